From an optimization exercise on the open Yosys and OpenROAD flow, aimed at small area and a short achievable clock period; shortcuts taken in it are not production practice. Only simulation tests tie the RTL to the original design; equivalence was not proved. The runs stand in the order in which they began. Some may have run side by side, so a run need not build on the results above it, and the first need not be the original design. Some runs may be left out. An edit can pass the tests and still lose a function that they never use. No activity file was given, so power comes from the tool's default toggle rates.

[design/flow/design.v]
module safe_mult #(
        parameter A_WIDTH = 16,  
        parameter A_FRAC  = 14,  
        parameter B_WIDTH = 16,  
        parameter B_FRAC  = 14,  
        parameter Q_WIDTH = 16,  
        parameter Q_FRAC  = 14   
    ) (
        input signed [A_WIDTH-1:0] A,
        input signed [B_WIDTH-1:0] B,
        output [Q_WIDTH-1:0] Q,
        output overflow
    );
    localparam A_INT = A_WIDTH - A_FRAC;
    localparam B_INT = B_WIDTH - B_FRAC;
    localparam Q_FULLSCALE_FRAC = A_FRAC + B_FRAC;
    localparam Q_FULLSCALE_INT  = A_INT + B_INT;
    localparam Q_FULLSCALE_WIDTH = Q_FULLSCALE_INT + Q_FULLSCALE_FRAC;
    localparam Q_FRAC_OVERHEAD = (Q_FULLSCALE_FRAC >= Q_FRAC) ? (Q_FULLSCALE_FRAC-Q_FRAC) : (Q_FRAC-Q_FULLSCALE_FRAC);
    localparam Q_int = Q_WIDTH - Q_FRAC;
    localparam GUARD_WIDTH = (Q_FULLSCALE_INT > Q_int) ? Q_FULLSCALE_INT - Q_int : 1;  
    wire [GUARD_WIDTH-1:0] guard_bits;
    wire signed [Q_FULLSCALE_WIDTH - 1:0]  Q_fullscale;
    wire        [Q_FULLSCALE_INT-1:0]  Q_fullscale_int_bits;
    wire        [Q_FULLSCALE_FRAC-1:0] Q_fullscale_frac_bits;
    wire        [Q_int-1:0]            Q_int_bits;
    wire        [Q_FRAC-1:0]           Q_frac_bits;
    assign Q_fullscale = A*B;
    assign Q_fullscale_int_bits  = Q_fullscale[Q_FULLSCALE_WIDTH-1:Q_FULLSCALE_FRAC];
    assign Q_fullscale_frac_bits = Q_fullscale[Q_FULLSCALE_FRAC-1:0];
    generate
        if (Q_FULLSCALE_INT >= Q_int) begin : g_int_trunc
            assign Q_int_bits = Q_fullscale_int_bits[Q_int-1:0];
        end else begin : g_int_ext
            assign Q_int_bits = { {Q_int - Q_FULLSCALE_INT{Q_fullscale_int_bits[Q_FULLSCALE_INT-1]}} , Q_fullscale_int_bits};
        end
        if (Q_FULLSCALE_FRAC >= Q_FRAC) begin : g_frac_trunc
            assign Q_frac_bits = Q_fullscale_frac_bits[Q_FULLSCALE_FRAC-1:Q_FRAC_OVERHEAD];
        end else begin : g_frac_ext
            assign Q_frac_bits = {Q_fullscale_frac_bits, {Q_FRAC_OVERHEAD{1'b0}}};
        end
    endgenerate
    assign Q = {Q_int_bits, Q_frac_bits};
    generate
        if (Q_FULLSCALE_INT > Q_int) begin : g_guard
            assign guard_bits = Q_fullscale[Q_FULLSCALE_WIDTH-1:Q_FULLSCALE_WIDTH-GUARD_WIDTH];
        end else begin : g_no_guard
            assign guard_bits = 0;
        end
    endgenerate
    assign overflow = (Q_FULLSCALE_INT > Q_int) ? ( (Q[Q_WIDTH-1] == 1'b0) ? |guard_bits != 1'b0 : &guard_bits != 1'b1) : 1'b0;
endmodule
module safe_adder #(
        parameter A_WIDTH = 16,  
        parameter A_FRAC  = 14,  
        parameter B_WIDTH = 16,  
        parameter B_FRAC  = 14,  
        parameter Q_WIDTH = 16,  
        parameter Q_FRAC  = 14,   
        parameter OP = "ADD"     
    ) (
        input signed [A_WIDTH-1:0] A,
        input signed [B_WIDTH-1:0] B,
        output [Q_WIDTH-1:0] Q,
        output overflow
    );
    initial
      begin
          if (OP != "ADD" && OP != "SUB")
              $error("Illegal value for OP parameter");
      end
    localparam A_INT = A_WIDTH - A_FRAC;
    localparam B_INT = B_WIDTH - B_FRAC;
    localparam Q_FULLSCALE_FRAC = (A_FRAC > B_FRAC) ? A_FRAC : B_FRAC;
    localparam Q_FULLSCALE_INT  = (A_INT > B_INT) ? A_INT + 1 : B_INT + 1;  
    localparam Q_FULLSCALE_WIDTH = Q_FULLSCALE_INT + Q_FULLSCALE_FRAC;
    localparam Q_FRAC_OVERHEAD = (Q_FULLSCALE_FRAC >= Q_FRAC) ? (Q_FULLSCALE_FRAC-Q_FRAC) : (Q_FRAC-Q_FULLSCALE_FRAC);
    localparam Q_INT = Q_WIDTH - Q_FRAC;
    localparam GUARD_WIDTH = (Q_FULLSCALE_INT > Q_INT) ? Q_FULLSCALE_INT - Q_INT : 1;  
    wire [GUARD_WIDTH-1:0] guard_bits;
    wire signed [Q_FULLSCALE_WIDTH - 1:0]  Q_fullscale;
    wire        [Q_FULLSCALE_INT-1:0]  Q_fullscale_int_bits;
    wire        [Q_FULLSCALE_FRAC-1:0] Q_fullscale_frac_bits;
    wire        [Q_INT-1:0]            Q_int_bits;
    wire        [Q_FRAC-1:0]           Q_frac_bits;
    wire signed [B_WIDTH-1:0] B_buff;
    assign B_buff = (OP == "SUB") ? ~(B) + 1 : B;
    wire [Q_FULLSCALE_WIDTH-2:0] B_scaled;  
    wire [Q_FULLSCALE_WIDTH-2:0] A_scaled;  
    generate
        if (A_WIDTH == B_WIDTH && A_FRAC == B_FRAC)  
          begin 
              assign Q_fullscale = A + B_buff;
          end
        else if (A_INT == B_INT && A_FRAC > B_FRAC)  
          begin
              assign A_scaled = A;
              assign B_scaled = {B_buff, {A_FRAC-B_FRAC{1'b0}}};
              assign Q_fullscale = A + $signed({B_buff, {A_FRAC-B_FRAC{1'b0}}});
          end
        else if (A_INT == B_INT && A_FRAC < B_FRAC)  
          begin
              assign A_scaled = {A, {B_FRAC-A_FRAC{1'b0}}};
              assign B_scaled = B_buff;
              assign Q_fullscale = $signed({A, {B_FRAC-A_FRAC{1'b0}}}) + B_buff;
          end
        else if (A_INT > B_INT && A_FRAC == B_FRAC)  
          begin
              assign A_scaled = A;
              assign B_scaled = {{A_INT-B_INT{B_buff[B_WIDTH-1]}}, B_buff};
              assign Q_fullscale = A + $signed({{A_INT-B_INT{B_buff[B_WIDTH-1]}}, B_buff});  
          end
        else if (A_INT < B_INT && A_FRAC == B_FRAC)  
          begin
              assign A_scaled = {{B_INT-A_INT{A[A_WIDTH-1]}}, A};
              assign B_scaled = B_buff;
              assign Q_fullscale = $signed({{B_INT-A_INT{A[A_WIDTH-1]}}, A}) + B_buff;   
          end
        else if (A_INT > B_INT && A_FRAC > B_FRAC)
          begin
              assign A_scaled = A;
              assign B_scaled = {{A_INT-B_INT{B_buff[B_WIDTH-1]}}, B_buff, {A_FRAC-B_FRAC{1'b0}}};
              assign Q_fullscale = A + $signed({{A_INT-B_INT{B_buff[B_WIDTH-1]}}, B_buff, {A_FRAC-B_FRAC{1'b0}}});  
          end
        else if (A_INT > B_INT && A_FRAC < B_FRAC)
          begin
              assign A_scaled = {A, {B_FRAC-A_FRAC{1'b0}}};
              assign B_scaled = {{A_INT-B_INT{B_buff[B_WIDTH-1]}}, B_buff};
              assign Q_fullscale = $signed({A, {B_FRAC-A_FRAC{1'b0}}}) + $signed({{A_INT-B_INT{B_buff[B_WIDTH-1]}}, B_buff});  
          end
        else if (A_INT < B_INT && A_FRAC < B_FRAC)
          begin
              assign A_scaled = {{B_INT-A_INT{A[A_WIDTH-1]}}, A, {B_FRAC-A_FRAC{1'b0}}};
              assign B_scaled = B_buff;
              assign Q_fullscale = $signed({{B_INT-A_INT{A[A_WIDTH-1]}}, A, {B_FRAC-A_FRAC{1'b0}}}) + B_buff;
          end
        else if (A_INT < B_INT && A_FRAC > B_FRAC)
          begin
              assign B_scaled    = {B_buff, {A_FRAC-B_FRAC{1'b0}}};
              assign A_scaled    = {{B_INT-A_INT{A[A_WIDTH-1]}}, A};
              assign Q_fullscale = $signed({{B_INT-A_INT{A[A_WIDTH-1]}}, A}) +$signed( {B_buff, {A_FRAC-B_FRAC{1'b0}}});
          end
        else
          begin
              assign Q_fullscale = A + B_buff;
          end 
    endgenerate
    integer test_width1;
    integer test_width2;
    initial begin
    end
    assign Q_fullscale_int_bits  = Q_fullscale[Q_FULLSCALE_WIDTH-1:Q_FULLSCALE_FRAC];
    assign Q_fullscale_frac_bits = Q_fullscale[Q_FULLSCALE_FRAC-1:0];
    generate
        if (Q_FULLSCALE_INT >= Q_INT) begin : g_int_trunc
            assign Q_int_bits = Q_fullscale_int_bits[Q_INT-1:0];
        end else begin : g_int_ext
            assign Q_int_bits = { {Q_INT - Q_FULLSCALE_INT{Q_fullscale_int_bits[Q_FULLSCALE_INT-1]}} , Q_fullscale_int_bits};
        end
        if (Q_FULLSCALE_FRAC >= Q_FRAC) begin : g_frac_trunc
            assign Q_frac_bits = Q_fullscale_frac_bits[Q_FULLSCALE_FRAC-1:Q_FRAC_OVERHEAD];
        end else begin : g_frac_ext
            assign Q_frac_bits = {Q_fullscale_frac_bits, {Q_FRAC_OVERHEAD{1'b0}}};
        end
    endgenerate
    assign Q = {Q_int_bits, Q_frac_bits};
    generate
        if (Q_FULLSCALE_INT > Q_INT) begin : g_guard
            assign guard_bits = Q_fullscale[Q_FULLSCALE_WIDTH-1:Q_FULLSCALE_WIDTH-(Q_FULLSCALE_INT-Q_INT)];
        end else begin : g_no_guard
            assign guard_bits = 0;
        end
    endgenerate
    assign overflow = (Q_FULLSCALE_INT > Q_INT) ? ( (Q[Q_WIDTH-1] == 1'b0) ? |guard_bits != 1'b0 : &guard_bits != 1'b1) : 1'b0;
endmodule
module fir_generic #(
        parameter INPUT_W       = 16,
        parameter INPUT_FRAC_W  = 14,
        parameter COEFF_W       = 16,
        parameter COEFF_FRAC_W  = 14,
        parameter OUTPUT_W      = 16,
        parameter OUTPUT_FRAC_W = 14,
        parameter FILTER_TAPS   = 4
    ) (
        input rst,
        input clk,
        input         [FILTER_TAPS*COEFF_W - 1 : 0] coeff_vector,
        input  signed [INPUT_W-1:0]                 data_in,
        input                                       sample_en,
        output signed [OUTPUT_W-1:0]                data_out,
        output reg                                  sample_valid,
        output                                      overflow
    );
    localparam MULT_W = INPUT_W + COEFF_W;
    localparam MULT_FRAC_W = OUTPUT_FRAC_W + COEFF_FRAC_W;
    localparam ACC_W = (MULT_W + FILTER_TAPS);
    localparam ACC_FRAC_W = MULT_FRAC_W;
    wire signed [MULT_W - 1: 0] filter_product [FILTER_TAPS - 1: 0];
    wire signed [ACC_W - 1: 0] filter_sum [FILTER_TAPS - 2: 0];
    reg  signed [ACC_W - 1: 0] filter_pipeline [FILTER_TAPS - 1: 0];
    wire signed [OUTPUT_W - 1: 0] result;
    wire signed [INPUT_W - 1: 0] coeff[FILTER_TAPS-1: 0];
    wire [FILTER_TAPS-1:0] mult_overflow;
    wire [FILTER_TAPS-2:0] add_overflow;
    wire                   rescale_overflow;
    genvar i;
    generate
        for (i = 1; i <= FILTER_TAPS; i = i + 1)
          begin
              assign coeff[i-1] = coeff_vector[i*INPUT_W - 1 : (i-1)*INPUT_W];
          end
    endgenerate
    generate
      for (i = 0; i < FILTER_TAPS; i = i + 1)
        begin
            safe_mult #(
                .A_WIDTH (INPUT_W),  
                .A_FRAC  (INPUT_FRAC_W),  
                .B_WIDTH (COEFF_W),  
                .B_FRAC  (COEFF_FRAC_W),  
                .Q_WIDTH (MULT_W),  
                .Q_FRAC  (MULT_FRAC_W)   
            ) filter_mult (
                .A        (data_in),
                .B        (coeff[i]),
                .Q        (filter_product[i]),
                .overflow (mult_overflow[i])
            );
        end
    endgenerate
    always @(posedge clk)
      begin: PIPELINE
          integer k;
          if (rst)
            begin
                for (k = 0; k <= FILTER_TAPS-1; k = k + 1)
                  begin
                      filter_pipeline[k] <= 0;
                  end
                sample_valid <= 1'b0;
            end
          else if (sample_en)
             begin
                 filter_pipeline[FILTER_TAPS-1] <= filter_product[FILTER_TAPS-1];
                 for (k = 0; k < FILTER_TAPS-1; k = k + 1)
                   begin
                       filter_pipeline[k] <= filter_sum[k];
                   end
                 sample_valid <= 1'b1;
             end
          else
            begin
                sample_valid <= 1'b0;
            end
      end
    genvar j;
    generate
        for (j = 0; j < FILTER_TAPS - 1; j = j + 1)
          begin
              safe_adder #(
                  .A_WIDTH (ACC_W),  
                  .A_FRAC  (ACC_FRAC_W),  
                  .B_WIDTH (MULT_W),  
                  .B_FRAC  (MULT_FRAC_W),  
                  .Q_WIDTH (ACC_W),  
                  .Q_FRAC  (ACC_FRAC_W),   
                  .OP ("ADD")     
              ) filter_add (
                  .A (filter_pipeline[j+1]),
                  .B (filter_product[j]),
                  .Q (filter_sum[j]),
                  .overflow (add_overflow[j])
              );
          end
    endgenerate
    safe_adder #(
          .A_WIDTH (ACC_W),  
          .A_FRAC  (ACC_FRAC_W),  
          .B_WIDTH (2),  
          .B_FRAC  (1),  
          .Q_WIDTH (OUTPUT_W),  
          .Q_FRAC  (OUTPUT_FRAC_W),   
          .OP ("ADD")     
      ) output_rescale (
          .A (filter_pipeline[0]),
          .B (2'd0),
          .Q (result),
          .overflow (rescale_overflow)
      );
    assign data_out = result;
    assign overflow = |add_overflow | |mult_overflow | rescale_overflow;
endmodule
module fir_top (
        input          rst,
        input          clk,
        input  [255:0] coeff_vector,
        input  [15:0]  data_in,
        input          sample_en,
        output [15:0]  data_out,
        output         sample_valid,
        output         overflow
    );
    fir_generic #(
        .INPUT_W       (16),
        .INPUT_FRAC_W  (14),
        .COEFF_W       (16),
        .COEFF_FRAC_W  (14),
        .OUTPUT_W      (16),
        .OUTPUT_FRAC_W (14),
        .FILTER_TAPS   (16)
    ) u_fir (
        .rst          (rst),
        .clk          (clk),
        .coeff_vector (coeff_vector),
        .data_in      (data_in),
        .sample_en    (sample_en),
        .data_out     (data_out),
        .sample_valid (sample_valid),
        .overflow     (overflow)
    );
endmodule
[design/flow/run.sh]
#!/bin/bash
# synth_recipe.tcl (not shown) runs the flow's synth.tcl, then flattens the netlist and writes it again
# the make line also repeats each setting of config.mk as NAME=value (left out here)
make -C /OpenROAD-flow-scripts/flow DESIGN_CONFIG=/design/flow/config.mk WORK_HOME=/design/flow/orfs CLKGATE_MAP_FILE= SYNTH_SCRIPT=/design/flow/synth_recipe.tcl finish
[design/flow/config.mk]
export PLATFORM = sky130hd
export DESIGN_NAME = fir_top
export DESIGN_NICKNAME = fir_top
export VERILOG_FILES = /design/flow/design.v
export SDC_FILE = /design/flow/constraint.sdc
export NUM_CORES = 4
export LEC_CHECK = 0
export CAP_MARGIN = 20
export CORE_MARGIN = 2
export CORE_UTILIZATION = 40
export SETUP_SLACK_MARGIN = 0.5
export SLEW_MARGIN = 20
[design/flow/constraint.sdc]
create_clock -name core_clock -period 16.0 [get_ports {clk}]
set_input_delay 3.2000 -clock core_clock [delete_from_list [all_inputs] [get_ports {clk}]]
set_output_delay 3.2000 -clock core_clock [all_outputs]
set_load 0.01 [all_outputs]
==> impl_metrics.toml, run 1 <==
[die]
io_pins = 293
dieWidth_microns = 768.9
floorplan.die_area_sq_mm = 0.5911
start_util_pct = 40.19
row_count = 280
fp.coreArea_sq_mm = 0.5823
die_h_microns = 768.9

[yosys]
syn_nets = 33264
synth-edff-count = 0
synth.cell_area_sq_mm = 0.2340
muxShareOfSynthArea_pct = 1.802
synth.largest_area_cell = "fa_1"
synth_simple_gate_area_share_pct = 12.27
yosysWarnings = 5
synth_xor_area_share_pct = 2.624
ys_seq_area_share_pct = 6.194
ys_types = 95
synth_area_leaders = "fa_1 (48%), ha_1 (11%), inv_1 (11%)"
synthArstFlopShare_pct = 0
synthAdderAreaFrac_pct = 59.02
ys.flop_type = "dfxtp_1"
avgSynthCellArea_sq_um = 9.238
synth_top_family_by_area = "adder cells"
synth_cells = 25330
synth_top_area_share_pct = 48.18
ys_seq_elements = 724
synth-compound-area-share_pct = 5.805

[placed_design]
portBuffers = 292
gp_congestion = 0.9140
place_ws_ps = -381.3
placed_cells = 32943
dp_hpwl_microns = 551700

[setup_path]
crit_family = "adder cells"
reg2reg_depth = 24
crit_fanout = 16
required_ps = 12800
critPathLaunchType = "input pin"
cp_num_cells = 28
cp.arrival_ps = 12100
slowest_stage = "clkdlybuf4s15_1"
end_kind = "primary output"
worst-setup-path-type = "in -> out"
cpMostUsedCell = "fa_1"
cp.buffers_inverters = 7
regToRegSetupSlack_ps = 8820
cpPeakStageDelay_ps = 650

[detailed_routing]
wl_per_cell_microns = 19.95
routed_wl_microns = 663300
drc = 0
ant_nets = 0
viasPerCell = 4.963
vias = 165019
first_pass_iters = 6
drt-initial-drc-count = 9187

[timing]
hold_viol = 0
fin_crit_sh_pct = 95.65
slew_headroom_pct = 27.36
fin_ws_ps = 695.8
skew_ps = 44.65
hold_slack_ps = 463.9
setup_viol = 0
tightest_slew_ps = 1090
min_period_ps = 15300
slew_violations = 0
fmax_mhz = 65.34
rsz0062_at_grt = "no"

[cells_and_area]
layout_common_cells = "inv_1 (6677), fa_1 (5590), nand2_1 (2479)"
area_growth_pct = 8.017
drive_above_1_share_pct = 3.793
fin_cells = 33249
fill_cells = 56787
final_common_cell = "inv_1"
nNetsFinal = 33292

[global_routing]
grt_pass1_wl_microns = 1048000
antenna_found_initial = 116
first_global_vias = 178228
grt_remaining_overflow = 0
grtUsageTotal_pct = 22.81
grt_max_degree = 141

[min_path]
min_path_type = "reg -> reg"
min_path_cells = 1

[clock_tree]
tritoncts = "done"
clock_latency_ps = 900
cts_num_sinks = 724
cts_made_buffers = 105
h-tree-depth = 3
clk_pin_slew_ps = 60
root_buffer = "clkbuf_16"
cts_hold_buf = 0
clockBufferDepth = 4

[status]
status = "finished clean"

[flow_run]
maxCapViolCount = 0
## routing by layer
metal / vias to the layer above / global-route usage [%] / wire length, microns / part of all wire (%)
met4: 54 / 5.944 / 20490 / 3.1
met1: 85257 / 31.43 / 287700 / 43
li1: 74620 / - / - / -
met3: 858 / 3.255 / 41510 / 6.3
met2: 4230 / 37.82 / 313200 / 47
met5: - / 0 / 345 / 0.052
## sequential cells by signal, summed over array words and instances (netlist names)
name	cells
u_fir.sample_valid	1
u_fir.filter_pipeline	723
## cell type report
| cell class | instances | area [sq um] | area share (%) |
|---|---|---|---|
| repair buffers | 867 | 8379 | 3.315 |
| well taps | 7755 | 9703 | 3.839 |
| clock buffers | 130 | 2893 | 1.144 |
| diodes | 55 | 137.6 | 0.05445 |
| flip-flops and latches | 724 | 14490 | 5.734 |
| multi-input cells | 16967 | 191300 | 75.69 |
| clock inverters | 58 | 653.1 | 0.2584 |
| inverters | 6693 | 25180 | 9.962 |
## per-stage QoR
step                setup TNS, ps  utilization (%)  area (sq um)
finish                          0            43.41        252800
detailed placement         -381.3            42.55        247800
global placement           -335.9            42.55        247800
CTS                             0            43.22        251700
global route                    0            43.40        252700
floorplan                       0                -        234000
## kinds of logic (layout without fill, tap and decap cells)
group                    after synthesis  after routing
flip-flops                           724            724
other                                  0             55
adder cells (fa/ha/maj)             7659           7659
multiplexers                         421            421
AO/OA/AOI/OAI                       2112           2112
XOR/XNOR                             699            699
AND/OR/NAND/NOR                     6076           6076
buffers and inverters               7639           7748
## synth_stat cells (all sizes together) (12+ instances only)
library cell	n
and3	52
xor2	208
or3	32
nand4	76
a21boi	14
o2111ai	12
a31o	13
xnor2	491
buf	58
a221o	14
a2111oi	18
fa	5632
nor4	15
a211oi	116
a41oi	13
or2	13
mux2i	418
nand3	107
nor3	79
o31a	13
o31ai	32
clkbuf	888
a31oi	49
o21ai	369
inv	6692
a21o	378
o21bai	118
dfxtp	724
nor2	1172
nor2b	96
a21oi	696
o211ai	39
nand2	2486
ha	2027
o21a	93
nand2b	146
and2	1756
a211o	20
nor3b	12
## path summary, 6_finish.rpt
check,start,end
worst max register to register,u_fir.filter_pipeline[4][15],u_fir.filter_pipeline[3][46]
worst min-delay path,u_fir.filter_pipeline[13][39],u_fir.filter_pipeline[13][39]
worst min register to register,u_fir.filter_pipeline[13][39],u_fir.filter_pipeline[13][39]
worst max-delay path,coeff_vector[68],overflow
## timing repair
action,in CTS,in global routing
endpoints found under the setup margin,1,1
buffers inserted,22,38
gates resized for setup,103,166
gates cloned,0,3
pin swaps,8,19
endpoints found under the hold margin,0,0
Power of run 1 is not shown: default switching activity piles up to over one toggle a cycle in this logic, so the estimate is an artifact.
==> run 2: too many edits to list; what changed since run 1 <==
design/flow/design.v: 321 -> 7897 lines; modules unchanged: 0
  fir_top: edited, 29 -> 7897 lines, shown in part
  removed: safe_mult, safe_adder, fir_generic
==> module fir_top, changes in run 2, first 53 of 7925 lines <==
@@ -1,29 +1,7897 @@
 module fir_top (
-        input          rst,
-        input          clk,
-        input  [255:0] coeff_vector,
-        input  [15:0]  data_in,
-        input          sample_en,
-        output [15:0]  data_out,
-        output         sample_valid,
-        output         overflow
-    );
-    fir_generic #(
-        .INPUT_W       (16),
-        .INPUT_FRAC_W  (14),
-        .COEFF_W       (16),
-        .COEFF_FRAC_W  (14),
-        .OUTPUT_W      (16),
-        .OUTPUT_FRAC_W (14),
-        .FILTER_TAPS   (16)
-    ) u_fir (
-        .rst          (rst),
-        .clk          (clk),
-        .coeff_vector (coeff_vector),
-        .data_in      (data_in),
-        .sample_en    (sample_en),
-        .data_out     (data_out),
-        .sample_valid (sample_valid),
-        .overflow     (overflow)
-    );
+    input          rst,
+    input          clk,
+    input  [255:0] coeff_vector,
+    input  [15:0]  data_in,
+    input          sample_en,
+    output [15:0]  data_out,
+    output         sample_valid,
+    output         overflow
+);
+    reg sample_valid_r;
+    always @(posedge clk) sample_valid_r <= ~rst & sample_en;
+    assign sample_valid = sample_valid_r;
+    wire [15:0] c0 = coeff_vector[15:0];
+    wire [7:0] one0, two0, neg0;
+    assign one0[0] = c0[0] ^ 1'b0;
+    assign two0[0] = (c0[1] & ~c0[0] & ~1'b0) | (~c0[1] & c0[0] & 1'b0);
+    assign neg0[0] = c0[1];
+    assign one0[1] = c0[2] ^ c0[1];
+    assign two0[1] = (c0[3] & ~c0[2] & ~c0[1]) | (~c0[3] & c0[2] & c0[1]);
+    assign neg0[1] = c0[3];
+    assign one0[2] = c0[4] ^ c0[3];
+    assign two0[2] = (c0[5] & ~c0[4] & ~c0[3]) | (~c0[5] & c0[4] & c0[3]);
+    assign neg0[2] = c0[5];
+    assign one0[3] = c0[6] ^ c0[5];
--- a/design/flow/config.mk
+++ b/design/flow/config.mk
@@ -6,7 +6,10 @@
 export NUM_CORES = 4
 export LEC_CHECK = 0
 export CAP_MARGIN = 20
+export CELL_PAD_IN_SITES_DETAIL_PLACEMENT = 1
+export CELL_PAD_IN_SITES_GLOBAL_PLACEMENT = 1
 export CORE_MARGIN = 2
 export CORE_UTILIZATION = 40
+export PLACE_DENSITY = 0.55
 export SETUP_SLACK_MARGIN = 0.5
 export SLEW_MARGIN = 20
==> run 2 against run 1 <==
Die area down 38%. Critical path depth down 16. Still clean. Cell count down 36%. Sequential share of layout area up 7.4 points.
==> impl_metrics.toml, run 2 <==
[timing]
setup_viol = 0
tightest_slew_ps = 1149
hold_viol = 0
fmax_mhz = 127.0
slew_headroom_pct = 23.41
min_period_ps = 7871
skew_ps = 47.12
fin_crit_sh_pct = 49.19
slew_violations = 0
hold_slack_ps = 479.3
tns_ps = 0
rsz0062_at_grt = "no"

[setup_path]
end_kind = "register"
crit_fanout = 86
required_ps = 16770
cpMostUsedCell = "fa_1"
cpPeakStageDelay_ps = 680
worst-setup-path-type = "in -> reg"
regToRegSetupSlack_ps = 12150
cp.arrival_ps = 8640
timing.critical_path.cells = "buf_8 -> buf_4 -> buf_4 -> xnor2_1 -> nor2_1 -> a211oi_1 -> fa_1 -> fa_1 -> fa_1 -> fa_1 -> fa_1 -> a211oi_1"
slowest_stage = "buf_4"
critPathLaunchType = "input pin"

[pwr]
powerDensity_mw_per_mm2 = 173.3
leakagePower_nw = 60.46
total_power_mw = 27.01
vdd_drop_max_uv = 139.4

[cells_and_area]
final_common_cell = "nor2_1"
layout_common_cells = "nor2_1 (3610), fa_1 (2227), xnor2_1 (1884)"
nNetsFinal = 19259
drive_above_1_share_pct = 5.025
finish.utilization_pct = 43.43
multiInputGateArea_sq_mm = 0.1106
seqCellArea_sq_mm = 0.02040
area_growth_pct = 8.164
fill_cells = 42023

[die]
floorplan.die_area_sq_mm = 0.3652
io_pins = 293
fp.coreArea_sq_mm = 0.3589
start_util_pct = 40.16
dieWidth_microns = 604.3
die_h_microns = 604.3
row_count = 220

[yosys]
ys_types = 56
yosysWarnings = 1
synth_top_area_share_pct = 30.93
synth.largest_area_cell = "fa_1"
syn_nets = 20080
synth_area_leaders = "fa_1 (31%), dfxtp_1 (14%), xnor2_1 (12%)"
synthArstFlopShare_pct = 0
avgSynthCellArea_sq_um = 8.301
synth_cells = 17365
synth.most_common_cell = "nor2_1"
synth.cell_area_sq_mm = 0.1441
ys.flop_type = "dfxtp_1"
ys_seq_elements = 1019
synth-edff-count = 0
ys_seq_area_share_pct = 14.15
synth_commonest_cells = "nor2_1 (3613), fa_1 (2227), xnor2_1 (1903), inv_1 (1783), a211oi_1 (1622)"

[clock_tree]
cts_num_sinks = 1019
cts_made_buffers = 146
tritoncts = "done"
clk_pin_slew_ps = 50
post_cts_resized = 0
postCtsSetupBuffers = 0
root_buffer = "clkbuf_16"
clock_latency_ps = 890
h-tree-depth = 4
clockBufferDepth = 4
cts_hold_buf = 0

[min_path]
min_path_type = "reg -> reg"

[flow_run]
maxCapViolCount = 0

[detailed_routing]
drt-initial-drc-count = 10044
vias = 123387
first_pass_iters = 6
routed_wl_microns = 620700
ant_nets = 0
wl_per_cell_microns = 28.94
viasPerCell = 5.754
drc = 0

[global_routing]
grtUsageTotal_pct = 33.85
first_global_vias = 130483
grt_remaining_overflow = 0
grt_pass1_wl_microns = 915100
grt_max_degree = 177
antenna_found_initial = 77

[placed_design]
dp_hpwl_microns = 461000
gp_congestion = 0.8963
portBuffers = 292

[status]
status = "finished clean"
[run 2: changes by cell type in the layout (fill, tap and decap cells not counted), moves of 295 or more]
cell      previous run  this run
o22ai_1              6       424
nand2_1           2479       696
a211oi_1           112      1621
xnor2_1            484      1884
dfxtp_1            724      1019
ha_1              2024       213
a21o_1             377         6
and2_1            1756        28
fa_1              5590      2227
inv_1             6677      1782
nor2_1            1171      3610
[run 2: path summary, 6_finish.rpt]
check | start | end | cells past startpoint
min | vs1[30] | vs1[30] | 2
max reg2reg | vc8[14] | vc7[16] | 10
max | data_in[9] | vc4[19] | 12
min reg2reg | vs1[30] | vs1[30] | 2
[run 2: final cells by class]
cell class                      instances  area share [%]
Antenna cell                           16         0.02568
Sequential cell                      1019           13.08
Clock buffer                          192           2.676
Inverter                             1785           4.306
Clock inverter                         68          0.5931
Multi-Input combinational cell      12795           70.92
Tap cell                             4773           3.831
Timing Repair Buffer                  797           4.562
[run 2: where the power goes]
part	leakage (nW)	total, mW	switching [mW]	internal (mW)
Sequential	8.44	3.94	0.558	3.39
Clock	2.48	3.60	1.44	2.16
Combinational	49.5	19.5	11.3	8.19
Total	60.5	27.0	13.3	13.7
[run 2: cell families (layout without fill, tap and decap cells)]
family,Yosys count,after routing,synth area share (%)
buffers and inverters,3551,2842,9.247
xor gates and xnor gates,1982,1982,12.04
adders and majority gates,2440,2440,32.78
AOI/OAI and AO/OA,3197,3197,15.04
muxes,644,644,4.474
DFF,1019,1019,14.15
other,0,16,0
and+or+nand+nor,4532,4532,12.26
[run 2: per-layer routing]
metal / up-vias / GRT usage [%] / part of all wire (%) / wire length, microns
li1: 54136 / - / - / -
met1: 64451 / 48.10 / 45 / 280500
met2: 3944 / 51.86 / 44 / 273200
met3: 812 / 6.023 / 7.1 / 44330
met4: 44 / 11.02 / 3.6 / 22390
met5: - / 0 / 0.046 / 285
[run 2: through the flow]
| step | worst slack (ps) | cells | cell area, sq um |
|---|---|---|---|
| after floorplan | 8711 | 17365 | 144100 |
| after global placement | 7368 | 21169 | 150800 |
| after detailed placement | 7324 | 21169 | 150800 |
| after CTS | 8217 | 21429 | 155900 |
| after global routing | 8009 | 21439 | 155900 |
| final | 8129 | 21445 | 155900 |
[run 2: critical path: cells and delay by family]
kind	cells	cell delay, ps
simple gates	1	70
xor+xnor	1	200
fa+ha+maj	5	2340
compound gates	2	580
buf+inv	3	1980
==> inputs of run 3 (changes only) <==
==> design/flow/flow/run.sh (new file) <==
#!/bin/bash
set -euo pipefail
bash standard.sh SETUP_SLACK_MARGIN=9 finish > standard_flow.log 2>&1
==> design/flow/standard.sh (new file) <==
#!/bin/bash
# synth_recipe.tcl (not shown) runs the flow's synth.tcl, then flattens the netlist and writes it again
# the make line also repeats each setting of config.mk as NAME=value (left out here)
make -C /OpenROAD-flow-scripts/flow DESIGN_CONFIG=/design/flow/config.mk WORK_HOME=/design/flow/orfs CLKGATE_MAP_FILE= SYNTH_SCRIPT=/design/flow/synth_recipe.tcl "${@:-finish}"
--- a/design/flow/config.mk
+++ b/design/flow/config.mk
@@ -11,5 +11,4 @@
 export CORE_MARGIN = 2
 export CORE_UTILIZATION = 40
 export PLACE_DENSITY = 0.55
-export SETUP_SLACK_MARGIN = 0.5
 export SLEW_MARGIN = 20
removed: design/flow/run.sh
==> run 3 against run 2 <==
Combinational power grew 3%. Cell count is essentially flat. Total power grew 2.0%.
==> impl_metrics.toml, run 3 <==
[clock_tree]
tritoncts = "done"
cts_hold_buf = 0
clockBufferDepth = 4
clk_pin_slew_ps = 50
cts_num_sinks = 1019
cts_made_buffers = 145
h-tree-depth = 4
clock_latency_ps = 900
root_buffer = "clkbuf_16"

[cells_and_area]
finish.utilization_pct = 43.91
fill_cells = 41725
layout_common_cells = "nor2_1 (3600), fa_1 (2226), xnor2_1 (1874)"
final_common_cell = "nor2_1"
drive_above_1_share_pct = 5.870
nNetsFinal = 19271
area_growth_pct = 9.354

[flow_run]
maxCapViolCount = 0

[detailed_routing]
top_layer = "met5"
wl_met3_microns = 48200
ant_nets = 0
wl_per_cell_microns = 29.93
routed_wl_microns = 642400
drc = 0
drt-met1-wl_microns = 288100
met2_length_microns = 279300
drt-initial-drc-count = 10533
vias = 124305
viasPerCell = 5.791
first_pass_iters = 5

[yosys]
synth_commonest_cells = "nor2_1 (3613), fa_1 (2227), xnor2_1 (1903), inv_1 (1783), a211oi_1 (1622)"
ys_seq_elements = 1019
synth_area_leaders = "fa_1 (31%), dfxtp_1 (14%), xnor2_1 (12%)"
ys_seq_area_share_pct = 14.15
synth-edff-count = 0
synth.largest_area_cell = "fa_1"
synth_cells = 17365
avgSynthCellArea_sq_um = 8.301
ys.flop_type = "dfxtp_1"
syn_nets = 20080
synth.cell_area_sq_mm = 0.1441
ys_types = 56
yosysWarnings = 1
synthArstFlopShare_pct = 0
synth.most_common_cell = "nor2_1"
synth_top_area_share_pct = 30.93

[global_routing]
first_global_vias = 131420
grt_max_degree = 186
grt_pass1_wl_microns = 932500
antenna_found_initial = 94
grt_remaining_overflow = 0
grtUsageTotal_pct = 34.64

[setup_path]
cp.arrival_ps = 7730
critPathLaunchType = "input pin"
crit_fanout = 101
worst-setup-path-type = "in -> reg"
required_ps = 16720
end_kind = "register"

[timing]
slew_headroom_pct = 5.967
rsz0062_at_grt = "yes"
tns_ps = 0
fin_crit_sh_pct = 43.83
slew_violations = 0
setup_viol = 0
min_period_ps = 7012
hold_viol = 0
tightest_slew_ps = 1396
skew_ps = 34.50
fmax_mhz = 142.6

[min_path]
min_path_type = "reg -> reg"

[die]
floorplan.die_area_sq_mm = 0.3652
row_count = 220
io_pins = 293
fp.coreArea_sq_mm = 0.3589
die_h_microns = 604.3
start_util_pct = 40.16
dieWidth_microns = 604.3

[placed_design]
portBuffers = 292
dp_hpwl_microns = 466500
gp_congestion = 0.8875

[status]
status = "finished clean"

[pwr]
leakagePower_nw = 61.15
vdd_drop_max_uv = 142.9
powerDensity_mw_per_mm2 = 174.8
==> run 3: stage by stage <==
stage	power, mW	instance area, sq um	hold WS (ps)	instances	worst slack, ps
2_1_floorplan	16.44	144300	444.2	17365	8963
3_3_place_gp	23.65	150700	464.1	21159	7414
3_5_place_dp	24.05	150700	464.6	21159	7395
4_1_cts	27.84	156400	479.7	21418	8890
5_1_grt	30.36	157600	502.7	21451	8880
6_report	27.55	157600	479.2	21465	8988
==> run 3: cell families (layout without fill, tap and decap cells) <==
group,after synthesis,after routing,share of synthesized area (%)
other,0,31,0
adder cells (fa/ha/maj),2440,2440,32.78
AO/OA/AOI/OAI,3197,3197,15.04
multiplexers,644,644,4.474
XOR/XNOR,1982,1982,12.04
AND/OR/NAND/NOR,4532,4532,12.26
buffers and inverters,3551,2847,9.247
flip-flops,1019,1019,14.15
==> run 3: routing by layer <==
metal | vias up | track usage, %
met1 | 64838 | 49.10
met3 | 953 | 6.277
met4 | 50 | 12.79
li1 | 54183 | -
met5 | - | 0
met2 | 4281 | 52.46
==> run 3: layout make-up <==
class	instances	area (sq um)	share of cell area (%)
diodes	31	77.57	0.04922
clock inverters	57	833.3	0.5287
flip-flops and latches	1019	20400	12.94
clock buffers	195	4139	2.626
repair buffers	810	8215	5.212
well taps	4773	5972	3.789
inverters	1785	6720	4.264
multi-input cells	12795	111300	70.59
==> run 3: final timing paths <==
path | start | to | slack (ps) | cells past startpoint
setup / recovery | data_in[4] | vc15[14] | 8990 | 14
hold / removal | vc12[14] | vc12[14] | 480 | 2
setup reg to reg | vs8[14] | vc7[16] | 12150 | 10
hold reg to reg | vc12[14] | vc12[14] | 480 | 2
==> run 3: timing repair <==
action | in CTS | in global routing
gates cloned | 5 | 8
pin swaps | 13 | 8
endpoints found under the hold margin | 0 | 0
resized for setup | 131 | 241
endpoints found under the setup margin | 293 | 206
setup buffers | 2 | 8
==> run 3: where the power goes <==
part	switching, mW	internal (mW)	leakage [nW]
Clock	1.44	2.10	2.43
Sequential	0.558	3.39	8.44
Combinational	11.7	8.32	50.3
==> run 3: worst max-delay path: stages <==
cell and delay [ps]:
buf_8 350, buf_16 440, buf_6 410, xnor2_1 140
o22ai_1 150, a21oi_1 90, fa_1 520, fa_1 460
fa_1 550, inv_1 50, fa_1 460, ha_1 290
mux2i_1 140, nor2_1 50
==> inputs of run 4 (changes only) <==
--- a/design/flow/config.mk
+++ b/design/flow/config.mk
@@ -5,6 +5,7 @@
 export SDC_FILE = /design/flow/constraint.sdc
 export NUM_CORES = 4
 export LEC_CHECK = 0
+export ABC_AREA = 1
 export CAP_MARGIN = 20
 export CELL_PAD_IN_SITES_DETAIL_PLACEMENT = 1
 export CELL_PAD_IN_SITES_GLOBAL_PLACEMENT = 1
==> run 4 against run 3 <==
Still clean. Setup slack gained 6.1 ps. Flip-flop and latch count is the same. Area after synthesis shrank 9.6%. Clock power shrank 3%. Global-route usage grew 5.2 points. Critical endpoint is now vc13[20].
==> impl_metrics.toml, run 4 <==
[status]
status = "finished clean"

[die]
io_pins = 293
fp.coreArea_sq_mm = 0.3240
row_count = 209
start_util_pct = 40.20
floorplan.die_area_sq_mm = 0.3302
dieWidth_microns = 574.7
die_h_microns = 574.7

[placed_design]
place_ws_ps = 7220
portBuffers = 292
dp_hpwl_microns = 473000
gp_congestion = 0.9442

[global_routing]
grt_pass1_wl_microns = 964600
grtUsageTotal_pct = 39.87
first_global_vias = 133080
grt_max_degree = 176
grt_remaining_overflow = 0
antenna_found_initial = 67

[clock_tree]
cts_num_sinks = 1019
cts_made_buffers = 147
clock_latency_ps = 900
h-tree-depth = 4
clk_pin_slew_ps = 70
clockBufferDepth = 4
tritoncts = "done"
root_buffer = "clkbuf_16"

[setup_path]
end_kind = "register"
cp.arrival_ps = 7700
cpPeakStageDelay_ps = 520
cp.buffers_inverters = 4
timing.critical_path.cells = "buf_8 -> inv_16 -> buf_16 -> o22ai_1 -> a221oi_1 -> fa_1 -> fa_1 -> fa_1 -> fa_1 -> inv_1 -> ha_1 -> o21ai_1 -> a21oi_1"
r2r-start = "vs13[14]"
required_ps = 16700
critPathLaunchType = "input pin"
crit_fanout = 85
cpMostUsedCell = "fa_1"
crit_family = "adder cells"
cp-startpoint = "data_in[13]"
slowest_stage = "fa_1"
worst-setup-path-type = "in -> reg"

[cells_and_area]
final_common_cell = "fa_1"
drive_above_1_share_pct = 8.747
area_growth_pct = 10.92
finish.utilization_pct = 44.59
fill_cells = 37544
nNetsFinal = 17769
layout_common_cells = "fa_1 (2226), inv_1 (2209), o22ai_1 (1934)"

[yosys]
synth.most_common_cell = "inv_1"
synth_top_area_share_pct = 34.23
synth_area_leaders = "fa_1 (34%), dfxtp_1 (16%), o22ai_1 (9.3%)"
avgSynthCellArea_sq_um = 8.314
ys_seq_area_share_pct = 15.66
syn_nets = 18382
ys_seq_elements = 1019
synthArstFlopShare_pct = 0
synth-edff-count = 0
ys_types = 44
yosysWarnings = 1
synth_commonest_cells = "inv_1 (2329), fa_1 (2227), o22ai_1 (1935), a221oi_1 (1368), o21ai_0 (1310)"
synth.largest_area_cell = "fa_1"
ys.flop_type = "dfxtp_1"
synth_cells = 15667
synth.cell_area_sq_mm = 0.1303

[detailed_routing]
drt-initial-drc-count = 15012
vias = 131102
ant_nets = 0
wl_per_cell_microns = 34.81
routed_wl_microns = 679100
drc = 0
viasPerCell = 6.720
first_pass_iters = 7

[pwr]
vdd_drop_max_uv = 140.9
powerDensity_mw_per_mm2 = 183.3
leakagePower_nw = 55.71
total_power_mw = 26.49

[flow_run]
maxCapViolCount = 0

[timing]
slew_violations = 0
rsz0062_at_grt = "yes"
hold_viol = 0
tightest_slew_ps = 1304
fin_ws_ps = 8994
min_period_ps = 7006
fin_crit_sh_pct = 43.79
slew_headroom_pct = 12.13
tns_ps = 0
setup_viol = 0
fmax_mhz = 142.7
skew_ps = 57.45

[min_path]
min-delay-start = "vc1[23]"
min_path_type = "reg -> reg"
run 4: metrics by stage:
step | instance area [sq um] | hold slack (ps) | std cells
after global routing | 144400 | 502.0 | 19498
after detailed placement | 135100 | 457.8 | 18963
after floorplan | 130300 | 435.4 | 15667
final | 144500 | 466.6 | 19510
after global placement | 135100 | 448.2 | 18962
after CTS | 141000 | 465.6 | 19249
run 4: final cells by class:
cell class	instances	area, sq um	area share [%]
clock buffers	205	4292	2.970
flip-flops and latches	1019	20400	14.12
multi-input cells	10576	95010	65.76
clock inverters	49	573.1	0.3966
well taps	4325	5411	3.745
inverters	2360	9478	6.560
repair buffers	937	9160	6.340
diodes	26	65.06	0.04503
repair inverters	13	85.08	0.05889
run 4: layer usage:
metal  share of wire (%)  up-vias  global-route usage, %  wire length [microns]
li1                    -    53658                      -                      -
met1                  40    67685                  53.43                 273900
met2                  42     7976                  58.20                 283300
met3                  12     1737                  11.98                  80680
met4                 6.0       46                  19.99                  40920
met5               0.051        -                      0                    346
run 4: power breakdown:
group | total, mW | switching, mW | internal, mW
combinational | 19.2 | 11.6 | 7.62
clock | 3.42 | 1.40 | 2.02
sequential | 3.83 | 0.447 | 3.38
total | 26.5 | 13.5 | 13.0
run 4: logic make-up after synthesis:
group | synth area share (%)
AO/OA/AOI/OAI | 29.45
buffers and inverters | 12.11
adder cells (fa/ha/maj) | 36.27
AND/OR/NAND/NOR | 6.388
flip-flops | 15.66
XOR/XNOR | 0.1210
run 4: repair_timing:
action,in CTS,in global routing
endpoints found under the setup margin,324,258
endpoints found under the hold margin,0,0
cloned,5,15
hold buffers,0,0
resized for setup,251,462
setup buffers,27,219
pin swaps,0,3
run 4: final timing paths:
check	cells past startpoint	slack [ps]	end
max	13	8990	vc13[20]
min	2	470	vc1[23]
max reg2reg	10	12020	vc12[16]
min reg2reg	2	470	vc1[23]
run 4: tightest hold or removal path: stages, from the launching register on:
cell and delay, ps:
dfxtp_1 300, inv_1 60, a21oi_1 60
--- run 5: outline of the changes from run 4 ---
design/flow/design.v: 7897 -> 7266 lines; modules unchanged: 0
  fir_top: edited, 7897 -> 7266 lines, shown in part
==> module fir_top as of run 5, first 44 of 7266 lines <==
module fir_top (
    input          rst,
    input          clk,
    input  [255:0] coeff_vector,
    input  [15:0]  data_in,
    input          sample_en,
    output [15:0]  data_out,
    output         sample_valid,
    output         overflow
);
    reg sample_valid_r;
    always @(posedge clk) sample_valid_r <= ~rst & sample_en;
    assign sample_valid = sample_valid_r;
    reg [15:0] xr;
    always @(posedge clk)
        if (rst) xr <= 16'h0;
        else if (sample_en) xr <= data_in;
    reg [15:0] cr2;
    always @(posedge clk) if (rst) cr2 <= 16'h0; else if (sample_en) cr2 <= coeff_vector[47:32];
    reg [15:0] cr3;
    always @(posedge clk) if (sample_en) cr3 <= coeff_vector[63:48];
    reg [15:0] cr4;
    always @(posedge clk) if (sample_en) cr4 <= coeff_vector[79:64];
    reg [15:0] cr5;
    always @(posedge clk) if (sample_en) cr5 <= coeff_vector[95:80];
    reg [15:0] cr6;
    always @(posedge clk) if (sample_en) cr6 <= coeff_vector[111:96];
    reg [15:0] cr7;
    always @(posedge clk) if (sample_en) cr7 <= coeff_vector[127:112];
    reg [15:0] cr8;
    always @(posedge clk) if (sample_en) cr8 <= coeff_vector[143:128];
    reg [15:0] cr9;
    always @(posedge clk) if (sample_en) cr9 <= coeff_vector[159:144];
    reg [15:0] cr10;
    always @(posedge clk) if (sample_en) cr10 <= coeff_vector[175:160];
    reg [15:0] cr11;
    always @(posedge clk) if (sample_en) cr11 <= coeff_vector[191:176];
    reg [15:0] cr12;
    always @(posedge clk) if (sample_en) cr12 <= coeff_vector[207:192];
    reg [15:0] cr13;
    always @(posedge clk) if (sample_en) cr13 <= coeff_vector[223:208];
    reg [15:0] cr14;
    always @(posedge clk) if (sample_en) cr14 <= coeff_vector[239:224];
    reg [15:0] cr15;
==> design/flow/flow/run.sh (replaced) <==
#!/bin/bash
set -euo pipefail
bash standard.sh SETUP_SLACK_MARGIN=10 finish > standard_flow.log 2>&1
==> run 5 against run 4 <==
Die area is essentially flat. Clock skew is 37 ps higher. Non-clock buffer count decreased by 53. Flip-flop and latch count increased by 202. Cell count decreased by 6.8%. Via count down 17%. Total power is 38% higher. Area after synthesis about the same. Wire length decreased by 15%. Clock power is about 20% higher. Critical path type unchanged. Critical endpoint is now a0s[23]. Largest cell class unchanged. Highest routed layer unchanged.
==> impl_metrics.toml, run 5 <==
[clock_tree]
clock_latency_ps = 950
cts_hold_buf = 0
root_buffer = "clkbuf_16"
tritoncts = "done"
clk_pin_slew_ps = 60
h-tree-depth = 4
cts_made_buffers = 175
clockBufferDepth = 4
cts_num_sinks = 1221

[timing]
slew_headroom_pct = 18.26
setup_viol = 0
min_period_ps = 6719
hold_viol = 0
skew_ps = 94.75
slew_violations = 0
rsz0062_at_grt = "yes"
fmax_mhz = 148.8
tightest_slew_ps = 1225
fin_crit_sh_pct = 41.99
tns_ps = 0

[placed_design]
dp_hpwl_microns = 379100
portBuffers = 292
placed_cell_area_sq_mm = 0.1368
gp_congestion = 0.8765

[global_routing]
grt_pass1_wl_microns = 847900
grt_remaining_overflow = 0
first_global_vias = 121799
grtUsageTotal_pct = 34.81
antenna_found_initial = 19
grt_max_degree = 193

[detailed_routing]
drt-initial-drc-count = 7648
first_pass_iters = 5
viasPerCell = 6.008
vias = 109297
routed_wl_microns = 580400
wl_per_cell_microns = 31.91
ant_nets = 0
drc = 0

[setup_path]
worst-setup-path-type = "in -> reg"
cp.arrival_ps = 7490
required_ps = 16770
cp-startpoint = "coeff_vector[9]"
r2r-start = "xr[3]"
critPathLaunchType = "input pin"
crit_fanout = 5
end_kind = "register"

[die]
start_util_pct = 40.18
floorplan.die_area_sq_mm = 0.3303
die_h_microns = 574.7
fp.coreArea_sq_mm = 0.3243
io_pins = 293
dieWidth_microns = 574.7
row_count = 209

[yosys]
ys.flop_type = "dfxtp_1"
synth_top_area_share_pct = 33.25
ys_types = 40
synthAdderAreaFrac_pct = 35.48
ys_seq_elements = 1221
synth_simple_gate_area_share_pct = 3.337
muxShareOfSynthArea_pct = 0
yosysWarnings = 1
synth_top_family_by_area = "adder cells"
synth-edff-count = 208
synthArstFlopShare_pct = 0
synth.most_common_cell = "fa_1"
avgSynthCellArea_sq_um = 9.358
synth_xor_area_share_pct = 14.07
ys_seq_area_share_pct = 20.36
syn_nets = 16592
synth_commonest_cells = "fa_1 (2164), xor2_1 (2025), o22ai_1 (1900), inv_1 (1842), o21ai_0 (1059)"
synth-compound-area-share_pct = 17.16
synth_cells = 13921
synth_area_leaders = "fa_1 (33%), dfxtp_1 (16%), xor2_1 (14%)"
synth.cell_area_sq_mm = 0.1303
synth.largest_area_cell = "fa_1"

[cells_and_area]
area_growth_pct = 13.98
layout_common_cells = "fa_1 (2054), xor2_1 (1979), o22ai_1 (1831)"
fin_area_sq_mm = 0.1485
nNetsFinal = 16385
drive_above_1_share_pct = 10.47
final_common_cell = "fa_1"

[flow_run]
maxCapViolCount = 0

[min_path]
min_path_type = "reg -> reg"
min-delay-start = "bs5[33]"

[pwr]
pwr-share-comb_pct = 76.4
p_seq_share_pct = 12.4
p_int_mw = 18.69
total_power_mw = 36.46
leakagePower_nw = 58.59
switchingPower_mw = 17.77
swShare_pct = 48.75
vdd_drop_max_uv = 355.6
powerDensity_mw_per_mm2 = 245.5
clkPwrFrac_pct = 11.2

[status]
status = "finished clean"
[run 5: power by group through the flow]
stage,combinational [mW],sequential (mW),clock [mW]
global placement,26.0,4.56,0
floorplan,18.3,4.41,0
global route,31.6,4.62,4.30
CTS,27.6,4.52,4.19
finish,27.8,4.52,4.10
detailed placement,26.4,4.59,0
[run 5: final timing paths]
check | end | slack (ps) | cells past startpoint
hold reg to reg | bs5[33] | 470 | 2
setup / recovery | a0s[23] | 9280 | 23
setup reg to reg | bc8[19] | 9980 | 14
hold / removal | bs5[33] | 470 | 2
[run 5: logic make-up (layout without fill, tap and decap cells)]
group	count (synthesis)	in the layout
AOI/OAI and AO/OA	3958	3958
xor gates and xnor gates	2093	2093
adders and majority gates	2396	2396
buffers and inverters	3156	3094
DFF	1221	1221
other	0	7
and+or+nand+nor	1097	1097
[run 5: worst max-delay path, cell delays in order]
cell and delay [ps]:
buf_6 80, buf_12 150, nor2_4 60, o21ai_4 150, buf_6 140, buf_6 110, o22ai_4 60, xor2_2 180
fa_2 410, fa_2 550, fa_2 440, fa_2 360, fa_1 420, inv_2 80, ha_4 220, a21oi_4 170
nand2_4 80, a21oi_2 140, nor2_1 60, nor2_1 140, xnor2_1 80, o21ai_1 120, inv_1 50
[run 5: stage by stage]
step | util, % | instances | hold slack, ps | setup WS (ps)
detailed placement | 42.20 | 17563 | 462.0 | 6982
global placement | 42.20 | 17563 | 446.4 | 6834
CTS | 45.35 | 18127 | 474.3 | 9226
global route | 45.79 | 18188 | 494.9 | 9125
finish | 45.79 | 18191 | 467.8 | 9281
floorplan | - | 13921 | 435.4 | 8702
[run 5: final cells by class]
| class | count | area, sq um |
|---|---|---|
| clock inverter | 76 | 838.3 |
| fill | 35820 | 175800 |
| multi-input combinational | 9544 | 93910 |
| timing repair buffer | 884 | 9094 |
| sequential | 1221 | 26580 |
| clock buffer | 246 | 4911 |
| tap | 4325 | 5411 |
| timing repair inverter | 6 | 55.05 |
| antenna | 7 | 17.52 |
| inverter | 1882 | 7665 |
[run 5: what timing repair did]
item | 4_1_cts | 5_1_grt
endpoints found under the hold margin | 0 | 0
setup buffers | 220 | 52
gates resized for setup | 666 | 251
endpoints found under the setup margin | 601 | 235
gates cloned | 22 | 4
pin swaps | 145 | 140
[run 5: routing by layer]
metal | vias up | global-route usage (%) | share of wire [%]
met3 | 1503 | 5.917 | 6.7
met2 | 4414 | 58.48 | 48
li1 | 45155 | - | -
met1 | 58217 | 43.75 | 40
met4 | 8 | 15.96 | 5.1
met5 | - | 0 | 0.0091
==> inputs of run 6 (changes only) <==
--- a/design/flow/design.v
+++ b/design/flow/design.v
@@ -7234,33 +7234,68 @@
     wire [35:0] s0 = {t0_c320, t0_c318, t0_c316, t0_c314, t0_c310, t0_c306, t0_c300, t0_c294, t0_c286, t0_c278, t0_c268, t0_c258, t0_c246, t0_c234, t0_c220, t0_c206, t0_c192, t0_c176, t0_c160, t0_c144, t0_c128, t0_c112, t0_c98, t0_c84, t0_c72, t0_c60, t0_c50, t0_c40, t0_c32, t0_c24, t0_c18, t0_c12, t0_c8, t0_c4, p0_0_1, p0_0_0};
     wire [35:0] c0s = {t0_s321, t0_s319, t0_s317, t0_s315, t0_s313, t0_s309, t0_s305, t0_s299, t0_s293, t0_s285, t0_s277, t0_s267, t0_s257, t0_s245, t0_s233, t0_s219, t0_s205, t0_s191, t0_s175, t0_s159, t0_s143, t0_s127, t0_s111, t0_s97, t0_s83, t0_s71, t0_s59, t0_s49, t0_s39, t0_s31, t0_s23, t0_s17, t0_s11, t0_s7, t0_s3, t0_s1};
     wire [35:0] a0s_d;
-    wire [5:0] a0g_d, a0p_d;
+    wire [8:0] a0g_d, a0p_d;
     wire [35:0] pr0 = s0 ^ c0s;
-    assign {a0g_d[0], a0s_d[5:0]} = s0[5:0] + c0s[5:0];
-    assign a0p_d[0] = &pr0[5:0];
-    assign {a0g_d[1], a0s_d[11:6]} = s0[11:6] + c0s[11:6];
-    assign a0p_d[1] = &pr0[11:6];
-    assign {a0g_d[2], a0s_d[17:12]} = s0[17:12] + c0s[17:12];
-    assign a0p_d[2] = &pr0[17:12];
-    assign {a0g_d[3], a0s_d[23:18]} = s0[23:18] + c0s[23:18];
-    assign a0p_d[3] = &pr0[23:18];
-    assign {a0g_d[4], a0s_d[29:24]} = s0[29:24] + c0s[29:24];
-    assign a0p_d[4] = &pr0[29:24];
-    assign {a0g_d[5], a0s_d[35:30]} = s0[35:30] + c0s[35:30];
-    assign a0p_d[5] = &pr0[35:30];
+    assign {a0g_d[0], a0s_d[3:0]} = s0[3:0] + c0s[3:0];
+    assign a0p_d[0] = &pr0[3:0];
+    assign {a0g_d[1], a0s_d[7:4]} = s0[7:4] + c0s[7:4];
+    assign a0p_d[1] = &pr0[7:4];
+    assign {a0g_d[2], a0s_d[11:8]} = s0[11:8] + c0s[11:8];
+    assign a0p_d[2] = &pr0[11:8];
+    assign {a0g_d[3], a0s_d[15:12]} = s0[15:12] + c0s[15:12];
+    assign a0p_d[3] = &pr0[15:12];
+    assign {a0g_d[4], a0s_d[19:16]} = s0[19:16] + c0s[19:16];
+    assign a0p_d[4] = &pr0[19:16];
+    assign {a0g_d[5], a0s_d[23:20]} = s0[23:20] + c0s[23:20];
+    assign a0p_d[5] = &pr0[23:20];
+    assign {a0g_d[6], a0s_d[27:24]} = s0[27:24] + c0s[27:24];
+    assign a0p_d[6] = &pr0[27:24];
+    assign {a0g_d[7], a0s_d[31:28]} = s0[31:28] + c0s[31:28];
+    assign a0p_d[7] = &pr0[31:28];
+    assign {a0g_d[8], a0s_d[35:32]} = s0[35:32] + c0s[35:32];
+    assign a0p_d[8] = &pr0[35:32];
     reg [35:0] a0s;
-    reg [5:0] a0g, a0p;
+    reg [8:0] a0g, a0p;
     always @(posedge clk)
-        if (rst) begin a0s <= 36'h0; a0g <= 6'h0; a0p <= 6'h0; end
+        if (rst) begin a0s <= 36'h0; a0g <= 9'h0; a0p <= 9'h0; end
         else if (sample_en) begin a0s <= a0s_d; a0g <= a0g_d; a0p <= a0p_d; end
-    wire [5:0] bcin;
+    wire [8:0] bcin;
     assign bcin[0] = 1'b0;
-    assign bcin[1] = a0g[0] | (a0p[0] & bcin[0]);
-    assign bcin[2] = a0g[1] | (a0p[1] & bcin[1]);
-    assign bcin[3] = a0g[2] | (a0p[2] & bcin[2]);
-    assign bcin[4] = a0g[3] | (a0p[3] & bcin[3]);
-    assign bcin[5] = a0g[4] | (a0p[4] & bcin[4]);
-    wire [35:0] a0 = {a0s[35] ^ (bcin[5] & (&a0s[34:30])), a0s[34] ^ (bcin[5] & (&a0s[33:30])), a0s[33] ^ (bcin[5] & (&a0s[32:30])), a0s[32] ^ (bcin[5] & (&a0s[31:30])), a0s[31] ^ (bcin[5] & (&a0s[30:30])), a0s[30] ^ bcin[5], a0s[29] ^ (bcin[4] & (&a0s[28:24])), a0s[28] ^ (bcin[4] & (&a0s[27:24])), a0s[27] ^ (bcin[4] & (&a0s[26:24])), a0s[26] ^ (bcin[4] & (&a0s[25:24])), a0s[25] ^ (bcin[4] & (&a0s[24:24])), a0s[24] ^ bcin[4], a0s[23] ^ (bcin[3] & (&a0s[22:18])), a0s[22] ^ (bcin[3] & (&a0s[21:18])), a0s[21] ^ (bcin[3] & (&a0s[20:18])), a0s[20] ^ (bcin[3] & (&a0s[19:18])), a0s[19] ^ (bcin[3] & (&a0s[18:18])), a0s[18] ^ bcin[3], a0s[17] ^ (bcin[2] & (&a0s[16:12])), a0s[16] ^ (bcin[2] & (&a0s[15:12])), a0s[15] ^ (bcin[2] & (&a0s[14:12])), a0s[14] ^ (bcin[2] & (&a0s[13:12])), a0s[13] ^ (bcin[2] & (&a0s[12:12])), a0s[12] ^ bcin[2], a0s[11] ^ (bcin[1] & (&a0s[10:6])), a0s[10] ^ (bcin[1] & (&a0s[9:6])), a0s[9] ^ (bcin[1] & (&a0s[8:6])), a0s[8] ^ (bcin[1] & (&a0s[7:6])), a0s[7] ^ (bcin[1] & (&a0s[6:6])), a0s[6] ^ bcin[1], a0s[5] ^ (bcin[0] & (&a0s[4:0])), a0s[4] ^ (bcin[0] & (&a0s[3:0])), a0s[3] ^ (bcin[0] & (&a0s[2:0])), a0s[2] ^ (bcin[0] & (&a0s[1:0])), a0s[1] ^ (bcin[0] & (&a0s[0:0])), a0s[0] ^ bcin[0]};
+    wire bG0_1 = a0g[1] | (a0p[1] & a0g[0]);
+    wire bP0_1 = a0p[1] & a0p[0];
+    wire bG0_3 = a0g[3] | (a0p[3] & a0g[2]);
+    wire bP0_3 = a0p[3] & a0p[2];
+    wire bG0_5 = a0g[5] | (a0p[5] & a0g[4]);
+    wire bP0_5 = a0p[5] & a0p[4];
+    wire bG0_7 = a0g[7] | (a0p[7] & a0g[6]);
+    wire bP0_7 = a0p[7] & a0p[6];
+    wire bG1_2 = a0g[2] | (a0p[2] & bG0_1);
+    wire bP1_2 = a0p[2] & bP0_1;
+    wire bG1_3 = bG0_3 | (bP0_3 & bG0_1);
+    wire bP1_3 = bP0_3 & bP0_1;
+    wire bG1_6 = a0g[6] | (a0p[6] & bG0_5);
+    wire bP1_6 = a0p[6] & bP0_5;
+    wire bG1_7 = bG0_7 | (bP0_7 & bG0_5);
+    wire bP1_7 = bP0_7 & bP0_5;
+    wire bG2_4 = a0g[4] | (a0p[4] & bG1_3);
+    wire bP2_4 = a0p[4] & bP1_3;
+    wire bG2_5 = bG0_5 | (bP0_5 & bG1_3);
+    wire bP2_5 = bP0_5 & bP1_3;
+    wire bG2_6 = bG1_6 | (bP1_6 & bG1_3);
+    wire bP2_6 = bP1_6 & bP1_3;
+    wire bG2_7 = bG1_7 | (bP1_7 & bG1_3);
+    wire bP2_7 = bP1_7 & bP1_3;
+    wire bG3_8 = a0g[8] | (a0p[8] & bG2_7);
+    wire bP3_8 = a0p[8] & bP2_7;
+    assign bcin[1] = a0g[0];
+    assign bcin[2] = bG0_1;
+    assign bcin[3] = bG1_2;
+    assign bcin[4] = bG1_3;
+    assign bcin[5] = bG2_4;
+    assign bcin[6] = bG2_5;
+    assign bcin[7] = bG2_6;
+    assign bcin[8] = bG2_7;
+    wire [35:0] a0 = {a0s[35] ^ (bcin[8] & (&a0s[34:32])), a0s[34] ^ (bcin[8] & (&a0s[33:32])), a0s[33] ^ (bcin[8] & (&a0s[32:32])), a0s[32] ^ bcin[8], a0s[31] ^ (bcin[7] & (&a0s[30:28])), a0s[30] ^ (bcin[7] & (&a0s[29:28])), a0s[29] ^ (bcin[7] & (&a0s[28:28])), a0s[28] ^ bcin[7], a0s[27] ^ (bcin[6] & (&a0s[26:24])), a0s[26] ^ (bcin[6] & (&a0s[25:24])), a0s[25] ^ (bcin[6] & (&a0s[24:24])), a0s[24] ^ bcin[6], a0s[23] ^ (bcin[5] & (&a0s[22:20])), a0s[22] ^ (bcin[5] & (&a0s[21:20])), a0s[21] ^ (bcin[5] & (&a0s[20:20])), a0s[20] ^ bcin[5], a0s[19] ^ (bcin[4] & (&a0s[18:16])), a0s[18] ^ (bcin[4] & (&a0s[17:16])), a0s[17] ^ (bcin[4] & (&a0s[16:16])), a0s[16] ^ bcin[4], a0s[15] ^ (bcin[3] & (&a0s[14:12])), a0s[14] ^ (bcin[3] & (&a0s[13:12])), a0s[13] ^ (bcin[3] & (&a0s[12:12])), a0s[12] ^ bcin[3], a0s[11] ^ (bcin[2] & (&a0s[10:8])), a0s[10] ^ (bcin[2] & (&a0s[9:8])), a0s[9] ^ (bcin[2] & (&a0s[8:8])), a0s[8] ^ bcin[2], a0s[7] ^ (bcin[1] & (&a0s[6:4])), a0s[6] ^ (bcin[1] & (&a0s[5:4])), a0s[5] ^ (bcin[1] & (&a0s[4:4])), a0s[4] ^ bcin[1], a0s[3] ^ (bcin[0] & (&a0s[2:0])), a0s[2] ^ (bcin[0] & (&a0s[1:0])), a0s[1] ^ (bcin[0] & (&a0s[0:0])), a0s[0] ^ bcin[0]};
     assign data_out = a0[29:14];
     assign overflow = ~(&a0[35:29] | ~|a0[35:29]);
 endmodule
==> run 6 against run 5 <==
Register-to-register slack improved by 40 ps. Global-route usage rose by 1.0 points. Critical endpoint is now a0s[19]. Total power barely moved. Clock skew fell by 2.1 ps. First-iteration DRC count rose by 21%. Area after synthesis rose by 0.41%. Setup slack improved by 210 ps. Flip-flop and latch count rose by 6. Still clean on timing, DRC and antenna. Non-clock buffer count fell by 2. Critical path type unchanged. Wire length rose by 2.9%.
==> impl_metrics.toml, run 6 <==
[status]
status = "finished clean"

[die]
dieWidth_microns = 575.9
floorplan.die_area_sq_mm = 0.3316
io_pins = 293
fp.coreArea_sq_mm = 0.3248
die_h_microns = 575.9
start_util_pct = 40.28
row_count = 209

[placed_design]
dp_hpwl_microns = 408300
portBuffers = 292
gp_congestion = 0.8898
placed_cell_area_sq_mm = 0.1372

[yosys]
synth_commonest_cells = "fa_1 (2166), xor2_1 (2020), o22ai_1 (1880), inv_1 (1871), o21ai_0 (1055)"
ys_seq_elements = 1227
synth-edff-count = 208
synth_top_area_share_pct = 33.15
synth.most_common_cell = "fa_1"
synth.cell_area_sq_mm = 0.1308
ys.flop_type = "dfxtp_1"
synth_cells = 13977
synthArstFlopShare_pct = 0
yosysWarnings = 1
ys_types = 40
avgSynthCellArea_sq_um = 9.360
synth_area_leaders = "fa_1 (33%), dfxtp_1 (16%), xor2_1 (14%)"
synth.largest_area_cell = "fa_1"
ys_seq_area_share_pct = 20.37
syn_nets = 16652

[detailed_routing]
drt-initial-drc-count = 9216
viasPerCell = 6.034
wl_per_cell_microns = 32.75
drc = 0
vias = 110084
first_pass_iters = 6
ant_nets = 0
routed_wl_microns = 597500

[timing]
slew_violations = 0
slew_headroom_pct = 13.87
hold_viol = 0
fmax_mhz = 153.8
hold_slack_ps = 468.2
setup_viol = 0
rsz0062_at_grt = "yes"
min_period_ps = 6504
tns_ps = 0
fin_crit_sh_pct = 40.65
skew_ps = 92.62
tightest_slew_ps = 1292

[global_routing]
grt_pass1_wl_microns = 872600
grt_max_degree = 157
grtUsageTotal_pct = 35.82
antenna_found_initial = 17
grt_remaining_overflow = 0
first_global_vias = 121504

[min_path]
min-delay-start = "bs4[33]"
min_path_type = "reg -> reg"

[cells_and_area]
layout_common_cells = "fa_1 (2059), xor2_1 (1973), o22ai_1 (1803)"
final_common_cell = "fa_1"
nNetsFinal = 16442
fin_area_sq_mm = 0.1488
area_growth_pct = 13.76
finish.utilization_pct = 45.82
drive_above_1_share_pct = 10.78

[setup_path]
critPathLaunchType = "input pin"
required_ps = 16800
end_kind = "register"
cp.arrival_ps = 7300
r2r-start = "xr[1]"
worst-setup-path-type = "in -> reg"
crit_fanout = 4
cp-startpoint = "coeff_vector[14]"

[clock_tree]
clock_latency_ps = 950
cts_made_buffers = 176
cts_hold_buf = 0
clockBufferDepth = 4
clk_pin_slew_ps = 60
h-tree-depth = 4
cts_num_sinks = 1227
tritoncts = "done"
root_buffer = "clkbuf_16"

[pwr]
vdd_drop_max_uv = 255.0
leakagePower_nw = 58.86
powerDensity_mw_per_mm2 = 245.2

[flow_run]
maxCapViolCount = 0
run 6: cells by family after synthesis:
group           Yosys count  share of synthesized area, %
compound gates         3953                         17.15
xor+xnor               2089                         13.99
fa+ha+maj              2400                         35.38
buf+inv                3184                         9.739
flops                  1227                         20.37
simple gates           1124                         3.371
run 6: cell type report:
| type | instances | area (sq um) |
|---|---|---|
| flip-flops and latches | 1227 | 26710 |
| clock buffers | 230 | 4818 |
| inverters | 1910 | 7620 |
| repair buffers | 882 | 8951 |
| multi-input cells | 9570 | 94180 |
| fillers | 36007 | 176000 |
| clock inverters | 97 | 1114 |
| well taps | 4325 | 5411 |
| diodes | 3 | 7.507 |
run 6: path summary, 6_finish.rpt:
kind	endpoint	slack, ps	cells after the start
max	a0s[19]	9500	21
min	bs4[33]	470	2
max reg2reg	bc7[11]	10020	12
min reg2reg	bs4[33]	470	2
run 6: per-layer routing:
layer	GRT usage, %	vias up	routed length (microns)
met1	47.92	58437	248500
met2	57.13	4940	273200
met3	6.804	1419	48080
met5	0	-	57
met4	14.31	8	27640
li1	-	45280	-
run 6: power by group:
| group | internal, mW | switching [mW] |
|---|---|---|
| sequential | 4.05 | 0.526 |
| clock | 2.42 | 1.76 |
| combinational | 12.1 | 15.6 |
| total | 18.6 | 17.9 |
run 6: critical path: stages:
cell           delay, ps
dlygate4sd2_1        260
nand2_2               80
nand2_1               50
o21ai_1               90
buf_6                150
o22ai_4               70
xor2_2               190
fa_2                 410
fa_2                 550
fa_2                 440
fa_2                 540
inv_2                 40
ha_4                 270
ha_4                 220
nand2_1               80
nor2_2                50
a211oi_2             240
nand2_1              100
nand2_2               70
o221ai_2             110
inv_1                 80
run 6: per-stage QoR:
stage | worst slack, ps | cells | power (mW)
3_3_place_gp | 7011 | 17621 | 30.68
3_5_place_dp | 7106 | 17624 | 31.09
5_1_grt | 9330 | 18243 | 40.54
2_1_floorplan | 8929 | 13977 | 22.52
6_report | 9496 | 18244 | 36.49
4_1_cts | 9470 | 18157 | 36.14
run 6: what timing repair did:
item                                    4_1_cts  5_1_grt
hold endpoints to repair                      0        0
pin swaps                                   140      146
cloned                                       18        2
endpoints found under the setup margin      641      352
setup buffers                               188       77
resized for setup                           645      269
--- run 7: outline of the changes from run 6 ---
design/flow/design.v: 7301 -> 7460 lines; modules unchanged: 0
  fir_top: edited, 7301 -> 7460 lines, shown in part
==> module fir_top, changes in run 7, first 38 of 1541 lines <==
@@ -6182,571 +6182,762 @@
     wire t1_s91, t1_c92;
     assign {t1_c92, t1_s91} = q1_5_9 + q1_6_7 + q1_7_5;
     wire t1_s93, t1_c94;
-    assign {t1_c94, t1_s93} = bs2[20] + bc2[20] + q1_2_16;
+    assign {t1_c94, t1_s93} = 1'b1 + bs2[20] + bc2[20];
     wire t1_s95, t1_c96;
-    assign {t1_c96, t1_s95} = q1_3_14 + q1_4_12 + q1_5_10;
+    assign {t1_c96, t1_s95} = q1_2_16 + q1_3_14 + q1_4_12;
     wire t1_s97, t1_c98;
-    assign {t1_c98, t1_s97} = q1_6_8 + q1_7_6;
+    assign {t1_c98, t1_s97} = q1_5_10 + q1_6_8 + q1_7_6;
     wire t1_s99, t1_c100;
-    assign {t1_c100, t1_s99} = bs2[21] + bc2[21] + q1_3_15;
+    assign {t1_c100, t1_s99} = 1'b1 + bs2[21] + bc2[21];
     wire t1_s101, t1_c102;
-    assign {t1_c102, t1_s101} = q1_4_13 + q1_5_11 + q1_6_9;
+    assign {t1_c102, t1_s101} = q1_3_15 + q1_4_13 + q1_5_11;
     wire t1_s103, t1_c104;
-    assign {t1_c104, t1_s103} = bs2[22] + bc2[22] + q1_3_16;
+    assign {t1_c104, t1_s103} = q1_6_9 + q1_7_7;
     wire t1_s105, t1_c106;
-    assign {t1_c106, t1_s105} = q1_4_14 + q1_5_12;
+    assign {t1_c106, t1_s105} = bs2[22] + bc2[22] + q1_3_16;
     wire t1_s107, t1_c108;
-    assign {t1_c108, t1_s107} = bs2[23] + bc2[23] + q1_4_15;
+    assign {t1_c108, t1_s107} = q1_4_14 + q1_5_12 + q1_6_10;
     wire t1_s109, t1_c110;
-    assign {t1_c110, t1_s109} = bs2[24] + bc2[24];
+    assign {t1_c110, t1_s109} = 1'b1 + bs2[23] + bc2[23];
     wire t1_s111, t1_c112;
-    assign {t1_c112, t1_s111} = bs2[2] + bc2[2];
+    assign {t1_c112, t1_s111} = q1_4_15 + q1_5_13;
     wire t1_s113, t1_c114;
-    assign {t1_c114, t1_s113} = bs2[3] + bc2[3];
+    assign {t1_c114, t1_s113} = bs2[24] + bc2[24] + q1_4_16;
     wire t1_s115, t1_c116;
-    assign {t1_c116, t1_s115} = bs2[4] + bc2[4] + q1_0_4;
--- a/design/flow/config.mk
+++ b/design/flow/config.mk
@@ -10,6 +10,6 @@
 export CELL_PAD_IN_SITES_DETAIL_PLACEMENT = 1
 export CELL_PAD_IN_SITES_GLOBAL_PLACEMENT = 1
 export CORE_MARGIN = 2
-export CORE_UTILIZATION = 40
+export CORE_UTILIZATION = 30
 export PLACE_DENSITY = 0.55
 export SLEW_MARGIN = 20
==> run 7 against run 6 <==
Final area increased by 1.5%. Sequential share of layout area decreased by 0.27 points. Worst hold slack got worse by 1.5 ps. Flip-flop and latch count unchanged. Global-route usage decreased by 10 points. Via count decreased by 1.2%. Still clean on timing, DRC and antenna. Critical endpoint is now a0s[15]. Count of clock-buffer cells in the layout increased by 13.
==> impl_metrics.toml, run 7 <==
[status]
status = "finished clean"

[cells_and_area]
layout_common_cells = "fa_1 (2050), xor2_1 (2000), o22ai_1 (1825)"
finish.utilization_pct = 34.71
nNetsFinal = 16708
final_common_cell = "fa_1"
fin_area_sq_mm = 0.1510
drive_above_1_share_pct = 9.828
fill_cells = 49177
area_growth_pct = 15.03

[clock_tree]
clock_latency_ps = 990
h-tree-depth = 4
cts_made_buffers = 177
cts_num_sinks = 1227
root_buffer = "clkbuf_16"
tritoncts = "done"
cts_hold_buf = 0
clockBufferDepth = 4
clk_pin_slew_ps = 50

[detailed_routing]
viasPerCell = 5.462
first_pass_iters = 6
drt-initial-drc-count = 8495
ant_nets = 0
routed_wl_microns = 576200
wl_per_cell_microns = 28.95
drc = 0
vias = 108715

[yosys]
synth_cells = 14265
synth.cell_area_sq_mm = 0.1313
synth.most_common_cell = "fa_1"
synth-edff-count = 208
avgSynthCellArea_sq_um = 9.203
synth.largest_area_cell = "fa_1"
synth_commonest_cells = "fa_1 (2142), xor2_1 (2027), o22ai_1 (1894), inv_1 (1872), o21ai_0 (1074)"
ys.flop_type = "dfxtp_1"
synth_top_area_share_pct = 32.66
ys_seq_elements = 1227
ys_seq_area_share_pct = 20.30
yosysWarnings = 1
syn_nets = 16953
synth_area_leaders = "fa_1 (33%), dfxtp_1 (16%), xor2_1 (14%)"
ys_types = 44
synthArstFlopShare_pct = 0

[timing]
min_period_ps = 6459
tightest_slew_ps = 1171
tns_ps = 0
slew_violations = 0
skew_ps = 125.9
setup_viol = 0
hold_slack_ps = 466.7
slew_headroom_pct = 21.96
rsz0062_at_grt = "yes"
fin_crit_sh_pct = 40.37
hold_viol = 0
fmax_mhz = 154.8

[global_routing]
grt_pass1_wl_microns = 842900
grt_max_degree = 204
grt_remaining_overflow = 0
antenna_found_initial = 26
grtUsageTotal_pct = 25.66
first_global_vias = 116619

[setup_path]
crit_fanout = 6
cp.buffers_inverters = 6
reg2reg_depth = 35
crit_family = "adder cells"
worst-setup-path-type = "in -> reg"
cpPeakStageDelay_ps = 520
critPathLaunchType = "input pin"
worstReg2RegEnd = "a0s[23]"
regToRegSetupSlack_ps = 9860
required_ps = 16850
timing.critical_path.cells = "buf_8 -> buf_12 -> nor2_4 -> o21ai_4 -> buf_12 -> o22ai_2 -> xor2_1 -> fa_2 -> fa_2 -> fa_2 -> fa_1 -> inv_1 -> fa_1 -> ha_4 -> nand2_2 -> inv_1 -> a221oi_2 -> nand2_1 -> nand2_1 -> o221ai_1 -> inv_1"
cp.arrival_ps = 7310
end_kind = "register"
slowest_stage = "fa_1"
r2r-start = "as1[0]"

[flow_run]
maxCapViolCount = 0

[min_path]
min_path_cells = 2
min_path_type = "reg -> reg"
min-delay-start = "bc2[33]"
whs_endpoint = "bc2[33]"

[die]
io_pins = 293
floorplan.die_area_sq_mm = 0.4429
row_count = 242
start_util_pct = 30.17
fp.coreArea_sq_mm = 0.4351
dieWidth_microns = 665.5
die_h_microns = 665.5

[placed_design]
placed_cell_area_sq_mm = 0.1401
portBuffers = 292
gp_congestion = 0.8521
dp_hpwl_microns = 383900
-- run 7: changes by cell type after synthesis, moves of 29 or more --
cell | before | now
buf_2 | 487 | 102
clkbuf_1 | 650 | 1012
nand2_1 | 426 | 572
buf_1 | 98 | 150
nor2_1 | 585 | 626
nand3_1 | 61 | 99
ha_1 | 234 | 271
buf_4 | 29 | 0
-- run 7: stage by stage --
stage,worst slack [ps],instances
2_1_floorplan,8890,14265
3_3_place_gp,7216,19299
3_5_place_dp,7235,19299
4_1_cts,9546,19853
5_1_grt,9366,19900
6_report,9541,19905
-- run 7: kinds of logic (layout without fill, tap and decap cells) --
| kind of cell | after synthesis | in the layout | share of synthesized area [%] |
|---|---|---|---|
| other cells | 0 | 7 | 0 |
| flops | 1227 | 1227 | 20.30 |
| xor+xnor | 2098 | 2098 | 14.00 |
| fa+ha+maj | 2413 | 2413 | 35.25 |
| buf+inv | 3174 | 3071 | 9.181 |
| compound gates | 3972 | 3973 | 17.08 |
| simple gates | 1381 | 1382 | 4.205 |
-- run 7: area by class of cell --
class | count | area (sq um) | share of cell area [%]
Sequential cell | 1227 | 26700 | 17.68
Timing Repair Buffer | 839 | 8600 | 5.694
Multi-Input combinational cell | 9866 | 94910 | 62.84
Antenna cell | 7 | 17.52 | 0.01160
Inverter | 1909 | 7657 | 5.070
Clock inverter | 80 | 1011 | 0.6694
Tap cell | 5734 | 7174 | 4.751
Clock buffer | 243 | 4952 | 3.279
-- run 7: repair_timing --
item	4_1_cts	5_1_grt
hold endpoints to repair	0	0
gates resized for setup	635	156
cloned	23	2
setup buffers	208	43
pin swaps	158	64
endpoints found under the setup margin	405	229
-- run 7: worst max path at each step --
stage | start | end | slack, ps | cells after the start
finish | coeff_vector[7] | a0s[15] | 9540 | 21
global route | coeff_vector[7] | a0s[23] | 9370 | 21
CTS | a0p[1] | overflow | 9550 | 16
detailed placement | coeff_vector[9] | a0s[23] | 7240 | 20
global placement | coeff_vector[13] | a0s[19] | 7220 | 19
floorplan | coeff_vector[15] | a0s[23] | 8890 | 23
-- run 7: routing by layer --
layer	routed length (microns)	global-route usage, %	up-vias
met4	23430	9.085	14
met5	102	0	-
li1	-	-	46219
met3	40390	4.725	1091
met1	248300	34.26	57452
met2	264100	41.49	3939
-- run 7: tightest hold or removal path: cells and delay by family (launching register included) --
| kind | cells | cell delay (ps) |
|---|---|---|
| buffers and inverters | 1 | 60 |
| DFF | 1 | 290 |
| AOI/OAI and AO/OA | 1 | 60 |
Power of run 7 is not shown: the default activity estimate is doubtful for this run.
==> inputs of run 8 (changes only) <==
==> design/flow/flow/run.sh (replaced) <==
#!/bin/bash
set -euo pipefail
bash standard.sh SETUP_SLACK_MARGIN=9.6 finish > standard_flow.log 2>&1
--- a/design/flow/config.mk
+++ b/design/flow/config.mk
@@ -10,6 +10,8 @@
 export CELL_PAD_IN_SITES_DETAIL_PLACEMENT = 1
 export CELL_PAD_IN_SITES_GLOBAL_PLACEMENT = 1
 export CORE_MARGIN = 2
-export CORE_UTILIZATION = 30
+export CORE_UTILIZATION = 40
+export CTS_CLUSTER_DIAMETER = 120
+export CTS_CLUSTER_SIZE = 16
 export PLACE_DENSITY = 0.55
 export SLEW_MARGIN = 20
==> run 8 against run 7 <==
Still clean. Sequential share of layout area up 0.67 points. Wire length grew 4.5%. Via count grew 1.7%. Non-clock buffer count fell by 39. Die area fell by 25%. Worst hold slack improved by 3.0 ps. Synthesized cell count is the same. Critical path depth down 1. Count of clock-buffer cells in the layout fell by 103.
==> impl_metrics.toml, run 8 <==
[status]
status = "finished clean"

[setup_path]
worst-setup-path-type = "in -> reg"
reg2reg_depth = 16
cp.arrival_ps = 7350
r2r-start = "xr[3]"
critPathLaunchType = "input pin"
cp-startpoint = "data_in[11]"
crit_fanout = 5
worstReg2RegEnd = "bc11[19]"
end_kind = "register"
regToRegSetupSlack_ps = 9590
required_ps = 16780

[cells_and_area]
area_growth_pct = 10.75
seqCellArea_sq_mm = 0.02669
layout_common_cells = "fa_1 (2067), xor2_1 (2004), o22ai_1 (1849)"
fill_cells = 36651
multiInputGateArea_sq_mm = 0.09451
fin_cells = 18324
final_common_cell = "fa_1"
fin_area_sq_mm = 0.1454
nNetsFinal = 16591
drive_above_1_share_pct = 7.925

[yosys]
synth.cell_area_sq_mm = 0.1313
muxShareOfSynthArea_pct = 0
synth_cells = 14265
synth_area_leaders = "fa_1 (33%), dfxtp_1 (16%), xor2_1 (14%)"
synth.most_common_cell = "fa_1"
ys_seq_elements = 1227
synthArstFlopShare_pct = 0
synth_xor_area_share_pct = 14.00
synth_top_area_share_pct = 32.66
synth_top_family_by_area = "adder cells"
syn_nets = 16953
synth-compound-area-share_pct = 17.08
synth.largest_area_cell = "fa_1"
avgSynthCellArea_sq_um = 9.203
synth-edff-count = 208
yosysWarnings = 1
ys.flop_type = "dfxtp_1"
ys_seq_area_share_pct = 20.30
synth_commonest_cells = "fa_1 (2142), xor2_1 (2027), o22ai_1 (1894), inv_1 (1872), o21ai_0 (1074)"
synthAdderAreaFrac_pct = 35.25
ys_types = 44
synth_simple_gate_area_share_pct = 4.205

[global_routing]
antenna_found_initial = 20
first_global_vias = 121823
grt_pass1_wl_microns = 878700
grt_remaining_overflow = 0
grt_max_degree = 176
grtUsageTotal_pct = 36.07

[placed_design]
portBuffers = 292
dp_hpwl_microns = 413600
placed_cell_area_sq_mm = 0.1383
gp_congestion = 0.8853
placed_cells = 17947

[clock_tree]
clk_pin_slew_ps = 70
cts_made_buffers = 100
clockBufferDepth = 4
clock_latency_ps = 940
tritoncts = "done"
cts_hold_buf = 0
root_buffer = "clkbuf_16"
h-tree-depth = 3
cts_num_sinks = 1227

[flow_run]
maxCapViolCount = 0

[timing]
skew_ps = 107.4
slew_headroom_pct = 16.89
rsz0062_at_grt = "yes"
hold_viol = 0
slew_violations = 0
min_period_ps = 6568
tightest_slew_ps = 1245
fmax_mhz = 152.2
fin_crit_sh_pct = 41.05
setup_viol = 0
tns_ps = 0

[min_path]
whs_endpoint = "bs3[33]"
min_path_type = "reg -> reg"
min_path_cells = 2
min-delay-start = "bs3[33]"

[die]
fp.coreArea_sq_mm = 0.3269
die_h_microns = 576.9
dieWidth_microns = 576.9
floorplan.die_area_sq_mm = 0.3328
io_pins = 293
row_count = 210
start_util_pct = 40.16

[detailed_routing]
ant_nets = 0
routed_wl_microns = 602000
drt-initial-drc-count = 9232
drc = 0
first_pass_iters = 5
viasPerCell = 6.036
vias = 110598
wl_per_cell_microns = 32.86
## run 8: per-layer routing
metal	wire length (microns)	part of all wire (%)	global-route usage [%]	up-vias
met5	0	0	0	-
met4	31060	5.2	15.73	0
met3	44110	7.3	6.425	1465
met2	280100	47	58.85	4874
met1	246800	41	46.88	58367
li1	-	-	-	45892
## run 8: kinds of logic after synthesis
family / count (synthesis)
AO/OA/AOI/OAI: 3972
XOR/XNOR: 2098
adder cells (fa/ha/maj): 2413
buffers and inverters: 3174
flip-flops: 1227
AND/OR/NAND/NOR: 1381
## run 8: layout make-up
type	count	share of cell area, %
multi-input combinational	9865	65.00
sequential	1227	18.36
timing repair buffer	800	5.498
inverter	1909	5.260
tap	4346	3.740
clock buffer	140	1.884
clock inverter	27	0.2444
antenna	10	0.01721
## run 8: worst max path at each step
stage | slack (ps) | cells past startpoint | end
after CTS | 9470 | 20 | a0s[15]
after global routing | 9270 | 19 | a0s[15]
final | 9430 | 20 | a0s[15]
after global placement | 6910 | 20 | a0s[23]
after detailed placement | 6950 | 19 | a0s[15]
after floorplan | 8890 | 23 | a0s[23]
## run 8: stage by stage
step | setup WS, ps | hold WS [ps] | util, %
floorplan | 8890 | 435.4 | -
finish | 9432 | 469.8 | 44.48
global route | 9269 | 495.2 | 44.48
detailed placement | 6953 | 451.8 | 42.30
global placement | 6912 | 446.3 | 42.29
CTS | 9473 | 470.2 | 44.16
## run 8: worst max-delay path: stages
cell and delay [ps]:
clkdlybuf4s15_1 210, clkinvlp_4 130, buf_12 160, o22ai_4 120, xor2_1 100, fa_2 530, inv_1 60, fa_2 360
fa_2 340, fa_1 490, inv_1 60, fa_2 560, ha_4 230, nand2_2 70, inv_1 50, a221oi_2 280
nand2_1 90, nand2_1 70, o221ai_1 130, inv_1 110
## run 8: what timing repair did
item / CTS / global route
pin swaps: 96 / 70
setup buffers: 135 / 44
cloned: 18 / 0
gates resized for setup: 438 / 179
endpoints found under the setup margin: 258 / 114
Power of run 8 is not shown: the default activity estimate is doubtful for this run.
==> inputs of run 9 (changes only) <==
==> design/flow/design.v: back to that of run 6 <==
==> design/flow/flow/run.sh (replaced) <==
#!/bin/bash
set -euo pipefail
bash standard.sh SETUP_SLACK_MARGIN=9.7 finish > standard_flow.log 2>&1
--- a/design/flow/config.mk
+++ b/design/flow/config.mk
@@ -11,7 +11,7 @@
 export CELL_PAD_IN_SITES_GLOBAL_PLACEMENT = 1
 export CORE_MARGIN = 2
 export CORE_UTILIZATION = 40
-export CTS_CLUSTER_DIAMETER = 120
-export CTS_CLUSTER_SIZE = 16
+export CTS_CLUSTER_DIAMETER = 100
+export CTS_CLUSTER_SIZE = 14
 export PLACE_DENSITY = 0.55
 export SLEW_MARGIN = 20
==> run 9 against run 8 <==
Still clean on timing, DRC and antenna. First-iteration DRC count decreased by 2.9%. Worst hold slack got worse by 0.76 ps. Sequential share of layout area about the same. Count of clock-buffer cells in the layout increased by 27. Setup slack improved by 86 ps. Synthesized cell count decreased by 2.0%. Area after synthesis decreased by 0.36%. Core utilization increased by 0.21 points. Wire length decreased by 1.9%. Critical path type unchanged.
==> impl_metrics.toml, run 9 <==
[status]
status = "finished clean"

[yosys]
ys.flop_type = "dfxtp_1"
synth.largest_area_cell = "fa_1"
synth.most_common_cell = "fa_1"
avgSynthCellArea_sq_um = 9.360
synth_area_leaders = "fa_1 (33%), dfxtp_1 (16%), xor2_1 (14%)"
synthArstFlopShare_pct = 0
ys_seq_elements = 1227
synth.cell_area_sq_mm = 0.1308
synth_top_area_share_pct = 33.15
synth_commonest_cells = "fa_1 (2166), xor2_1 (2020), o22ai_1 (1880), inv_1 (1871), o21ai_0 (1055)"
ys_types = 40
ys_seq_area_share_pct = 20.37
yosysWarnings = 1
synth_cells = 13977
synth-edff-count = 208
syn_nets = 16652

[die]
fp.coreArea_sq_mm = 0.3248
die_h_microns = 575.9
dieWidth_microns = 575.9
io_pins = 293
floorplan.die_area_sq_mm = 0.3316
row_count = 209
start_util_pct = 40.28

[clock_tree]
cts_made_buffers = 125
h-tree-depth = 3
clk_pin_slew_ps = 70
cts_num_sinks = 1227
tritoncts = "done"
root_buffer = "clkbuf_16"
clockBufferDepth = 4
cts_hold_buf = 0
clock_latency_ps = 980

[timing]
skew_ps = 114.2
hold_viol = 0
hold_slack_ps = 469.0
setup_viol = 0
fin_crit_sh_pct = 40.52
tightest_slew_ps = 1269
fmax_mhz = 154.3
slew_violations = 0
slew_headroom_pct = 15.41
rsz0062_at_grt = "yes"
tns_ps = 0
fin_ws_ps = 9517
min_period_ps = 6483

[detailed_routing]
viasPerCell = 6.036
routed_wl_microns = 590400
first_pass_iters = 6
wl_per_cell_microns = 32.65
drc = 0
vias = 109127
ant_nets = 0
drt-initial-drc-count = 8965

[cells_and_area]
nNetsFinal = 16328
layout_common_cells = "fa_1 (2089), xor2_1 (1987), o22ai_1 (1830)"
final_common_cell = "fa_1"
area_growth_pct = 10.96
drive_above_1_share_pct = 8.664
fin_area_sq_mm = 0.1452
fin_cells = 18079
finish.utilization_pct = 44.69

[min_path]
min_path_type = "reg -> reg"

[pwr]
leakagePower_nw = 57.30
powerDensity_mw_per_mm2 = 242.3
total_power_mw = 35.16
vdd_drop_max_uv = 288.8

[placed_design]
portBuffers = 292
place_ws_ps = 7139
placed_cell_area_sq_mm = 0.1372
gp_congestion = 0.8882
placed_cells = 17644
dp_hpwl_microns = 405200

[setup_path]
required_ps = 16770
critPathLaunchType = "input pin"
cp.arrival_ps = 7260
end_kind = "register"
worst-setup-path-type = "in -> reg"
crit_fanout = 6

[global_routing]
first_global_vias = 120455
grt_max_degree = 204
grtUsageTotal_pct = 35.33
antenna_found_initial = 17
grt_remaining_overflow = 0
grt_pass1_wl_microns = 862300

[flow_run]
maxCapViolCount = 0
[run 9: cell types whose count changed after synthesis, sizes merged, moves of 9 or more]
cell and change:
fa +24, a21oi +12, nor3 -12, ha -37, clkbuf -361, nand2 -151, nor2 -40, o21ai -14
nand3 -43, o22ai +9, buf +370, o21bai -9
[run 9: where the power goes]
group / internal, mW / switching, mW
clock network: 1.55 / 1.60
logic: 11.9 / 15.5
registers: 4.05 / 0.510
total: 17.5 / 17.6
[run 9: kinds of logic after synthesis]
kind of cell / after synthesis / share of synthesized area, %
AND/OR/NAND/NOR: 1124 / 3.371
AO/OA/AOI/OAI: 3953 / 17.15
buffers and inverters: 3184 / 9.739
adder cells (fa/ha/maj): 2400 / 35.38
XOR/XNOR: 2089 / 13.99
flip-flops: 1227 / 20.37
[run 9: worst paths after layout]
kind | cells after the start | endpoint | slack [ps] | startpoint
hold / removal | 2 | a0s[12] | 470 | a0s[12]
setup reg to reg | 16 | bc4[17] | 9670 | xr[7]
hold reg to reg | 2 | a0s[12] | 470 | a0s[12]
setup / recovery | 20 | a0s[22] | 9520 | coeff_vector[11]
[run 9: cell type report]
class | instances | area, sq um
inverters | 1910 | 7600
multi-input cells | 9569 | 93440
repair buffers | 819 | 8059
diodes | 7 | 17.52
clock inverters | 54 | 573.1
clock buffers | 167 | 3357
repair inverters | 1 | 11.26
flip-flops and latches | 1227 | 26680
fillers | 36407 | 179600
well taps | 4325 | 5411
[run 9: what timing repair did]
item	4_1_cts	5_1_grt
resized for setup	447	226
gates cloned	15	5
setup endpoints to repair	387	217
buffers inserted	143	43
hold endpoints to repair	0	0
pin swaps	98	111
[run 9: worst max-delay path, cell delays in order]
cell     delay (ps)
buf_6            80
buf_12          160
nand2_8          90
nand2_4          80
o21ai_4          80
buf_4           150
o22ai_4         110
xor2_2          160
fa_1            470
fa_2            400
fa_2            340
fa_1            520
fa_2            440
inv_2            70
ha_4            130
inv_4            40
fa_2            380
xnor2_2         140
o21ai_1         120
inv_1            50
[run 9: metal layers]
| layer | GRT usage [%] | wire length, microns | vias up |
|---|---|---|---|
| met5 | 0 | 41 | - |
| met1 | 47.27 | 247800 | 57856 |
| met3 | 6.781 | 45900 | 1415 |
| met4 | 14.34 | 28750 | 6 |
| met2 | 56.21 | 267900 | 4858 |
| li1 | - | - | 44992 |

separate check: timing with driven ports:
In the flow no input, the clock included, has a driving cell. The finished layouts below were timed again as built, in two steps. Step 1, drivers: a clkbuf_16 drives clk and a buf_2 each remaining input, both assumed. Step 2 also shifts input and output timing later by t, the mid clock arrival at the registers, as if the neighbouring blocks saw the same clock. a / b / c = no drivers / after step 1 / after step 2; a / b = the first two.
run	t (ns)	setup slack, ns	worst data-port slew with drivers (ns)	cell pins on the clock port's net
run 1	0.998	0.696 / 0.547 / 0.547	0.41	1
run 2	0.978	8.129 / 8.181 / 7.203	0.41	1
run 3	0.998	8.988 / 8.887 / 8.014	0.49	1
run 4	0.988	8.994 / 8.717 / 7.729	0.58	1
run 5	0.995	9.281 / 9.333 / 8.338	0.10	1
run 6	1.026	9.496 / 9.589 / 8.563	0.12	1
run 7	1.046	9.541 / 9.589 / 8.542	0.13	1
run 8	0.989	9.432 / 9.493 / 8.504	0.14	1
run 9	1.034	9.517 / 9.557 / 8.524	0.09	1
After both steps setup and hold are still met in every run listed. The setup slack of run 4, which loses most, moves by -0.277 ns with the drivers and by -1.265 ns with both steps.
